This is an optimization exercise on Yosys and OpenROAD, whose aim is small area, a short achievable clock period and few clock cycles per item, not a production implementation.
The RTL was checked by simulation tests, not by an equivalence proof against the original design.
Runs are listed by start time; runs that overlapped did not see each other's results, and the first one shown may already differ from the original design.
Some runs may be left out. An edit can pass the tests and still lose a function that they never use.
Power figures rest on the tool's default switching activity, not on a simulated workload.

==> flow/design.v <==
module padder1(in, byte_num, out);
    input      [63:0] in;
    input      [2:0]  byte_num;
    output reg [63:0] out;
    always @ (*)
      case (byte_num)
        0: out =             64'h0100000000000000;
        1: out = {in[63:56], 56'h01000000000000};
        2: out = {in[63:48], 48'h010000000000};
        3: out = {in[63:40], 40'h0100000000};
        4: out = {in[63:32], 32'h01000000};
        5: out = {in[63:24], 24'h010000};
        6: out = {in[63:16], 16'h0100};
        7: out = {in[63:8],   8'h01};
      endcase
endmodule
module padder(clk, reset, in, in_ready, is_last, byte_num, buffer_full, out, out_ready, f_ack);
    input              clk, reset;
    input      [63:0]  in;
    input              in_ready, is_last;
    input      [2:0]   byte_num;
    output             buffer_full;  
    output reg [575:0] out;          
    output             out_ready;    
    input              f_ack;        
    reg                state;       
    reg                done;         
    reg        [8:0]   i;            
    wire       [63:0]  v0;           
    reg        [63:0]  v1;           
    wire               accept,       
                       update;
    assign buffer_full = i[8];
    assign out_ready = buffer_full;
    assign accept = (~ state) & in_ready & (~ buffer_full);  
    assign update = (accept | (state & (~ buffer_full))) & (~ done);  
    always @ (posedge clk)
      if (reset)
        out <= 0;
      else if (update)
        out <= {out[575-64:0], v1};
    always @ (posedge clk)
      if (reset)
        i <= 0;
      else if (f_ack | update)
        i <= {i[7:0], 1'b1} & {9{~ f_ack}};
    always @ (posedge clk)
      if (reset)
        state <= 0;
      else if (is_last)
        state <= 1;
    always @ (posedge clk)
      if (reset)
        done <= 0;
      else if (state & out_ready)
        done <= 1;
    padder1 p0 (in, byte_num, v0);
    always @ (*)
      begin
        if (state)
          begin
            v1 = 0;
            v1[7] = v1[7] | i[7];  
          end
        else if (is_last == 0)
          v1 = in;
        else
          begin
            v1 = v0;
            v1[7] = v1[7] | i[7];
          end
      end
endmodule
module rconst2in1(i, rc1, rc2);
    input  [11:0] i;
    output [63:0] rc1, rc2;
    reg    [63:0] rc1, rc2;
    always @ (i)
      begin
        rc1 = 0;
        rc1[0] = i[0] | i[2] | i[3] | i[5] | i[6] | i[7] | i[10] | i[11];
        rc1[1] = i[1] | i[2] | i[4] | i[6] | i[8] | i[9];
        rc1[3] = i[1] | i[2] | i[4] | i[5] | i[6] | i[7] | i[9];
        rc1[7] = i[1] | i[2] | i[3] | i[4] | i[6] | i[7] | i[10];
        rc1[15] = i[1] | i[2] | i[3] | i[5] | i[6] | i[7] | i[8] | i[9] | i[10];
        rc1[31] = i[3] | i[5] | i[6] | i[10] | i[11];
        rc1[63] = i[1] | i[3] | i[7] | i[8] | i[10];
      end
    always @ (i)
      begin
        rc2 = 0;
        rc2[0] = i[2] | i[3] | i[6] | i[7];
        rc2[1] = i[0] | i[5] | i[6] | i[7] | i[9];
        rc2[3] = i[3] | i[4] | i[5] | i[6] | i[9] | i[11];
        rc2[7] = i[0] | i[4] | i[6] | i[8] | i[10];
        rc2[15] = i[0] | i[1] | i[3] | i[7] | i[10] | i[11];
        rc2[31] = i[1] | i[2] | i[5] | i[9] | i[11];
        rc2[63] = i[1] | i[3] | i[6] | i[7] | i[8] | i[9] | i[10] | i[11];
      end
endmodule
module round2in1(in, round_const_1, round_const_2, out);
    input  [1599:0] in;
    input  [63:0]   round_const_1, round_const_2;
    output [1599:0] out;
    wire   [63:0]   a[4:0][4:0];
    wire   [63:0]   b[4:0];
    wire   [63:0]   c[4:0][4:0], d[4:0][4:0], e[4:0][4:0], f[4:0][4:0], g[4:0][4:0];
    wire   [63:0]   bb[4:0];
    wire   [63:0]   cc[4:0][4:0], dd[4:0][4:0], ee[4:0][4:0], ff[4:0][4:0], gg[4:0][4:0];
    genvar x, y;
    generate
      for(y=0; y<5; y=y+1)
        begin : L0
          for(x=0; x<5; x=x+1)
            begin : L1
              assign a[x][y] = in[1599 - 64*(5*y+x) : 1599 - 64*(5*y+x) - 63];
            end
        end
    endgenerate
    generate
      for(x=0; x<5; x=x+1)
        begin : L2
          assign b[x] = a[x][0] ^ a[x][1] ^ a[x][2] ^ a[x][3] ^ a[x][4];
        end
    endgenerate
    generate
      for(y=0; y<5; y=y+1)
        begin : L3
          for(x=0; x<5; x=x+1)
            begin : L4
              assign c[x][y] = a[x][y] ^ b[(x == 0 ? 4 : x - 1)] ^ {b[(x == 4 ? 0 : x + 1)][62:0], b[(x == 4 ? 0 : x + 1)][63]};
            end
        end
    endgenerate
    assign d[0][0] = c[0][0];
    assign d[1][0] = {c[1][0][62:0], c[1][0][63]};
    assign d[2][0] = {c[2][0][63-62:0], c[2][0][63:63-62+1]};
    assign d[3][0] = {c[3][0][63-28:0], c[3][0][63:63-28+1]};
    assign d[4][0] = {c[4][0][63-27:0], c[4][0][63:63-27+1]};
    assign d[0][1] = {c[0][1][63-36:0], c[0][1][63:63-36+1]};
    assign d[1][1] = {c[1][1][63-44:0], c[1][1][63:63-44+1]};
    assign d[2][1] = {c[2][1][63-6:0], c[2][1][63:63-6+1]};
    assign d[3][1] = {c[3][1][63-55:0], c[3][1][63:63-55+1]};
    assign d[4][1] = {c[4][1][63-20:0], c[4][1][63:63-20+1]};
    assign d[0][2] = {c[0][2][63-3:0], c[0][2][63:63-3+1]};
    assign d[1][2] = {c[1][2][63-10:0], c[1][2][63:63-10+1]};
    assign d[2][2] = {c[2][2][63-43:0], c[2][2][63:63-43+1]};
    assign d[3][2] = {c[3][2][63-25:0], c[3][2][63:63-25+1]};
    assign d[4][2] = {c[4][2][63-39:0], c[4][2][63:63-39+1]};
    assign d[0][3] = {c[0][3][63-41:0], c[0][3][63:63-41+1]};
    assign d[1][3] = {c[1][3][63-45:0], c[1][3][63:63-45+1]};
    assign d[2][3] = {c[2][3][63-15:0], c[2][3][63:63-15+1]};
    assign d[3][3] = {c[3][3][63-21:0], c[3][3][63:63-21+1]};
    assign d[4][3] = {c[4][3][63-8:0], c[4][3][63:63-8+1]};
    assign d[0][4] = {c[0][4][63-18:0], c[0][4][63:63-18+1]};
    assign d[1][4] = {c[1][4][63-2:0], c[1][4][63:63-2+1]};
    assign d[2][4] = {c[2][4][63-61:0], c[2][4][63:63-61+1]};
    assign d[3][4] = {c[3][4][63-56:0], c[3][4][63:63-56+1]};
    assign d[4][4] = {c[4][4][63-14:0], c[4][4][63:63-14+1]};
    assign e[0][0] = d[0][0];
    assign e[0][2] = d[1][0];
    assign e[0][4] = d[2][0];
    assign e[0][1] = d[3][0];
    assign e[0][3] = d[4][0];
    assign e[1][3] = d[0][1];
    assign e[1][0] = d[1][1];
    assign e[1][2] = d[2][1];
    assign e[1][4] = d[3][1];
    assign e[1][1] = d[4][1];
    assign e[2][1] = d[0][2];
    assign e[2][3] = d[1][2];
    assign e[2][0] = d[2][2];
    assign e[2][2] = d[3][2];
    assign e[2][4] = d[4][2];
    assign e[3][4] = d[0][3];
    assign e[3][1] = d[1][3];
    assign e[3][3] = d[2][3];
    assign e[3][0] = d[3][3];
    assign e[3][2] = d[4][3];
    assign e[4][2] = d[0][4];
    assign e[4][4] = d[1][4];
    assign e[4][1] = d[2][4];
    assign e[4][3] = d[3][4];
    assign e[4][0] = d[4][4];
    generate
      for(y=0; y<5; y=y+1)
        begin : L5
          for(x=0; x<5; x=x+1)
            begin : L6
              assign f[x][y] = e[x][y] ^ ((~ e[(x == 4 ? 0 : x + 1)][y]) & e[(x == 3 ? 0 : x == 4 ? 1 : x + 2)][y]);
            end
        end
    endgenerate
    generate
      for(x=0; x<64; x=x+1)
        begin : L60
          if(x==0 || x==1 || x==3 || x==7 || x==15 || x==31 || x==63)
            assign g[0][0][x] = f[0][0][x] ^ round_const_1[x];
          else
            assign g[0][0][x] = f[0][0][x];
        end
    endgenerate
    generate
      for(y=0; y<5; y=y+1)
        begin : L7
          for(x=0; x<5; x=x+1)
            begin : L8
              if(x!=0 || y!=0)
                assign g[x][y] = f[x][y];
            end
        end
    endgenerate
    generate
      for(x=0; x<5; x=x+1)
        begin : L12
          assign bb[x] = g[x][0] ^ g[x][1] ^ g[x][2] ^ g[x][3] ^ g[x][4];
        end
    endgenerate
    generate
      for(y=0; y<5; y=y+1)
        begin : L13
          for(x=0; x<5; x=x+1)
            begin : L14
              assign cc[x][y] = g[x][y] ^ bb[(x == 0 ? 4 : x - 1)] ^ {bb[(x == 4 ? 0 : x + 1)][62:0], bb[(x == 4 ? 0 : x + 1)][63]};
            end
        end
    endgenerate
    assign dd[0][0] = cc[0][0];
    assign dd[1][0] = {cc[1][0][62:0], cc[1][0][63]};
    assign dd[2][0] = {cc[2][0][63-62:0], cc[2][0][63:63-62+1]};
    assign dd[3][0] = {cc[3][0][63-28:0], cc[3][0][63:63-28+1]};
    assign dd[4][0] = {cc[4][0][63-27:0], cc[4][0][63:63-27+1]};
    assign dd[0][1] = {cc[0][1][63-36:0], cc[0][1][63:63-36+1]};
    assign dd[1][1] = {cc[1][1][63-44:0], cc[1][1][63:63-44+1]};
    assign dd[2][1] = {cc[2][1][63-6:0], cc[2][1][63:63-6+1]};
    assign dd[3][1] = {cc[3][1][63-55:0], cc[3][1][63:63-55+1]};
    assign dd[4][1] = {cc[4][1][63-20:0], cc[4][1][63:63-20+1]};
    assign dd[0][2] = {cc[0][2][63-3:0], cc[0][2][63:63-3+1]};
    assign dd[1][2] = {cc[1][2][63-10:0], cc[1][2][63:63-10+1]};
    assign dd[2][2] = {cc[2][2][63-43:0], cc[2][2][63:63-43+1]};
    assign dd[3][2] = {cc[3][2][63-25:0], cc[3][2][63:63-25+1]};
    assign dd[4][2] = {cc[4][2][63-39:0], cc[4][2][63:63-39+1]};
    assign dd[0][3] = {cc[0][3][63-41:0], cc[0][3][63:63-41+1]};
    assign dd[1][3] = {cc[1][3][63-45:0], cc[1][3][63:63-45+1]};
    assign dd[2][3] = {cc[2][3][63-15:0], cc[2][3][63:63-15+1]};
    assign dd[3][3] = {cc[3][3][63-21:0], cc[3][3][63:63-21+1]};
    assign dd[4][3] = {cc[4][3][63-8:0], cc[4][3][63:63-8+1]};
    assign dd[0][4] = {cc[0][4][63-18:0], cc[0][4][63:63-18+1]};
    assign dd[1][4] = {cc[1][4][63-2:0], cc[1][4][63:63-2+1]};
    assign dd[2][4] = {cc[2][4][63-61:0], cc[2][4][63:63-61+1]};
    assign dd[3][4] = {cc[3][4][63-56:0], cc[3][4][63:63-56+1]};
    assign dd[4][4] = {cc[4][4][63-14:0], cc[4][4][63:63-14+1]};
    assign ee[0][0] = dd[0][0];
    assign ee[0][2] = dd[1][0];
    assign ee[0][4] = dd[2][0];
    assign ee[0][1] = dd[3][0];
    assign ee[0][3] = dd[4][0];
    assign ee[1][3] = dd[0][1];
    assign ee[1][0] = dd[1][1];
    assign ee[1][2] = dd[2][1];
    assign ee[1][4] = dd[3][1];
    assign ee[1][1] = dd[4][1];
    assign ee[2][1] = dd[0][2];
    assign ee[2][3] = dd[1][2];
    assign ee[2][0] = dd[2][2];
    assign ee[2][2] = dd[3][2];
    assign ee[2][4] = dd[4][2];
    assign ee[3][4] = dd[0][3];
    assign ee[3][1] = dd[1][3];
    assign ee[3][3] = dd[2][3];
    assign ee[3][0] = dd[3][3];
    assign ee[3][2] = dd[4][3];
    assign ee[4][2] = dd[0][4];
    assign ee[4][4] = dd[1][4];
    assign ee[4][1] = dd[2][4];
    assign ee[4][3] = dd[3][4];
    assign ee[4][0] = dd[4][4];
    generate
      for(y=0; y<5; y=y+1)
        begin : L15
          for(x=0; x<5; x=x+1)
            begin : L16
              assign ff[x][y] = ee[x][y] ^ ((~ ee[(x == 4 ? 0 : x + 1)][y]) & ee[(x == 3 ? 0 : x == 4 ? 1 : x + 2)][y]);
            end
        end
    endgenerate
    generate
      for(x=0; x<64; x=x+1)
        begin : L160
          if(x==0 || x==1 || x==3 || x==7 || x==15 || x==31 || x==63)
            assign gg[0][0][x] = ff[0][0][x] ^ round_const_2[x];
          else
            assign gg[0][0][x] = ff[0][0][x];
        end
    endgenerate
    generate
      for(y=0; y<5; y=y+1)
        begin : L17
          for(x=0; x<5; x=x+1)
            begin : L18
              if(x!=0 || y!=0)
                assign gg[x][y] = ff[x][y];
            end
        end
    endgenerate
    generate
      for(y=0; y<5; y=y+1)
        begin : L99
          for(x=0; x<5; x=x+1)
            begin : L100
              assign out[1599 - 64*(5*y+x) : 1599 - 64*(5*y+x) - 63] = gg[x][y];
            end
        end
    endgenerate
endmodule
module f_permutation(clk, reset, in, in_ready, ack, out, out_ready);
    input               clk, reset;
    input      [575:0]  in;
    input               in_ready;
    output              ack;
    output reg [1599:0] out;
    output reg          out_ready;
    reg        [10:0]   i;  
    wire       [1599:0] round_in, round_out;
    wire       [63:0]   rc1, rc2;
    wire                update;
    wire                accept;
    reg                 calc;  
    assign accept = in_ready & (~ calc);  
    always @ (posedge clk)
      if (reset) i <= 0;
      else       i <= {i[9:0], accept};
    always @ (posedge clk)
      if (reset) calc <= 0;
      else       calc <= (calc & (~ i[10])) | accept;
    assign update = calc | accept;
    assign ack = accept;
    always @ (posedge clk)
      if (reset)
        out_ready <= 0;
      else if (accept)
        out_ready <= 0;
      else if (i[10])  
        out_ready <= 1;
    assign round_in = accept ? {in ^ out[1599:1599-575], out[1599-576:0]} : out;
    rconst2in1
      rconst_ ({i, accept}, rc1, rc2);
    round2in1
      round_ (round_in, rc1, rc2, round_out);
    always @ (posedge clk)
      if (reset)
        out <= 0;
      else if (update)
        out <= round_out;
endmodule
module keccak(clk, reset, in, in_ready, is_last, byte_num, buffer_full, out, out_ready);
    input              clk, reset;
    input      [63:0]  in;
    input              in_ready, is_last;
    input      [2:0]   byte_num;
    output             buffer_full;  
    output     [511:0] out;
    output reg         out_ready;
    reg                state;     
    wire       [575:0] padder_out,
                       padder_out_1;  
    wire               padder_out_ready;
    wire               f_ack;
    wire      [1599:0] f_out;
    wire               f_out_ready;
    wire       [511:0] out1;       
    reg        [10:0]  i;          
    genvar w, b;
    assign out1 = f_out[1599:1599-511];
    always @ (posedge clk)
      if (reset)
        i <= 0;
      else
        i <= {i[9:0], state & f_ack};
    always @ (posedge clk)
      if (reset)
        state <= 0;
      else if (is_last)
        state <= 1;
    generate
      for(w=0; w<8; w=w+1)
        begin : L0
          for(b=0; b<8; b=b+1)
            begin : L1
              assign out[(((w)*64 + (b)*8) + 7):((w)*64 + (b)*8)] = out1[(((w)*64 + (7-b)*8) + 7):((w)*64 + (7-b)*8)];
            end
        end
    endgenerate
    generate
      for(w=0; w<9; w=w+1)
        begin : L2
          for(b=0; b<8; b=b+1)
            begin : L3
              assign padder_out[(((w)*64 + (b)*8) + 7):((w)*64 + (b)*8)] = padder_out_1[(((w)*64 + (7-b)*8) + 7):((w)*64 + (7-b)*8)];
            end
        end
    endgenerate
    always @ (posedge clk)
      if (reset)
        out_ready <= 0;
      else if (i[10])
        out_ready <= 1;
    padder
      padder_ (clk, reset, in, in_ready, is_last, byte_num, buffer_full, padder_out_1, padder_out_ready, f_ack);
    f_permutation
      f_permutation_ (clk, reset, padder_out, padder_out_ready, f_ack, f_out, f_out_ready);
endmodule
==> flow/run.sh <==
#!/bin/bash
# synth_recipe.tcl (not shown) runs the flow's synth.tcl, then flattens the netlist and writes it again
# the make line also repeats each setting of config.mk as NAME=value (left out here)
make -C /OpenROAD-flow-scripts/flow DESIGN_CONFIG=/design/flow/config.mk WORK_HOME=/design/flow/orfs CLKGATE_MAP_FILE= SYNTH_SCRIPT=/design/flow/synth_recipe.tcl finish
==> flow/config.mk <==
export PLATFORM = sky130hd
export DESIGN_NAME = keccak
export DESIGN_NICKNAME = keccak
export VERILOG_FILES = /design/flow/design.v
export SDC_FILE = /design/flow/constraint.sdc
export NUM_CORES = 4
export LEC_CHECK = 0
export CAP_MARGIN = 30
export CORE_MARGIN = 2
export CORE_UTILIZATION = 25
export GPL_ROUTABILITY_DRIVEN = 1
export PLACE_DENSITY = 0.35
export SLEW_MARGIN = 40
==> flow/constraint.sdc <==
create_clock -name core_clock -period 9.0 [get_ports {clk}]
set_input_delay 1.8000 -clock core_clock [delete_from_list [all_inputs] [get_ports {clk}]]
set_output_delay 1.8000 -clock core_clock [all_outputs]
set_load 0.01 [all_outputs]
==> out/results.tsv, run 1 <==
stage	metric	value	unit
timing	hold_viol_final	0	
setup_path	worst_ep_required_time	9960	ps
placed_design	place_hpwl	2470000	um
synthesis	yosysWarnings	6	
global_routing	grt_use_total	55.0	%
power_and_ir_drop	p_int	21700	uW
timing	min_period_over_period	90.5	%
timing	fin_skew	145	ps
floorplanning	io_pins	585	
clocking	cts_buffers	353	
timing	clock.fmax	0.123	GHz
setup_path	cp-start-kind	flip-flop	
synthesis	async_flop_share	0	%
clocking	clk_path_buf_depth	5	
power_and_ir_drop	powerDensity	125	nW/um2
drt	top_layer_used	met5	
timing	grt_setup_unrepaired	no	
drt	wl_met1	997000	um
drt	vias	216000	
timing	setup_viol	0	
floorplanning	fp.coreArea	955000	um2
setup_path	r2r-start	f_permutation_.calc	
cells_and_area	regArea	44300	um2
cells_and_area	final_common_cell	nand2_1	
cells_and_area	layout_common_cells	nand2_1 (3,600), xnor2_1 (3,219), xnor3_1 (2,614)	
drt	drt_first_pass_iters	9	
floorplanning	die_w	983	um
global_routing	grt_pass1_vias	179000	
run	cap_violations	0	
setup_path	critPathKind	reg2reg	
drt	wl_met2	1040000	um
global_routing	grt_first_pass_wirelength	3140000	um
synthesis	synth_area	240000	um2
floorplanning	die_area	966000	um2
worst_hold_path	worstHoldStart	padder_.out[274]	
setup_path	critPathArrivalTime	9100	ps
cells_and_area	multi_input_area	191000	um2
clocking	cts_tree	done	
synthesis	synthTopCellsByArea	xnor3_1 (32%), dfxtp_1 (18%), xnor2_1 (13%), xor2_1 (7.7%), nand2_1 (5.6%)	
power_and_ir_drop	swShare	40.0	%
global_routing	grt_max_degree	145	
clocking	clk_pin_slew_worst_paths	60	ps
power_and_ir_drop	power_leakage	0.133	uW
drt	viasPerCell	5.72	
synthesis	synth_seq_area_share	18.5	%
drt	ant_nets	0	
synthesis	ys.flop_type	dfxtp_1	
synthesis	syn_inst	22800	
timing	tightest_slew	1230	ps
power_and_ir_drop	seq_power_share	27.4	%
clocking	clock_latency	1170	ps
global_routing	antenna_found_initial	478	
clocking	cts_hold_buf	0	
power_and_ir_drop	p_clk_share	43.5	%
timing	min_period	8140	ps
cells_and_area	syn_to_final_growth	20.8	%
worst_hold_path	hold_class	reg2reg	
run_status	status	no timing/DRC/antenna violations	
drt	routed_wl	2750000	um
setup_path	critPathLaunch	f_permutation_.calc	
drt	wl_met3	371000	um
floorplanning	initial_core_util	25.1	%
synthesis	synth-edff-count	0	
global_routing	overflow	0	
drt	wl_per_cell	72.8	um
cells_and_area	design_area	290000	um2
setup_path	worstPathMaxFanout	45	
synthesis	yosysTopAreaCell	xnor3_1	
synthesis	synth_top_area_share	31.8	%
floorplanning	rows	359	
clocking	post-cts-setup-buffers	0	
synthesis	ys_seq_elements	2211	
timing	holdWs	394	ps
cells_and_area	fillCellCount	98400	
synthesis	post_synth_num_cell_types	72	
placed_design	placed_area	276000	um2
setup_path	cp-end-kind	flip-flop	
power_and_ir_drop	power_frac_comb	29.2	%
placed_design	place.gp.congestion	1.19	
clocking	cts.sinks	2211	
clocking	cts_resized	0	
floorplanning	die_h	983	um
clocking	clockRootBuffer	clkbuf_16	
power_and_ir_drop	ir_worst_vdd	0.153	mV
timing	relSlewSlack	17.8	%
drt	drt_iter0_drc	37400	
clocking	cts_max_level	5	
synthesis	synth_area_per_cell	10.5	um2
cells_and_area	nets	24400	
cells_and_area	drive_above_1_share	17.5	%
synthesis	synth_fp_nets	22900	
drt	route.detailed.drc	0	
placed_design	io_buffers	584	
power_and_ir_drop	p_sw	14500	uW
timing	slew_violations	0	
==> per-layer routing <==
| layer | vias up | global-route usage [%] |
|---|---|---|
| met5 | - | 1.11 |
| met4 | 112 | 56.9 |
| met3 | 4565 | 30.0 |
| met2 | 18200 | 71.6 |
| met1 | 114000 | 60.9 |
| li1 | 78900 | - |
==> worst max-delay path, cell delays in order (launching register included) <==
cell and delay [ps]:
dfxtp_4 360, buf_12 160, buf_12 330, nand3b_1 350, xor2_1 660, xnor3_1 890, buf_4 280, xnor3_1 670
xnor2_1 770, xnor3_1 360, xnor2_2 670, xnor3_1 910, xnor2_1 820, o21ai_0 180
==> per-stage QoR <==
stage	setup TNS, ps	setup slack, ps	util, %	power [uW]	cells
after floorplan	0	4590	-	13400	22800
after global routing	0	1300	30.2	35700	37300
after global placement	-33140	-1520	28.5	19800	36600
after detailed placement	0	1510	28.8	19800	36600
final	0	858	30.3	36200	37800
after CTS	0	1410	30.1	35400	37200
==> layout make-up <==
cell class | count | share of cell area (%)
Antenna cell | 576 | 0.498
Clock buffer | 483 | 3.50
Clock inverter | 135 | 0.701
Inverter | 15 | 0.0220
Multi-Input combinational cell | 19000 | 66.0
Sequential cell | 2211 | 15.3
Tap cell | 12600 | 5.46
Timing Repair Buffer | 2784 | 8.48
==> power groups by stage <==
stage	Clock [uW]	Combinational (uW)	Sequential (uW)
global placement	0	9700	10100
CTS	15700	9740	9900
global route	15900	9850	9900
detailed placement	0	9690	10100
floorplan	0	3380	10100
finish	15700	10500	9900
==> path summary, 6_finish.rpt <==
check / endpoint / slack [ps] / cells past startpoint
max reg2reg: f_permutation_.out[701] / 860 / 13
max: f_permutation_.out[701] / 860 / 13
min: padder_.out[338] / 390 / 2
min reg2reg: padder_.out[338] / 390 / 2
==> sequential cells by signal (all words and copies together), names as in the netlist <==
name	cells
i	11
padder_.out	576
padder_.state	1
f_permutation_.calc	1
padder_.done	1
out_ready	1
padder_.i	9
f_permutation_.i	11
f_permutation_.out	1600
==> cell usage after synthesis, types with 59 or more instances <==
library cell and n:
a211oi_1 371, a21oi_1 630, buf_2 307, buf_4 581, clkbuf_1 631, dfxtp_1 2211
nand2_1 3601, nand2b_1 433, nand3b_1 170, nor2_1 1776, nor2b_1 528, o21ai_0 1097
o22ai_1 59, xnor2_1 3468, xnor2_2 97, xnor2_4 90, xnor3_1 3386, xor2_1 2104
xor3_1 517
==> logic make-up after synthesis <==
kind of cell,after synthesis,share of synthesized area [%]
xor+xnor,9760,59.8
simple gates,6823,12.3
compound gates,2403,5.70
flops,2211,18.5
buf+inv,1593,3.70
mux,4,0.0167
Testbench counts, summed over its fixed seeds: cycles 13,196, messages 320.
==> run 2: changes to the inputs <==
==> flow/design.v (replaced) <==
module padder1(in, is_last, byte_num, out);
    input  [63:0] in;
    input         is_last;
    input  [2:0]  byte_num;
    output [63:0] out;
    genvar k;
    generate
      for (k = 0; k < 8; k = k + 1) begin : B
        wire keep = ~is_last | (byte_num > k);
        wire pad  = is_last & (byte_num == k);
        assign out[8*k +: 8] = (in[63-8*k -: 8] & {8{keep}}) | {7'b0, pad};
      end
    endgenerate
endmodule
module padder(clk, reset, in, in_ready, is_last, byte_num, buffer_full,
              out, lane_valid, ready, fin, f_busy, f_ack);
    input              clk, reset;
    input      [63:0]  in;
    input              in_ready, is_last;
    input      [2:0]   byte_num;
    output             buffer_full;
    output     [575:0] out;          
    output     [8:0]   lane_valid;   
    output reg         ready;        
    output reg         fin;        
    input              f_busy;       
    input              f_ack;        
    reg        [575:0] buf_q;
    reg        [3:0]   wc;           
    wire       [3:0]   slot;
    wire       [63:0]  lane;
    wire               accept;
    assign buffer_full = fin | (ready & f_busy);
    assign accept      = in_ready & ~buffer_full;
    assign slot        = f_ack ? 4'd0 : wc;
    assign out         = buf_q;
    genvar j;
    generate
      for (j = 0; j < 9; j = j + 1) begin : L
        assign lane_valid[j] = (wc > j);
        always @ (posedge clk)
          if (accept && slot == j)
            buf_q[64*j +: 64] <= lane;
      end
    endgenerate
    padder1 p0 (in, is_last, byte_num, lane);
    always @ (posedge clk)
      if (reset)
        wc <= 0;
      else if (accept)
        wc <= slot + 1;
      else if (f_ack)
        wc <= 0;
    always @ (posedge clk)
      if (reset)
        ready <= 0;
      else if (accept && (is_last || slot == 8))
        ready <= 1;
      else if (f_ack)
        ready <= 0;
    always @ (posedge clk)
      if (reset)
        fin <= 0;
      else if (accept && is_last)
        fin <= 1;
endmodule
module rconst2in1(i, rc);
    input      [4:0]  i;
    output     [63:0] rc;
    reg        [6:0]  r;    
    always @ (*)
      case (i)
        5'd0:  r = 7'b0000001;   
        5'd1:  r = 7'b0011010;   
        5'd2:  r = 7'b1011110;   
        5'd3:  r = 7'b1110000;   
        5'd4:  r = 7'b0011111;   
        5'd5:  r = 7'b0100001;   
        5'd6:  r = 7'b1111001;   
        5'd7:  r = 7'b1010101;   
        5'd8:  r = 7'b0001110;   
        5'd9:  r = 7'b0001100;   
        5'd10: r = 7'b0110101;   
        5'd11: r = 7'b0100110;   
        5'd12: r = 7'b0111111;   
        5'd13: r = 7'b1001111;   
        5'd14: r = 7'b1011101;   
        5'd15: r = 7'b1010011;   
        5'd16: r = 7'b1010010;   
        5'd17: r = 7'b1001000;   
        5'd18: r = 7'b0010110;   
        5'd19: r = 7'b1100110;   
        5'd20: r = 7'b1111001;   
        5'd21: r = 7'b1011000;   
        5'd22: r = 7'b0100001;   
        5'd23: r = 7'b1110100;   
        default: r = 7'b0000000;
      endcase
    assign rc = {r[6], 31'b0, r[5], 15'b0, r[4], 7'b0, r[3], 3'b0, r[2], 1'b0, r[1], r[0]};
endmodule
module round2in1(in, rc, out);
    input  [1599:0] in;
    input  [63:0]   rc;
    output [1599:0] out;
    wire   [63:0]   c[0:4];
    wire   [63:0]   d[0:4];
    wire   [63:0]   b[0:24];
    function integer rotc(input integer l);
        case (l)
           0: rotc =  0;  1: rotc =  1;  2: rotc = 62;  3: rotc = 28;  4: rotc = 27;
           5: rotc = 36;  6: rotc = 44;  7: rotc =  6;  8: rotc = 55;  9: rotc = 20;
          10: rotc =  3; 11: rotc = 10; 12: rotc = 43; 13: rotc = 25; 14: rotc = 39;
          15: rotc = 41; 16: rotc = 45; 17: rotc = 15; 18: rotc = 21; 19: rotc =  8;
          20: rotc = 18; 21: rotc =  2; 22: rotc = 61; 23: rotc = 56; 24: rotc = 14;
          default: rotc = 0;
        endcase
    endfunction
    genvar x, y;
    generate
      for (x = 0; x < 5; x = x + 1) begin : TC
        assign c[x] = in[64*x +: 64] ^ in[64*(x+5) +: 64] ^ in[64*(x+10) +: 64]
                    ^ in[64*(x+15) +: 64] ^ in[64*(x+20) +: 64];
      end
      for (x = 0; x < 5; x = x + 1) begin : TD
        assign d[x] = c[(x+4)%5] ^ {c[(x+1)%5][62:0], c[(x+1)%5][63]};
      end
      for (y = 0; y < 5; y = y + 1) begin : TY
        for (x = 0; x < 5; x = x + 1) begin : TX
          wire [63:0] t = in[64*(5*y+x) +: 64] ^ d[x];
          if (rotc(5*y+x) == 0) begin : R0
            assign b[y + 5*((2*x+3*y)%5)] = t;
          end else begin : RN
            assign b[y + 5*((2*x+3*y)%5)] = {t[63-rotc(5*y+x):0], t[63:64-rotc(5*y+x)]};
          end
        end
      end
      for (y = 0; y < 5; y = y + 1) begin : CY
        for (x = 0; x < 5; x = x + 1) begin : CX
          if (x == 0 && y == 0) begin : IO
            assign out[0 +: 64] = b[0] ^ (~b[1] & b[2]) ^ rc;
          end else begin : CH
            assign out[64*(5*y+x) +: 64] = b[5*y+x] ^ (~b[5*y+(x+1)%5] & b[5*y+(x+2)%5]);
          end
        end
      end
    endgenerate
endmodule
module f_permutation(clk, reset, in, lane_valid, in_ready, in_final, ack, busy, out, out_ready);
    input               clk, reset;
    input      [575:0]  in;
    input      [8:0]    lane_valid;
    input               in_ready;    
    input               in_final;    
    output              ack;         
    output reg          busy;        
    output reg [1599:0] out;
    output reg          out_ready;
    reg        [4:0]    i;           
    reg                 last;        
    wire       [1599:0] round_in, round_out;
    wire       [575:0]  blk;
    wire       [63:0]   rc;
    wire                run, hold;
    assign ack  = in_ready & ~busy;
    assign run  = (ack | busy) & ~reset;
    assign hold = ~(ack | busy) & ~reset;
    genvar j;
    generate
      for (j = 0; j < 9; j = j + 1) begin : M
        if (j == 8) begin : P
          assign blk[64*j +: 64] = (in[64*j +: 64] & {64{ack & lane_valid[j]}})
                                 ^ {ack & in_final, 63'b0};
        end else begin : D
          assign blk[64*j +: 64] = in[64*j +: 64] & {64{ack & lane_valid[j]}};
        end
      end
    endgenerate
    assign round_in = {out[1599:576], out[575:0] ^ blk};
    rconst2in1 rconst_ (i, rc);
    round2in1 round_ (round_in, rc, round_out);
    always @ (posedge clk)
      out <= (round_out & {1600{run}}) | (out & {1600{hold}});
    always @ (posedge clk)
      if (reset)
        i <= 0;
      else if (ack)
        i <= 1;
      else if (busy)
        i <= (i == 23) ? 5'd0 : i + 1;
    always @ (posedge clk)
      if (reset)
        busy <= 0;
      else if (ack)
        busy <= 1;
      else if (i == 23)
        busy <= 0;
    always @ (posedge clk)
      if (reset)
        last <= 0;
      else if (ack)
        last <= in_final;
    always @ (posedge clk)
      if (reset)
        out_ready <= 0;
      else if (busy && i == 23 && last)
        out_ready <= 1;
endmodule
module keccak(clk, reset, in, in_ready, is_last, byte_num, buffer_full, out, out_ready);
    input              clk, reset;
    input      [63:0]  in;
    input              in_ready, is_last;
    input      [2:0]   byte_num;
    output             buffer_full;
    output     [511:0] out;
    output             out_ready;
    wire       [575:0] blk;
    wire       [8:0]   lane_valid;
    wire               blk_ready, blk_final, f_ack, f_busy;
    wire      [1599:0] state;
    padder
      padder_ (clk, reset, in, in_ready, is_last, byte_num, buffer_full,
               blk, lane_valid, blk_ready, blk_final, f_busy, f_ack);
    f_permutation
      f_permutation_ (clk, reset, blk, lane_valid, blk_ready, blk_final, f_ack, f_busy,
                      state, out_ready);
    genvar w, b;
    generate
      for (w = 0; w < 8; w = w + 1) begin : L0
        for (b = 0; b < 8; b = b + 1) begin : L1
          assign out[511 - 64*w - 8*b -: 8] = state[64*w + 8*b +: 8];
        end
      end
    endgenerate
endmodule
==> out/results.tsv, run 2 <==
stage	metric	value	unit	change
run_status	status	no timing/DRC/antenna violations		
synthesis	ys.flop_type	dfxtp_1		
worst_hold_path	hold_class	reg2reg		
floorplanning	initial_core_util	25.1	%	about the same
drt	top_layer_used	met5		
clocking	cts_hold_buf	0		unchanged
cells_and_area	design_area	184000	um2	-36%
global_routing	grt_use_total	38.5	%	-17 points
synthesis	yosysWarnings	4		-2
synthesis	post_synth_num_cell_types	59		-18%
clocking	cts_max_level	5		unchanged
setup_path	cp_cell_sequence	and2b_4, buf_4, buf_12, nand3_1, xor2_2, xnor3_1, xnor2_1, nand2_1, xnor2_1, o21ai_0		
timing	setup_viol	0		unchanged
synthesis	yosysTopAreaCell	dfxtp_1		
cells_and_area	fillCellCount	61700		-37%
drt	route.detailed.drc	0		unchanged
clocking	post-cts-setup-buffers	0		unchanged
cells_and_area	syn_to_final_growth	22.7	%	
cells_and_area	nets	15000		-39%
setup_path	critPathKind	reg2reg		
clocking	clk_path_buf_depth	4		-1
global_routing	overflow	0		unchanged
timing	relSlewSlack	24.5	%	+6.6 points
synthesis	synth_compound_area_share	5.83	%	+0.13 points
timing	clock.fmax	0.179	GHz	+45%
setup_path	cp-start-kind	flip-flop		
placed_design	io_buffers	584		unchanged
drt	wl_met2	499000	um	-52%
drt	viasPerCell	5.04		-12%
placed_design	placed_area	174000	um2	-37%
synthesis	synth_fp_nets	14400		-37%
clocking	clock_latency	1060	ps	-110 ps
synthesis	synthMuxAreaShare	0.0483	%	+0.032 points
setup_path	worst_ep_required_time	9910	ps	-50 ps
synthesis	synth_seq_area_share	33.0	%	+15 points
floorplanning	io_pins	585		unchanged
placed_design	place.gp.congestion	1.11		-7.0%
timing	slew_violations	0		unchanged
drt	vias	117000		-46%
drt	drt_first_pass_iters	5		-4
clocking	cts.sinks	2190		-0.95%
synthesis	yosys.area_share.simple	11.8	%	-0.47 points
setup_path	crit_path_frequent_cell	xnor2_1		
cells_and_area	reg.largest.list	f_permutation_.out: 1600 flops, padder_.buf_q: 576 flops, f_permutation_.i: 5 flops		
clocking	clk_pin_slew_worst_paths	60	ps	about the same
drt	drt_iter0_drc	16100		-57%
synthesis	synth_top_family_by_area	XOR/XNOR gates		
clocking	cts_buffers	314		-11%
floorplanning	rows	284		-21%
floorplanning	die_area	607000	um2	-37%
synthesis	yosys.cell_count.top_type	xnor2_1		
timing	min_period_over_period	62.2	%	-28 points
clocking	cts_resized	0		unchanged
drt	wl_met1	484000	um	-51%
timing	tns	0	ps	unchanged
floorplanning	die_w	779	um	-21%
timing	fin_skew	86.0	ps	-58.7 ps
synthesis	ys_seq_elements	2190		-0.95%
drt	routed_wl	1200000	um	-56%
synthesis	synthXorXnorAreaFrac	45.1	%	-15 points
synthesis	synthTopCellsByArea	dfxtp_1 (21%), xnor2_1 (16%), xnor3_1 (12%), edfxtp_1 (12%), xor2_1 (7.7%)		
drt	ant_nets	0		unchanged
timing	hold_viol_final	0		unchanged
setup_path	critPathSlowestCell	xnor2_1		
setup_path	cp_slowest_stage_delay	850	ps	-60 ps
timing	grt_setup_unrepaired	no		
floorplanning	fp.coreArea	599000	um2	-37%
synthesis	synthTopCellsByCount	xnor2_1 (2,675), nand2_1 (2,084), dfxtp_1 (1,614)		
synthesis	synth_area_per_cell	10.5	um2	about the same
cells_and_area	largest-register	f_permutation_.out		
global_routing	antenna_found_initial	199		-58%
cells_and_area	drive_above_1_share	17.4	%	-0.031 points
floorplanning	die_h	779	um	-21%
timing	tightest_slew	1130	ps	-99.6 ps
cells_and_area	layout_common_cells	xnor2_1 (2,366), nand2_1 (2,083), dfxtp_1 (1,607)		
cells_and_area	final_common_cell	xnor2_1		
setup_path	worstPathMaxFanout	75		+67%
synthesis	synth-edff-count	576		+576
clocking	cts_tree	done		
drt	wl_met3	114000	um	-69%
placed_design	place_hpwl	1030000	um	-58%
timing	min_period	5600	ps	-2550 ps
global_routing	grt_max_degree	157		+8.3%
drt	wl_per_cell	51.7	um	-29%
synthesis	synth_fa_ha_area_share	0.0832	%	+0.083 points
cells_and_area	largest_reg_flops	1600		unchanged
run	cap_violations	0		unchanged
setup_path	cp-end-kind	flip-flop		
clocking	clockRootBuffer	clkbuf_16		
global_routing	grt_pass1_vias	106000		-41%
synthesis	async_flop_share	0	%	unchanged
synthesis	syn_inst	14300		-37%
synthesis	synth_area	150000	um2	-37%
synthesis	synth_top_area_share	21.5	%	-10 points
setup_path	critPathArrivalTime	6510	ps	-2590 ps
cells_and_area	final_util	30.8	%	+0.49 points
global_routing	grt_first_pass_wirelength	1440000	um	-54%
run 2: cell families after synthesis:
| group | after synthesis |
|---|---|
| mux | 6 |
| compound gates | 1707 |
| simple gates | 3844 |
| fa+ha+maj | 10 |
| flops | 2190 |
| xor+xnor | 5504 |
| buf+inv | 1030 |
run 2: path summary, 6_finish.rpt:
kind	from	to	slack [ps]	cells after the start
setup reg to reg	f_permutation_.busy	f_permutation_.out[407]	3400	10
setup / recovery	f_permutation_.busy	f_permutation_.out[407]	3400	10
hold reg to reg	f_permutation_.last	f_permutation_.last	470	2
hold / removal	f_permutation_.last	f_permutation_.last	470	2
run 2: worst max-delay path: cells and delay by family, from the launching register on:
| family | cells | cell delay [ps] |
|---|---|---|
| xor gates and xnor gates | 4 | 2720 |
| DFF | 1 | 440 |
| buffers and inverters | 2 | 890 |
| and+or+nand+nor | 3 | 1130 |
| AOI/OAI and AO/OA | 1 | 150 |
run 2: layout make-up:
class	count	area, um2	area share, %
multi-input combinational	11100	102000	55.1
tap	8008	10000	5.43
timing repair buffer	1311	12400	6.70
clock inverter	99	1270	0.689
clock buffer	476	9180	4.98
inverter	10	37.5	0.0204
sequential	2190	49600	26.9
antenna	109	273	0.148
run 2: metrics by stage:
stage / std cells / hold slack, ps / setup WS, ps
final: 23300 / 467 / 3400
after detailed placement: 22600 / 462 / 3410
after global routing: 23200 / 491 / 3560
after floorplan: 14300 / 437 / 3870
after CTS: 23200 / 471 / 3460
after global placement: 22500 / 456 / 2380
run 2: per-layer routing:
metal	global-route usage, %	up-vias
li1	-	47500
met3	12.1	1573
met1	48.2	61800
met4	27.2	90
met2	56.0	6345
met5	0	-
Testbench counts for the RTL of run 2, summed over its fixed seeds: cycles 22,651, messages 320.
Power of run 2 is not shown: default switching activity piles up to over one toggle a cycle in this logic, so the estimate is an artifact.
==> run 3: changes to the inputs <==
--- a/flow/design.v
+++ b/flow/design.v
@@ -13,7 +13,7 @@
     endgenerate
 endmodule
 module padder(clk, reset, in, in_ready, is_last, byte_num, buffer_full,
-              out, lane_valid, ready, fin, f_busy, f_ack);
+              out, lane_valid, ready_n, fin, f_busy, f_ack);
     input              clk, reset;
     input      [63:0]  in;
     input              in_ready, is_last;
@@ -21,10 +21,11 @@
     output             buffer_full;
     output     [575:0] out;          
     output     [8:0]   lane_valid;   
-    output reg         ready;        
+    output             ready_n;      
     output reg         fin;        
     input              f_busy;       
     input              f_ack;        
+    reg                ready;        
     reg        [575:0] buf_q;
     reg        [3:0]   wc;           
     wire       [3:0]   slot;
@@ -51,13 +52,9 @@
         wc <= slot + 1;
       else if (f_ack)
         wc <= 0;
-    always @ (posedge clk)
-      if (reset)
-        ready <= 0;
-      else if (accept && (is_last || slot == 8))
-        ready <= 1;
-      else if (f_ack)
-        ready <= 0;
+    assign ready_n = ~reset & ((accept & (is_last | (slot == 8))) | (ready & ~f_ack));
+    always @ (posedge clk)
+      ready <= ready_n;
     always @ (posedge clk)
       if (reset)
         fin <= 0;
@@ -98,10 +95,12 @@
       endcase
     assign rc = {r[6], 31'b0, r[5], 15'b0, r[4], 7'b0, r[3], 3'b0, r[2], 1'b0, r[1], r[0]};
 endmodule
-module round2in1(in, rc, out);
+module round2in1(in, m, rc, out);
     input  [1599:0] in;
+    input  [575:0]  m;
     input  [63:0]   rc;
     output [1599:0] out;
+    wire   [63:0]   pm[0:4];    
     wire   [63:0]   c[0:4];
     wire   [63:0]   d[0:4];
     wire   [63:0]   b[0:24];
@@ -118,15 +117,26 @@
     genvar x, y;
     generate
       for (x = 0; x < 5; x = x + 1) begin : TC
-        assign c[x] = in[64*x +: 64] ^ in[64*(x+5) +: 64] ^ in[64*(x+10) +: 64]
-                    ^ in[64*(x+15) +: 64] ^ in[64*(x+20) +: 64];
+        if (x < 4) begin : M2
+          assign pm[x] = m[64*x +: 64] ^ m[64*(x+5) +: 64];
+        end else begin : M1
+          assign pm[x] = m[64*x +: 64];
+        end
+        assign c[x] = ((in[64*x +: 64] ^ in[64*(x+5) +: 64]) ^ (in[64*(x+10) +: 64]
+                    ^ in[64*(x+15) +: 64])) ^ (in[64*(x+20) +: 64] ^ pm[x]);
       end
       for (x = 0; x < 5; x = x + 1) begin : TD
         assign d[x] = c[(x+4)%5] ^ {c[(x+1)%5][62:0], c[(x+1)%5][63]};
       end
       for (y = 0; y < 5; y = y + 1) begin : TY
         for (x = 0; x < 5; x = x + 1) begin : TX
-          wire [63:0] t = in[64*(5*y+x) +: 64] ^ d[x];
+          wire [63:0] a;
+          if (5*y+x < 9) begin : AM
+            assign a = in[64*(5*y+x) +: 64] ^ m[64*(5*y+x) +: 64];
+          end else begin : AN
+            assign a = in[64*(5*y+x) +: 64];
+          end
+          wire [63:0] t = a ^ d[x];
           if (rotc(5*y+x) == 0) begin : R0
             assign b[y + 5*((2*x+3*y)%5)] = t;
           end else begin : RN
@@ -151,19 +161,19 @@
     input      [8:0]    lane_valid;
     input               in_ready;    
     input               in_final;    
-    output              ack;         
+    output reg          ack;         
     output reg          busy;        
     output reg [1599:0] out;
     output reg          out_ready;
     reg        [4:0]    i;           
     reg                 last;        
-    wire       [1599:0] round_in, round_out;
+    reg                 run, hold;   
+    wire       [1599:0] round_out;
     wire       [575:0]  blk;
     wire       [63:0]   rc;
-    wire                run, hold;
-    assign ack  = in_ready & ~busy;
-    assign run  = (ack | busy) & ~reset;
-    assign hold = ~(ack | busy) & ~reset;
+    wire                busy_n, ack_n;
+    assign busy_n = ack | (busy & (i != 23));
+    assign ack_n  = in_ready & ~busy_n;
     genvar j;
     generate
       for (j = 0; j < 9; j = j + 1) begin : M
@@ -175,11 +185,20 @@
         end
       end
     endgenerate
-    assign round_in = {out[1599:576], out[575:0] ^ blk};
     rconst2in1 rconst_ (i, rc);
-    round2in1 round_ (round_in, rc, round_out);
+    round2in1 round_ (out, blk, rc, round_out);
     always @ (posedge clk)
       out <= (round_out & {1600{run}}) | (out & {1600{hold}});
+    always @ (posedge clk)
+      begin
+        run  <= ~reset & (ack_n | busy_n);
+        hold <= ~reset & ~(ack_n | busy_n);
+      end
+    always @ (posedge clk)
+      if (reset)
+        ack <= 0;
+      else
+        ack <= ack_n;
     always @ (posedge clk)
       if (reset)
         i <= 0;
@@ -190,10 +209,8 @@
     always @ (posedge clk)
       if (reset)
         busy <= 0;
-      else if (ack)
-        busy <= 1;
-      else if (i == 23)
-        busy <= 0;
+      else
+        busy <= busy_n;
     always @ (posedge clk)
       if (reset)
         last <= 0;
--- a/flow/config.mk
+++ b/flow/config.mk
@@ -5,9 +5,12 @@
 export SDC_FILE = /design/flow/constraint.sdc
 export NUM_CORES = 4
 export LEC_CHECK = 0
+export ABC_CLOCK_PERIOD_IN_PS = 4000
 export CAP_MARGIN = 30
 export CORE_MARGIN = 2
-export CORE_UTILIZATION = 25
+export CORE_UTILIZATION = 30
 export GPL_ROUTABILITY_DRIVEN = 1
-export PLACE_DENSITY = 0.35
+export GPL_TIMING_DRIVEN = 1
+export PLACE_DENSITY = 0.45
+export SETUP_SLACK_MARGIN = 5
 export SLEW_MARGIN = 40
==> out/results.tsv, run 3 <==
stage	metric	value	unit	change
setup_path	critPathSlowestCell	xnor2_4		
global_routing	grt_use_total	54.6	%	+16 points
run_status	status	no timing/DRC/antenna violations		
clocking	clk_pin_slew_worst_paths	60	ps	about the same
placed_design	place_hpwl	1200000	um	+16%
floorplanning	initial_core_util	30.1	%	+5.0 points
global_routing	grt_pass1_vias	125000		+18%
timing	fin_skew	67.5	ps	-18.5 ps
floorplanning	die_area	511000	um2	-16%
drt	drt_first_pass_iters	7		+2
clocking	cts_hold_buf	0		unchanged
setup_path	critPathArrivalTime	5170	ps	-1340 ps
synthesis	async_flop_share	0	%	unchanged
synthesis	syn_inst	14300		+0.098%
cells_and_area	largest_reg_flops	1600		unchanged
synthesis	synth_fp_nets	14400		+0.097%
setup_path	r2r_cells	11		+1
timing	hold_viol_final	0		unchanged
clocking	cts_max_level	5		unchanged
cells_and_area	fillCellCount	48900		-21%
placed_design	place.gp.congestion	1.15		+4.2%
run	cap_violations	0		unchanged
cells_and_area	largest-register	f_permutation_.out		
cells_and_area	drive_above_1_share	25.6	%	+8.2 points
cells_and_area	syn_to_final_growth	32.3	%	
timing	grt_setup_unrepaired	yes		
cells_and_area	reg.largest.list	f_permutation_.out: 1600 flops, padder_.buf_q: 576 flops, f_permutation_.i: 5 flops		
setup_path	worst_ep_required_time	9910	ps	about the same
global_routing	overflow	0		unchanged
global_routing	grt_max_degree	149		-5.1%
synthesis	synth_seq_area_share	32.8	%	-0.25 points
clocking	cts_buffers	311		-0.96%
synthesis	yosysWarnings	4		unchanged
global_routing	antenna_found_initial	185		-7.0%
drt	wl_met3	215000	um	+89%
floorplanning	fp.coreArea	504000	um2	-16%
synthesis	post_synth_num_cell_types	70		+19%
floorplanning	rows	261		-8.1%
clocking	clockRootBuffer	clkbuf_16		
timing	min_period	4260	ps	-1340 ps
drt	wl_met1	515000	um	+6.4%
worst_hold_path	holdPathStages	2		unchanged
timing	relSlewSlack	28.3	%	+3.9 points
timing	tns	0	ps	unchanged
setup_path	worstPathMaxFanout	29		-61%
timing	slew_violations	0		unchanged
timing	clock.fmax	0.235	GHz	+31%
drt	top_layer_used	met5		
drt	wl_per_cell	63.5	um	+23%
timing	setup_viol	0		unchanged
clocking	clk_path_buf_depth	4		unchanged
cells_and_area	final_common_cell	nand2_1		
drt	ant_nets	0		unchanged
placed_design	io_buffers	584		unchanged
drt	viasPerCell	6.52		+29%
timing	tightest_slew	1080	ps	-57.9 ps
worst_hold_path	hold_class	reg2reg		
floorplanning	die_h	715	um	-8.3%
synthesis	yosys.cell_count.top_type	xnor2_1		
synthesis	ys.flop_type	dfxtp_1		
setup_path	cp-start-kind	flip-flop		
setup_path	cp-end-kind	flip-flop		
global_routing	grt_first_pass_wirelength	1720000	um	+19%
floorplanning	io_pins	585		unchanged
synthesis	synthTopCellsByCount	xnor2_1 (2,248), nand2_1 (1,640), dfxtp_1 (1,617)		
floorplanning	die_w	715	um	-8.3%
synthesis	synthTopCellsByArea	dfxtp_1 (21%), xnor2_1 (13%), edfxtp_1 (11%), xnor3_1 (9.0%), xor2_1 (5.6%)		
synthesis	yosysTopAreaCell	dfxtp_1		
synthesis	synth-edff-count	576		unchanged
drt	route.detailed.drc	0		unchanged
cells_and_area	layout_common_cells	nand2_1 (1,626), xnor2_1 (1,321), dfxtp_1 (1,312)		
drt	vias	148000		+26%
clocking	clock_latency	1070	ps	about the same
setup_path	critPathKind	reg2reg		
clocking	cts_tree	done		
drt	drt_iter0_drc	27900		+73%
synthesis	synth_area_per_cell	10.6	um2	+0.78%
clocking	cts.sinks	2193		+0.14%
drt	routed_wl	1440000	um	+20%
setup_path	cp_cell_sequence	buf_4, o21a_4, buf_12, buf_12, o211ai_1, xnor2_2, xnor2_2, buf_4, xnor2_4, o21ai_0, a32o_1		
drt	wl_met2	526000	um	+5.4%
synthesis	ys_seq_elements	2193		+0.14%
synthesis	synth_top_area_share	21.3	%	-0.15 points
timing	min_period_over_period	47.3	%	-15 points
setup_path	cp_slowest_stage_delay	710	ps	-140 ps
synthesis	synth_area	152000	um2	+0.88%
cells_and_area	nets	15700		+4.6%
[run 3: metal layers]
| metal | vias to the layer above | track usage [%] |
|---|---|---|
| met1 | 76900 | 64.0 |
| li1 | 55100 | - |
| met3 | 3085 | 27.0 |
| met2 | 12900 | 69.4 |
| met5 | - | 0.358 |
| met4 | 58 | 55.6 |
[run 3: timing repair]
item | CTS | global route
resized for setup | 868 | 252
pin swaps | 174 | 81
setup buffers | 308 | 97
gates cloned | 15 | 1
setup endpoints to repair | 1893 | 471
[run 3: final cells by class]
type / count / area [um2] / area share [%]
diodes: 164 / 410 / 0.205
flip-flops and latches: 2193 / 50100 / 25.0
clock inverters: 103 / 1000 / 0.500
repair buffers: 2086 / 21700 / 10.8
well taps: 6706 / 8390 / 4.18
inverters: 16 / 67.6 / 0.0337
clock buffers: 464 / 9130 / 4.55
multi-input cells: 11000 / 110000 / 54.7
[run 3: path summary, 6_finish.rpt]
| kind | start | to | slack (ps) |
|---|---|---|---|
| setup / recovery | padder_.wc[1] | f_permutation_.out[975] | 4740 |
| hold / removal | f_permutation_.last | f_permutation_.last | 460 |
| hold reg to reg | f_permutation_.last | f_permutation_.last | 460 |
| setup reg to reg | padder_.wc[1] | f_permutation_.out[975] | 4740 |
[run 3: logic make-up (layout without fill, tap and decap cells)]
logic type / Yosys count / in the layout / share of synthesized area (%)
fa+ha+maj: 10 / 10 / 0.0825
buf+inv: 1134 / 2669 / 4.28
other cells: 0 / 164 / 0
mux: 5 / 5 / 0.0413
simple gates: 3641 / 3641 / 12.0
compound gates: 2928 / 2928 / 15.0
flops: 2193 / 2193 / 32.8
xor+xnor: 4394 / 4394 / 35.8
[run 3: worst max-delay path: cells and delay by family, from the launching register on]
kind	cells	cell delay (ps)
buffers and inverters	4	740
AO/OA/AOI/OAI	4	1410
flip-flops	1	430
XOR/XNOR	3	1240
[run 3: metrics by stage]
stage	utilization [%]	cell area, um2	worst slack (ps)	instances	hold WS (ps)
6_report	39.8	201000	4740	22700	463
5_1_grt	39.7	200000	4930	22500	505
4_1_cts	39.1	197000	4930	22400	463
3_5_place_dp	35.4	178000	3400	21600	455
3_3_place_gp	34.1	172000	2550	21500	449
2_1_floorplan	-	152000	4120	14300	436
Testbench counts for the RTL of run 3, summed over its fixed seeds: cycles 22,651, messages 320.
Power of run 3 is left out for the same reason.
==> run 4: changes to the inputs <==
--- a/flow/config.mk
+++ b/flow/config.mk
@@ -8,9 +8,9 @@
 export ABC_CLOCK_PERIOD_IN_PS = 4000
 export CAP_MARGIN = 30
 export CORE_MARGIN = 2
-export CORE_UTILIZATION = 30
+export CORE_UTILIZATION = 25
 export GPL_ROUTABILITY_DRIVEN = 1
 export GPL_TIMING_DRIVEN = 1
-export PLACE_DENSITY = 0.45
+export PLACE_DENSITY = 0.35
 export SETUP_SLACK_MARGIN = 5
 export SLEW_MARGIN = 40
==> out/results.tsv, run 4 <==
stage	metric	value	unit	change
clocking	cts_max_level	5		unchanged
synthesis	yosys.cell_count.top_type	xnor2_1		
synthesis	synth_area	152000	um2	unchanged
synthesis	synthTopCellsByCount	xnor2_1 (2,248), nand2_1 (1,640), dfxtp_1 (1,617)		
clocking	cts_hold_buf	0		unchanged
drt	drt_iter0_drc	25700		-7.7%
global_routing	grt_max_degree	148		-0.67%
timing	min_period	4210	ps	-49.6 ps
cells_and_area	regArea	50200	um2	+0.20%
global_routing	grt_first_pass_wirelength	1750000	um	+1.7%
synthesis	async_flop_share	0	%	unchanged
timing	min_period_over_period	46.8	%	-0.55 points
clocking	cts.sinks	2193		unchanged
floorplanning	io_pins	585		unchanged
drt	route.detailed.drc	0		unchanged
clocking	clock_latency	1080	ps	about the same
cells_and_area	multi_input_area	109000	um2	-0.62%
timing	relSlewSlack	26.8	%	-1.5 points
clocking	cts_tree	done		
cells_and_area	reg.largest.list	f_permutation_.out: 1600 flops, padder_.buf_q: 576 flops, f_permutation_.i: 5 flops		
timing	setup_viol	0		unchanged
synthesis	ys.flop_type	dfxtp_1		
run	cap_violations	0		unchanged
clocking	clockRootBuffer	clkbuf_16		
global_routing	overflow	0		unchanged
drt	drt_first_pass_iters	7		unchanged
setup_path	worstPathMaxFanout	34		+17%
run_status	status	no timing/DRC/antenna violations		
synthesis	synth_area_per_cell	10.6	um2	unchanged
cells_and_area	largest_reg_flops	1600		unchanged
synthesis	synthTopCellsByArea	dfxtp_1 (21%), xnor2_1 (13%), edfxtp_1 (11%), xnor3_1 (9.0%), xor2_1 (5.6%)		
synthesis	post_synth_num_cell_types	70		unchanged
synthesis	synth_top_area_share	21.3	%	unchanged
placed_design	io_buffers	584		unchanged
drt	wl_per_cell	61.2	um	-3.7%
placed_design	place.gp.congestion	1.11		-3.8%
synthesis	synth-edff-count	576		unchanged
setup_path	cp_cell_sequence	buf_4, o311a_4, buf_16, nand2_1, xor3_1, xnor3_4, xnor2_4, buf_4, and3_1, o31ai_1		
clocking	clk_pin_slew_worst_paths	60	ps	about the same
timing	clock.fmax	0.237	GHz	+1.2%
placed_design	place_hpwl	1230000	um	+2.8%
drt	routed_wl	1470000	um	+2.1%
cells_and_area	syn_to_final_growth	33.1	%	
synthesis	yosysWarnings	4		unchanged
setup_path	critPathKind	reg2reg		
clocking	clk_path_buf_depth	4		unchanged
timing	tightest_slew	1100	ps	+20.7 ps
floorplanning	die_h	783	um	+9.5%
floorplanning	die_area	613000	um2	+20%
setup_path	critPathArrivalTime	5130	ps	-40 ps
timing	slew_violations	0		unchanged
timing	grt_setup_unrepaired	yes		
floorplanning	die_w	783	um	+9.5%
cells_and_area	final_common_cell	nand2_1		
synthesis	syn_inst	14300		unchanged
drt	vias	145000		-2.0%
synthesis	synth_seq_area_share	32.8	%	unchanged
global_routing	grt_use_total	46.3	%	-8.3 points
setup_path	critPathSlowestCell	xnor3_4		
timing	hold_viol_final	0		unchanged
timing	tns	0	ps	unchanged
floorplanning	rows	286		+9.6%
floorplanning	initial_core_util	25.0	%	-5.0 points
cells_and_area	nets	15700		+0.16%
drt	viasPerCell	6.02		-7.5%
synthesis	yosysTopAreaCell	dfxtp_1		
setup_path	crit_path_frequent_cell	buf_4		
setup_path	cp-end-kind	flip-flop		
worst_hold_path	hold_class	reg2reg		
cells_and_area	largest-register	f_permutation_.out		
global_routing	grt_pass1_vias	123000		-1.7%
drt	ant_nets	0		unchanged
setup_path	cp_slowest_stage_delay	670	ps	-40 ps
global_routing	antenna_found_initial	172		-7.0%
setup_path	cp-start-kind	flip-flop		
cells_and_area	layout_common_cells	nand2_1 (1,630), xnor2_1 (1,366), dfxtp_1 (1,256)		
cells_and_area	fillCellCount	61100		+25%
setup_path	worst_ep_required_time	9920	ps	about the same
clocking	cts_buffers	321		+3.2%
synthesis	ys_seq_elements	2193		unchanged
cells_and_area	drive_above_1_share	25.5	%	-0.15 points
floorplanning	fp.coreArea	605000	um2	+20%
timing	fin_skew	79.3	ps	+11.8 ps
synthesis	synth_fp_nets	14400		unchanged
run 4: cell type report:
class	count	area share, %
Timing Repair Buffer	2100	10.7
Sequential cell	2193	24.9
Clock buffer	469	4.57
Multi-Input combinational cell	11000	54.1
Clock inverter	112	0.556
Antenna cell	144	0.179
Inverter	16	0.0335
Tap cell	8064	5.00
run 4: worst max-delay path, delay by kind of cell (launching register included):
kind | cells | cell delay, ps
buf+inv | 3 | 620
compound gates | 2 | 450
xor+xnor | 3 | 1780
simple gates | 2 | 490
flops | 1 | 410
run 4: cells by family (layout without fill, tap and decap cells):
family                   count (synthesis)  count (layout)  synth area share (%)
XOR/XNOR                              4394            4394                  35.8
AND/OR/NAND/NOR                       3641            3641                  12.0
AO/OA/AOI/OAI                         2928            2929                  15.0
flip-flops                            2193            2193                  32.8
buffers and inverters                 1134            2697                  4.28
adder cells (fa/ha/maj)                 10              10                0.0825
multiplexers                             5               5                0.0413
other                                    0             144                     0
run 4: per-layer routing:
layer  share of wire (%)  up-vias  GRT usage (%)  routed length [um]
li1                    -    55100              -                   -
met1                  39    76300           58.8              574000
met2                  38    11200           60.9              555000
met3                  12     2315           16.1              178000
met4                  11       54           41.6              166000
met5               0.027        -              0                 396
run 4: what timing repair did:
action	4_1_cts	5_1_grt
cloned	23	1
endpoints found under the setup margin	1863	410
setup buffers	309	117
gates resized for setup	927	251
pin swaps	148	67
run 4: metrics by stage:
stage	std cells	area [um2]	hold WS, ps	util [%]	setup WS [ps]
after floorplan	14300	152000	436	-	4120
after global placement	22800	173000	449	28.6	2940
after detailed placement	22900	179000	457	29.6	3840
after CTS	23800	199000	467	32.8	4870
after global routing	23900	201000	493	33.3	4950
final	24100	202000	464	33.3	4790
run 4: path summary, 6_finish.rpt:
| check | startpoint | endpoint | slack (ps) | cells after the start |
|---|---|---|---|---|
| max | padder_.wc[1] | f_permutation_.out[248] | 4790 | 10 |
| min | f_permutation_.last | f_permutation_.last | 460 | 2 |
| max reg2reg | padder_.wc[1] | f_permutation_.out[248] | 4790 | 10 |
| min reg2reg | f_permutation_.last | f_permutation_.last | 460 | 2 |
Power of run 4 is left out for the same reason.
==> run 5: changes to the inputs <==
--- a/flow/design.v
+++ b/flow/design.v
@@ -13,19 +13,21 @@
     endgenerate
 endmodule
 module padder(clk, reset, in, in_ready, is_last, byte_num, buffer_full,
-              out, lane_valid, ready_n, fin, f_busy, f_ack);
+              out, lane_valid_n, ready_n, fin_n, f_busy, f_ack);
     input              clk, reset;
     input      [63:0]  in;
     input              in_ready, is_last;
     input      [2:0]   byte_num;
     output             buffer_full;
     output     [575:0] out;          
-    output     [8:0]   lane_valid;   
+    output     [8:0]   lane_valid_n;  
     output             ready_n;      
-    output reg         fin;        
+    output             fin_n;        
     input              f_busy;       
     input              f_ack;        
     reg                ready;        
+    reg                fin;          
+    wire       [3:0]   wc_n;
     reg        [575:0] buf_q;
     reg        [3:0]   wc;           
     wire       [3:0]   slot;
@@ -38,28 +40,22 @@
     genvar j;
     generate
       for (j = 0; j < 9; j = j + 1) begin : L
-        assign lane_valid[j] = (wc > j);
+        assign lane_valid_n[j] = (wc_n > j);
         always @ (posedge clk)
           if (accept && slot == j)
             buf_q[64*j +: 64] <= lane;
       end
     endgenerate
     padder1 p0 (in, is_last, byte_num, lane);
-    always @ (posedge clk)
-      if (reset)
-        wc <= 0;
-      else if (accept)
-        wc <= slot + 1;
-      else if (f_ack)
-        wc <= 0;
+    assign wc_n = reset ? 4'd0 : accept ? slot + 4'd1 : f_ack ? 4'd0 : wc;
+    always @ (posedge clk)
+      wc <= wc_n;
     assign ready_n = ~reset & ((accept & (is_last | (slot == 8))) | (ready & ~f_ack));
     always @ (posedge clk)
       ready <= ready_n;
-    always @ (posedge clk)
-      if (reset)
-        fin <= 0;
-      else if (accept && is_last)
-        fin <= 1;
+    assign fin_n = ~reset & (fin | (accept & is_last));
+    always @ (posedge clk)
+      fin <= fin_n;
 endmodule
 module rconst2in1(i, rc);
     input      [4:0]  i;
@@ -155,12 +151,12 @@
       end
     endgenerate
 endmodule
-module f_permutation(clk, reset, in, lane_valid, in_ready, in_final, ack, busy, out, out_ready);
+module f_permutation(clk, reset, in, lane_valid_n, in_ready, in_final_n, ack, busy, out, out_ready);
     input               clk, reset;
     input      [575:0]  in;
-    input      [8:0]    lane_valid;
+    input      [8:0]    lane_valid_n;  
     input               in_ready;    
-    input               in_final;    
+    input               in_final_n;  
     output reg          ack;         
     output reg          busy;        
     output reg [1599:0] out;
@@ -168,6 +164,9 @@
     reg        [4:0]    i;           
     reg                 last;        
     reg                 run, hold;   
+    reg        [8:0]    am;          
+    reg                 pad;         
+    reg                 fin;         
     wire       [1599:0] round_out;
     wire       [575:0]  blk;
     wire       [63:0]   rc;
@@ -178,10 +177,9 @@
     generate
       for (j = 0; j < 9; j = j + 1) begin : M
         if (j == 8) begin : P
-          assign blk[64*j +: 64] = (in[64*j +: 64] & {64{ack & lane_valid[j]}})
-                                 ^ {ack & in_final, 63'b0};
+          assign blk[64*j +: 64] = (in[64*j +: 64] & {64{am[j]}}) ^ {pad, 63'b0};
         end else begin : D
-          assign blk[64*j +: 64] = in[64*j +: 64] & {64{ack & lane_valid[j]}};
+          assign blk[64*j +: 64] = in[64*j +: 64] & {64{am[j]}};
         end
       end
     endgenerate
@@ -193,6 +191,12 @@
       begin
         run  <= ~reset & (ack_n | busy_n);
         hold <= ~reset & ~(ack_n | busy_n);
+      end
+    always @ (posedge clk)
+      begin
+        am  <= lane_valid_n & {9{~reset & ack_n}};
+        pad <= ~reset & ack_n & in_final_n;
+        fin <= in_final_n;
       end
     always @ (posedge clk)
       if (reset)
@@ -215,7 +219,7 @@
       if (reset)
         last <= 0;
       else if (ack)
-        last <= in_final;
+        last <= fin;
     always @ (posedge clk)
       if (reset)
         out_ready <= 0;
@@ -231,14 +235,14 @@
     output     [511:0] out;
     output             out_ready;
     wire       [575:0] blk;
-    wire       [8:0]   lane_valid;
+    wire       [8:0]   lane_valid_n;
     wire               blk_ready, blk_final, f_ack, f_busy;
     wire      [1599:0] state;
     padder
       padder_ (clk, reset, in, in_ready, is_last, byte_num, buffer_full,
-               blk, lane_valid, blk_ready, blk_final, f_busy, f_ack);
+               blk, lane_valid_n, blk_ready, blk_final, f_busy, f_ack);
     f_permutation
-      f_permutation_ (clk, reset, blk, lane_valid, blk_ready, blk_final, f_ack, f_busy,
+      f_permutation_ (clk, reset, blk, lane_valid_n, blk_ready, blk_final, f_ack, f_busy,
                       state, out_ready);
     genvar w, b;
     generate
==> flow/flow/run.sh (new file) <==
#!/bin/bash
# The standard layout, with two changes: the port buffers are buf_4 cells
# rather than the default pick, and timing repair may change a cell's
# footprint (so it can resize the port buffers too).
set -euo pipefail
bash standard.sh synth > synth.log 2>&1
sed -e 's#"\${@:-finish}"#MATCH_CELL_FOOTPRINT=0 "BUFFER_PORTS_ARGS=-buffer_cell sky130_fd_sc_hd__buf_4" "${@:-finish}"#' \
    standard.sh > layout.sh
grep -q 'MATCH_CELL_FOOTPRINT=0' layout.sh
bash layout.sh finish > layout.log 2>&1
test -s out/final.def
==> flow/standard.sh (new file) <==
#!/bin/bash
# synth_recipe.tcl (not shown) runs the flow's synth.tcl, then flattens the netlist and writes it again
# the make line also repeats each setting of config.mk as NAME=value (left out here)
make -C /OpenROAD-flow-scripts/flow DESIGN_CONFIG=/design/flow/config.mk WORK_HOME=/design/flow/orfs CLKGATE_MAP_FILE= SYNTH_SCRIPT=/design/flow/synth_recipe.tcl "${@:-finish}"
removed: flow/run.sh
==> out/results.tsv, run 5 <==
stage	metric	value	unit	change
timing	hold_viol_final	0		unchanged
floorplanning	die_h	791	um	+1.0%
clocking	cts.sinks	2203		+0.46%
setup_path	r2r_setup_slack	4860	ps	+70 ps
drt	drt_first_pass_iters	6		-1
drt	vias	112000		-23%
drt	wl_per_cell	51.5	um	-16%
cells_and_area	reg.largest.list	f_permutation_.out: 1600 flops, padder_.buf_q: 576 flops, f_permutation_.am: 9 flops		
global_routing	met3_usage	9.24	%	-6.9 points
global_routing	grt_first_pass_wirelength	1400000	um	-20%
drt	ant_nets	0		unchanged
timing	fin_skew	76.5	ps	-2.79 ps
cells_and_area	largest_reg_flops	1600		unchanged
timing	setup_viol	0		unchanged
synthesis	synthTopCellsByCount	nand2_1 (2,740), xnor3_1 (1,807), dfxtp_1 (1,627)		
setup_path	cp-end-kind	flip-flop		
floorplanning	fp.coreArea	618000	um2	+2.1%
setup_path	r2r-start	f_permutation_.am[7]		
timing	relSlewSlack	23.5	%	-3.3 points
cells_and_area	final_common_cell	nand2_1		
floorplanning	initial_core_util	25.0	%	about the same
drt	drt_iter0_drc	16000		-38%
cells_and_area	regArea	49900	um2	-0.55%
timing	clock.fmax	0.241	GHz	+1.6%
synthesis	synth_fp_nets	14100		-2.1%
floorplanning	io_pins	585		unchanged
run_status	status	no timing/DRC/antenna violations		
drt	routed_wl	1170000	um	-21%
synthesis	synthTopCellsByArea	xnor3_1 (26%), dfxtp_1 (21%), edfxtp_1 (11%), xnor2_1 (8.1%), xor2_1 (7.6%)		
global_routing	overflow	0		unchanged
placed_design	io_buffers	584		unchanged
drt	route.detailed.drc	0		unchanged
setup_path	worst_ep_required_time	9870	ps	-50 ps
clocking	cts_hold_buf	0		unchanged
worst_hold_path	holdPathStages	2		unchanged
floorplanning	die_w	791	um	+1.0%
cells_and_area	drive_above_1_share	17.6	%	-7.9 points
clocking	clock_latency	1060	ps	-20 ps
cells_and_area	nets	14200		-9.3%
clocking	clk_pin_slew_worst_paths	60	ps	about the same
timing	grt_setup_unrepaired	yes		
synthesis	synth_top_area_share	26.3	%	+4.9 points
cells_and_area	multi_input_area	99100	um2	-9.2%
setup_path	cp-start-kind	flip-flop		
clocking	clockRootBuffer	clkbuf_16		
synthesis	syn_inst	14000		-2.1%
cells_and_area	syn_to_final_growth	15.3	%	
drt	viasPerCell	4.94		-18%
timing	finalWorstSetupSlack	4860	ps	+67.9 ps
cells_and_area	largest-register	f_permutation_.out		
global_routing	grt_pass1_vias	102000		-17%
synthesis	ys.flop_type	dfxtp_1		
cells_and_area	layout_common_cells	nand2_1 (2,740), dfxtp_1 (1,615), xnor2_1 (1,374)		
synthesis	yosysWarnings	4		unchanged
placed_design	place_hpwl	998000	um	-19%
synthesis	ys_seq_elements	2203		+0.46%
clocking	clk_path_buf_depth	4		unchanged
global_routing	grt-busiest-layer	met2		
global_routing	grtUsageMet2	53.6	%	-7.4 points
synthesis	post_synth_num_cell_types	56		-20%
floorplanning	rows	289		+1.0%
timing	min_period	4140	ps	-67.9 ps
timing	min_period_over_period	46.0	%	-0.75 points
worst_hold_path	min_to	f_permutation_.out[517]		
synthesis	async_flop_share	0	%	unchanged
setup_path	critPathArrivalTime	5010	ps	-120 ps
clocking	cts_buffers	316		-1.6%
timing	tightest_slew	1150	ps	+51.1 ps
setup_path	critPathLaunch	f_permutation_.am[7]		
clocking	cts_max_level	5		unchanged
setup_path	worstPathMaxFanout	18		-47%
synthesis	synth-edff-count	576		unchanged
placed_design	placed_area	167000	um2	-6.9%
worst_hold_path	worstHoldStart	f_permutation_.out[517]		
timing	slew_violations	0		unchanged
global_routing	grt_max_degree	171		+16%
synthesis	synth_area	155000	um2	+2.1%
cells_and_area	design_area	179000	um2	-12%
synthesis	yosysTopAreaCell	xnor3_1		
setup_path	r2r_cells	9		-1
synthesis	synth_area_per_cell	11.1	um2	+4.3%
timing	tns	0	ps	unchanged
placed_design	place.gp.congestion	1.07		-3.4%
global_routing	grt_use_total	36.1	%	-10 points
synthesis	yosys.cell_count.top_type	nand2_1		
run	cap_violations	0		unchanged
global_routing	use_met1	46.7	%	-12 points
setup_path	critPathKind	reg2reg		
cells_and_area	fillCellCount	64100		+4.9%
clocking	cts_tree	done		
worst_hold_path	hold_class	reg2reg		
floorplanning	die_area	626000	um2	+2.1%
synthesis	synth_seq_area_share	32.2	%	-0.55 points
placed_design	post-place-ws	4360	ps	+517 ps
global_routing	antenna_found_initial	174		+1.2%
setup_path	timing.rr.end	f_permutation_.out[640]		
==> run 5: timing repair <==
action	4_1_cts	5_1_grt
setup endpoints to repair	738	58
gates cloned	0	0
pin swaps	1	0
resized for setup	205	31
setup buffers	8	0
==> run 5: worst max path at each step <==
stage	slack, ps	cells after the start	endpoint
floorplan	4510	5	padder_.buf_q[448]
global placement	4100	8	f_permutation_.out[523]
detailed placement	4360	9	f_permutation_.out[471]
CTS	4860	10	f_permutation_.out[1281]
global route	4950	9	f_permutation_.out[1213]
finish	4860	9	f_permutation_.out[640]
==> run 5: layer usage <==
metal,part of all wire [%],up-vias
li1,-,45800
met2,42,5607
met3,8.8,1284
met1,41,58900
met5,0.046,-
met4,8.0,72
==> run 5: metrics by stage <==
stage               instances  util (%)  hold slack [ps]
floorplan               14000         -              445
global placement        22000      26.8              456
detailed placement      22000      27.0              458
CTS                     22500      28.8              467
global route            22600      28.9              503
finish                  22600      28.9              465
==> run 5: final cells by class <==
cell class | instances | area share (%)
inverter | 14 | 0.0336
antenna | 58 | 0.0813
tap | 8148 | 5.71
timing repair buffer | 1074 | 4.89
clock buffer | 439 | 4.94
multi-input combinational | 10500 | 55.5
sequential | 2203 | 28.0
clock inverter | 125 | 0.898
==> run 5: logic make-up (layout without fill, tap and decap cells) <==
logic type | count (synthesis) | after routing | synth area share [%]
compound gates | 1661 | 1661 | 5.44
mux | 5 | 5 | 0.0331
simple gates | 3919 | 3919 | 10.4
fa+ha+maj | 6 | 6 | 0.0485
other cells | 0 | 58 | 0
buf+inv | 1249 | 1652 | 5.16
xor+xnor | 4957 | 4957 | 46.8
flops | 2203 | 2203 | 32.2
==> run 5: critical path: stages, from the launching register on <==
cell and delay [ps]:
dfxtp_4 510, buf_4 380, buf_12 230, nand2_1 140, xor2_2 330, xor3_1 740
xnor3_2 790, nand2_1 170, xnor2_1 370, o21ai_1 100
Testbench counts for the RTL of run 5, summed over its fixed seeds: cycles 22,651, messages 320.
Power of run 5 is left out for the same reason.
==> run 6: changes to the inputs <==
==> flow/design.v (replaced) <==
module padder1(in, is_last, byte_num, out);
    input  [63:0] in;
    input         is_last;
    input  [2:0]  byte_num;
    output [63:0] out;
    genvar k;
    generate
      for (k = 0; k < 8; k = k + 1) begin : B
        wire keep = ~is_last | (byte_num > k);
        wire pad  = is_last & (byte_num == k);
        assign out[8*k +: 8] = (in[63-8*k -: 8] & {8{keep}}) | {7'b0, pad};
      end
    endgenerate
endmodule
module padder(clk, reset, in, in_ready, is_last, byte_num, buffer_full,
              lane, sel, pad_now, buf_q, gv, gp, rnd, run, hold, out_ready);
    input              clk, reset;
    input      [63:0]  in;
    input              in_ready, is_last;
    input      [2:0]   byte_num;
    output reg         buffer_full;
    output     [63:0]  lane;         
    output     [8:0]   sel;          
    output             pad_now;      
    output reg [575:0] buf_q;        
    output reg [8:0]   gv;           
    output reg         gp;           
    output reg [4:0]   rnd;          
    output reg         run;          
    output reg         hold;         
    output reg         out_ready;
    reg                busy;         
    reg        [3:0]   wc;           
    reg                ready;        
    reg                fin;          
    reg                lastperm;     
    reg        [8:0]   v;            
    reg                p;            
    wire               r23, accept, direct, buffered, complete, start;
    wire               busy_n, ready_n, fin_n, p_n, r23_n;
    wire       [4:0]   rnd_n;
    wire       [3:0]   wc_n;
    wire       [8:0]   v_n;
    padder1 p0 (in, is_last, byte_num, lane);
    assign r23      = busy & (rnd == 5'd23);
    assign accept   = in_ready & ~buffer_full;
    assign direct   = accept & ~busy;
    assign buffered = accept & busy;
    assign complete = accept & (is_last | (wc == 4'd8));
    assign start    = (~busy & complete) | (r23 & ready);
    assign pad_now  = direct & is_last;
    assign busy_n   = ~reset & (start | (busy & ~r23));
    assign rnd_n    = (~reset & busy & ~r23) ? rnd + 5'd1 : 5'd0;
    assign r23_n    = busy_n & (rnd_n == 5'd23);
    assign wc_n     = (reset | start) ? 4'd0 : accept ? wc + 4'd1 : wc;
    assign ready_n  = ~reset & ~start & (ready | (buffered & complete));
    assign fin_n    = ~reset & (fin | (accept & is_last));
    assign p_n      = ~reset & ~r23 & (p | (buffered & is_last));
    genvar j;
    generate
      for (j = 0; j < 9; j = j + 1) begin : L
        assign sel[j] = direct & (wc == j);
        assign v_n[j] = ~reset & ~r23 & (v[j] | (buffered & (wc == j)));
        always @ (posedge clk)
          if (buffered && wc == j)
            buf_q[64*j +: 64] <= lane;
      end
    endgenerate
    always @ (posedge clk)
      begin
        busy        <= busy_n;
        rnd         <= rnd_n;
        wc          <= wc_n;
        ready       <= ready_n;
        fin         <= fin_n;
        v           <= v_n;
        p           <= p_n;
        gv          <= v_n & {9{r23_n}};
        gp          <= p_n & r23_n;
        run         <= busy_n;
        hold        <= ~reset & ~busy_n;
        buffer_full <= fin_n | ready_n | r23_n;
      end
    always @ (posedge clk)
      if (reset)
        lastperm <= 0;
      else if (start)
        lastperm <= fin_n;
    always @ (posedge clk)
      if (reset)
        out_ready <= 0;
      else if (r23 && lastperm)
        out_ready <= 1;
endmodule
module rconst2in1(i, rc);
    input      [4:0]  i;
    output     [63:0] rc;
    reg        [6:0]  r;    
    always @ (*)
      case (i)
        5'd0:  r = 7'b0000001;   
        5'd1:  r = 7'b0011010;   
        5'd2:  r = 7'b1011110;   
        5'd3:  r = 7'b1110000;   
        5'd4:  r = 7'b0011111;   
        5'd5:  r = 7'b0100001;   
        5'd6:  r = 7'b1111001;   
        5'd7:  r = 7'b1010101;   
        5'd8:  r = 7'b0001110;   
        5'd9:  r = 7'b0001100;   
        5'd10: r = 7'b0110101;   
        5'd11: r = 7'b0100110;   
        5'd12: r = 7'b0111111;   
        5'd13: r = 7'b1001111;   
        5'd14: r = 7'b1011101;   
        5'd15: r = 7'b1010011;   
        5'd16: r = 7'b1010010;   
        5'd17: r = 7'b1001000;   
        5'd18: r = 7'b0010110;   
        5'd19: r = 7'b1100110;   
        5'd20: r = 7'b1111001;   
        5'd21: r = 7'b1011000;   
        5'd22: r = 7'b0100001;   
        5'd23: r = 7'b1110100;   
        default: r = 7'b0000000;
      endcase
    assign rc = {r[6], 31'b0, r[5], 15'b0, r[4], 7'b0, r[3], 3'b0, r[2], 1'b0, r[1], r[0]};
endmodule
module round2in1(in, rc, out);
    input  [1599:0] in;
    input  [63:0]   rc;
    output [1599:0] out;
    wire   [63:0]   c[0:4];
    wire   [63:0]   d[0:4];
    wire   [63:0]   b[0:24];
    function integer rotc(input integer l);
        case (l)
           0: rotc =  0;  1: rotc =  1;  2: rotc = 62;  3: rotc = 28;  4: rotc = 27;
           5: rotc = 36;  6: rotc = 44;  7: rotc =  6;  8: rotc = 55;  9: rotc = 20;
          10: rotc =  3; 11: rotc = 10; 12: rotc = 43; 13: rotc = 25; 14: rotc = 39;
          15: rotc = 41; 16: rotc = 45; 17: rotc = 15; 18: rotc = 21; 19: rotc =  8;
          20: rotc = 18; 21: rotc =  2; 22: rotc = 61; 23: rotc = 56; 24: rotc = 14;
          default: rotc = 0;
        endcase
    endfunction
    genvar x, y;
    generate
      for (x = 0; x < 5; x = x + 1) begin : TC
        assign c[x] = in[64*x +: 64] ^ in[64*(x+5) +: 64] ^ in[64*(x+10) +: 64]
                    ^ in[64*(x+15) +: 64] ^ in[64*(x+20) +: 64];
      end
      for (x = 0; x < 5; x = x + 1) begin : TD
        assign d[x] = c[(x+4)%5] ^ {c[(x+1)%5][62:0], c[(x+1)%5][63]};
      end
      for (y = 0; y < 5; y = y + 1) begin : TY
        for (x = 0; x < 5; x = x + 1) begin : TX
          wire [63:0] t = in[64*(5*y+x) +: 64] ^ d[x];
          if (rotc(5*y+x) == 0) begin : R0
            assign b[y + 5*((2*x+3*y)%5)] = t;
          end else begin : RN
            assign b[y + 5*((2*x+3*y)%5)] = {t[63-rotc(5*y+x):0], t[63:64-rotc(5*y+x)]};
          end
        end
      end
      for (y = 0; y < 5; y = y + 1) begin : CY
        for (x = 0; x < 5; x = x + 1) begin : CX
          if (x == 0 && y == 0) begin : IO
            assign out[0 +: 64] = b[0] ^ (~b[1] & b[2]) ^ rc;
          end else begin : CH
            assign out[64*(5*y+x) +: 64] = b[5*y+x] ^ (~b[5*y+(x+1)%5] & b[5*y+(x+2)%5]);
          end
        end
      end
    endgenerate
endmodule
module f_permutation(clk, lane, sel, pad_now, buf_q, gv, gp, rnd, run, hold, out);
    input               clk;
    input      [63:0]   lane;
    input      [8:0]    sel;
    input               pad_now;
    input      [575:0]  buf_q;
    input      [8:0]    gv;
    input               gp;
    input      [4:0]    rnd;
    input               run, hold;
    output reg [1599:0] out;
    wire       [1599:0] round_out;
    wire       [63:0]   rc;
    wire       [575:0]  mb, md;      
    genvar j;
    generate
      for (j = 0; j < 9; j = j + 1) begin : M
        if (j == 8) begin : P
          assign mb[64*j +: 64] = (buf_q[64*j +: 64] & {64{gv[j]}}) ^ {gp, 63'b0};
          assign md[64*j +: 64] = (lane & {64{sel[j]}}) ^ {pad_now, 63'b0};
        end else begin : D
          assign mb[64*j +: 64] = buf_q[64*j +: 64] & {64{gv[j]}};
          assign md[64*j +: 64] = lane & {64{sel[j]}};
        end
      end
    endgenerate
    rconst2in1 rconst_ (rnd, rc);
    round2in1 round_ (out, rc, round_out);
    always @ (posedge clk)
      out <= run ? (round_out ^ {1024'b0, mb})
                 : ((out & {1600{hold}}) ^ {1024'b0, md});
endmodule
module keccak(clk, reset, in, in_ready, is_last, byte_num, buffer_full, out, out_ready);
    input              clk, reset;
    input      [63:0]  in;
    input              in_ready, is_last;
    input      [2:0]   byte_num;
    output             buffer_full;
    output     [511:0] out;
    output             out_ready;
    wire       [63:0]  lane;
    wire       [8:0]   sel, gv;
    wire               pad_now, gp, run, hold;
    wire       [575:0] buf_q;
    wire       [4:0]   rnd;
    wire      [1599:0] state;
    padder
      padder_ (clk, reset, in, in_ready, is_last, byte_num, buffer_full,
               lane, sel, pad_now, buf_q, gv, gp, rnd, run, hold, out_ready);
    f_permutation
      f_permutation_ (clk, lane, sel, pad_now, buf_q, gv, gp, rnd, run, hold, state);
    genvar w, b;
    generate
      for (w = 0; w < 8; w = w + 1) begin : L0
        for (b = 0; b < 8; b = b + 1) begin : L1
          assign out[511 - 64*w - 8*b -: 8] = state[64*w + 8*b +: 8];
        end
      end
    endgenerate
endmodule
--- a/flow/config.mk
+++ b/flow/config.mk
@@ -9,6 +9,8 @@
 export CAP_MARGIN = 30
 export CORE_MARGIN = 2
 export CORE_UTILIZATION = 25
+export CTS_CLUSTER_DIAMETER = 100
+export CTS_CLUSTER_SIZE = 30
 export GPL_ROUTABILITY_DRIVEN = 1
 export GPL_TIMING_DRIVEN = 1
 export PLACE_DENSITY = 0.35
==> out/results.tsv, run 6 <==
stage	metric	value	unit	change
clocking	clockRootBuffer	clkbuf_16		
cells_and_area	syn_to_final_growth	13.6	%	
clocking	clock_latency	1050	ps	about the same
cells_and_area	largest-register	f_permutation_.out		
setup_path	cp_slowest_stage_delay	900	ps	+110 ps
clocking	cts.sinks	2219		+0.73%
cells_and_area	largest_reg_flops	1600		unchanged
global_routing	grt_first_pass_wirelength	1450000	um	+4.1%
synthesis	syn_inst	14800		+5.9%
floorplanning	die_h	820	um	+3.7%
global_routing	grt_max_degree	148		-13%
timing	tightest_slew	1090	ps	-56.2 ps
global_routing	grt_pass1_vias	105000		+2.7%
floorplanning	io_pins	585		unchanged
clocking	cts_hold_buf	0		unchanged
timing	grt_setup_unrepaired	no		
setup_path	cp_num_buf_inv	1		-1
drt	wl_per_cell	49.8	um	-3.3%
floorplanning	fp.coreArea	663000	um2	+7.2%
timing	min_period	3990	ps	-156 ps
timing	relSlewSlack	27.3	%	+3.7 points
cells_and_area	final_util	28.5	%	-0.37 points
cells_and_area	regArea	50200	um2	+0.63%
synthesis	ys.flop_type	dfxtp_1		
synthesis	yosys.cell_count.top_type	nand2_1		
clocking	cts_buffers	172		-46%
timing	clock.fmax	0.251	GHz	+3.9%
synthesis	synth_top_area_share	25.6	%	-0.72 points
worst_hold_path	hold_class	reg2reg		
drt	routed_wl	1210000	um	+3.6%
cells_and_area	fillCellCount	68800		+7.4%
timing	hold_viol_final	0		unchanged
setup_path	worstPathMaxFanout	4		-14
setup_path	critPathSlowestCell	dfxtp_1		
synthesis	yosysTopAreaCell	xnor3_1		
drt	drt_iter0_drc	15800		-1.5%
setup_path	cp-end-kind	output port		
synthesis	synth-edff-count	576		unchanged
floorplanning	die_w	820	um	+3.7%
setup_path	cp_cell_sequence	buf_4		
floorplanning	die_area	672000	um2	+7.4%
drt	route.detailed.drc	0		unchanged
cells_and_area	layout_common_cells	nand2_1 (2,633), xnor2_1 (2,321), dfxtp_1 (1,632)		
cells_and_area	nets	15200		+6.7%
floorplanning	rows	299		+3.5%
timing	slew_violations	0		unchanged
setup_path	critical-path-top-delay-family	flip-flops		
synthesis	synth_seq_area_share	30.2	%	-2.1 points
setup_path	critPathArrivalTime	2190	ps	-2820 ps
clocking	cts_tree	done		
synthesis	synth_area	166000	um2	+7.5%
setup_path	cp-start-kind	flip-flop		
placed_design	place_hpwl	1030000	um	+3.0%
setup_path	critPathKind	reg2out		
clocking	clk_pin_slew_worst_paths	120	ps	+60 ps
cells_and_area	final_common_cell	nand2_1		
synthesis	synthTopCellsByCount	nand2_1 (2,641), xnor2_1 (2,340), xnor3_1 (1,889)		
drt	viasPerCell	4.83		-2.2%
drt	ant_nets	0		unchanged
synthesis	async_flop_share	0	%	unchanged
cells_and_area	reg.largest.list	f_permutation_.out: 1600 flops, padder_.buf_q: 576 flops		
synthesis	synthTopCellsByArea	xnor3_1 (26%), dfxtp_1 (20%), xnor2_1 (12%), edfxtp_1 (10%), nand2_1 (6.0%)		
setup_path	worst_ep_required_time	7200	ps	-2670 ps
global_routing	grt_use_total	34.9	%	-1.3 points
synthesis	ys_seq_elements	2219		+0.73%
timing	fin_skew	78.8	ps	+2.23 ps
placed_design	place.gp.congestion	1.05		-2.2%
timing	min_period_over_period	44.3	%	-1.7 points
global_routing	overflow	0		unchanged
global_routing	antenna_found_initial	182		+4.6%
floorplanning	initial_core_util	25.1	%	+0.064 points
placed_design	post-place-ws	3570	ps	-790 ps
synthesis	yosysWarnings	4		unchanged
placed_design	io_buffers	584		unchanged
timing	setup_viol	0		unchanged
clocking	cts_max_level	4		-1
synthesis	synth_fp_nets	14900		+5.9%
synthesis	post_synth_num_cell_types	52		-7.1%
clocking	clk_path_buf_depth	4		unchanged
cells_and_area	multi_input_area	112000	um2	+13%
drt	vias	117000		+4.8%
timing	tns	0	ps	unchanged
cells_and_area	drive_above_1_share	14.8	%	-2.8 points
synthesis	synth_area_per_cell	11.2	um2	+1.5%
drt	drt_first_pass_iters	5		-1
run_status	status	no timing/DRC/antenna violations		
run	cap_violations	0		unchanged
timing	finalWorstSetupSlack	5010	ps	+156 ps
## run 6: changes by cell type in the layout (fill, tap and decap cells not counted), sizes merged, moves of 78 or more
| cell | before | now |
|---|---|---|
| nor2b | 289 | 586 |
| xnor3 | 1811 | 1889 |
| xor3 | 162 | 31 |
| nand2b | 122 | 989 |
| nor2 | 673 | 243 |
| clkbuf | 439 | 185 |
| nand2 | 2770 | 2641 |
| o21ai | 1608 | 1041 |
| mux2i | 4 | 567 |
| xnor2 | 1458 | 2668 |
| xor2 | 1526 | 734 |
## run 6: final timing paths
check	depth (start not counted)	end	slack (ps)	from
max reg2reg	6	f_permutation_.out[628]	5230	f_permutation_.out[152]
min reg2reg	2	padder_.v[6]	470	padder_.v[6]
max	1	out[311]	5010	f_permutation_.out[207]
min	2	padder_.v[6]	470	padder_.v[6]
## run 6: logic make-up after synthesis
logic type,share of synthesized area (%)
buffers and inverters,3.59
adder cells (fa/ha/maj),0.0902
flip-flops,30.2
AO/OA/AOI/OAI,3.30
XOR/XNOR,46.7
AND/OR/NAND/NOR,12.7
multiplexers,3.42
## run 6: what timing repair did
action	CTS	global route
gates resized for setup	5	1
pin swaps	0	1
setup endpoints to repair	79	12
cloned	2	0
buffers inserted	2	4
hold endpoints to repair	0	0
## run 6: area by class of cell
class / count / area share (%)
Clock buffer: 185 / 2.35
Sequential cell: 2219 / 26.6
Timing Repair Buffer: 1150 / 4.84
Clock inverter: 134 / 1.04
Inverter: 29 / 0.0616
Antenna cell: 94 / 0.124
Multi-Input combinational cell: 11500 / 59.1
Tap cell: 8879 / 5.88
## run 6: layer usage
layer / GRT usage [%] / routed length, um / vias up
li1: - / - / 48900
met1: 47.7 / 531000 / 61700
met2: 49.3 / 491000 / 5546
met3: 9.80 / 106000 / 853
met4: 19.4 / 79200 / 60
met5: 0 / 413 / -
## run 6: metrics by stage
step	cell area (um2)	hold slack, ps	std cells
final	189000	467	24200
after global routing	189000	489	24100
after CTS	188000	472	24100
after detailed placement	182000	444	23800
after global placement	181000	434	23800
after floorplan	166000	427	14800
Testbench counts for the RTL of run 6, summed over its fixed seeds: cycles 22,651, messages 320.
Power of run 6 is left out for the same reason.
==> run 7: changes to the inputs <==
==> flow/flow/run.sh (replaced) <==
#!/bin/bash
# The standard flow (standard.sh make command and settings) with
# three changes: the 3-input XOR/XNOR cells are not used (two 2-input ones
# are smaller and as fast), the port buffers are buf_4 cells rather than the
# default pick, and timing repair may change a cell's footprint.
set -euo pipefail
PDU=$(sed -n '/export DONT_USE_CELLS += /,/^#/p' "$FLOW_HOME/platforms/sky130hd/config.mk" | grep -o 'sky130_fd_sc_hd__[A-Za-z0-9_]*' | tr '\n' ' ')
X3="sky130_fd_sc_hd__xnor3_1 sky130_fd_sc_hd__xnor3_2 sky130_fd_sc_hd__xnor3_4 sky130_fd_sc_hd__xor3_1 sky130_fd_sc_hd__xor3_2 sky130_fd_sc_hd__xor3_4"
sed -e "s#\"\\\${@:-finish}\"#'DONT_USE_CELLS=$PDU $X3' MATCH_CELL_FOOTPRINT=0 'BUFFER_PORTS_ARGS=-buffer_cell sky130_fd_sc_hd__buf_4' \"\${@:-finish}\"#" \
    standard.sh > layout.sh
grep -q 'MATCH_CELL_FOOTPRINT=0' layout.sh
bash layout.sh finish > layout.log 2>&1
test -s out/final.def
==> out/results.tsv, run 7 <==
stage	metric	value	unit	change
floorplanning	io_pins	585		unchanged
drt	viasPerCell	4.89		+1.2%
clocking	clockRootBuffer	clkbuf_16		
timing	relSlewSlack	26.7	%	-0.59 points
clocking	clk_pin_slew_worst_paths	100	ps	-20 ps
floorplanning	die_w	763	um	-7.0%
global_routing	antenna_found_initial	190		+4.4%
drt	ant_nets	0		unchanged
synthesis	ys_seq_elements	2219		unchanged
synthesis	synth_top_area_share	22.9	%	-2.7 points
synthesis	yosysWarnings	4		unchanged
setup_path	critical-path-top-delay-family	XOR/XNOR gates		
setup_path	critPathKind	reg2reg		
synthesis	post_synth_num_cell_types	41		-21%
clocking	cts_max_level	4		unchanged
setup_path	worstPathMaxFanout	5		+1
cells_and_area	nets	15000		-1.2%
drt	drt_first_pass_iters	5		unchanged
clocking	cts_hold_buf	0		unchanged
timing	tightest_slew	1100	ps	+7.97 ps
placed_design	place_hpwl	932000	um	-9.3%
setup_path	cp-end-kind	flip-flop		
synthesis	synth_area_per_cell	9.96	um2	-11%
setup_path	cp_cell_sequence	xnor2_1, xnor2_1, xnor2_2, xor2_4, xor2_1, nand2b_1, xnor2_1, a22o_1		
timing	slew_violations	0		unchanged
floorplanning	rows	278		-7.0%
synthesis	synthTopCellsByCount	xnor2_1 (3,684), nand2_1 (1,827), xor2_1 (1,772)		
timing	hold_viol_final	0		unchanged
placed_design	place.gp.congestion	1.13		+7.5%
drt	wl_per_cell	47.8	um	-4.2%
floorplanning	die_area	582000	um2	-13%
floorplanning	fp.coreArea	573000	um2	-14%
setup_path	worst_ep_required_time	9990	ps	+2790 ps
clocking	clk_path_buf_depth	4		unchanged
timing	clock.fmax	0.243	GHz	-3.0%
drt	route.detailed.drc	0		unchanged
clocking	cts_tree	done		
clocking	cts_buffers	163		-5.2%
timing	min_period	4110	ps	+122 ps
global_routing	grt_pass1_vias	102000		-2.9%
setup_path	critPathSlowestCell	xnor2_1		
setup_path	cp-start-kind	flip-flop		
global_routing	overflow	0		unchanged
timing	setup_viol	0		unchanged
synthesis	synth_area	144000	um2	-14%
worst_hold_path	hold_class	reg2reg		
cells_and_area	largest_reg_flops	1600		unchanged
global_routing	grt_first_pass_wirelength	1320000	um	-9.0%
setup_path	cp_slowest_stage_delay	760	ps	-140 ps
cells_and_area	fillCellCount	59100		-14%
timing	tns	0	ps	unchanged
global_routing	grt_max_degree	140		-5.4%
placed_design	io_buffers	584		unchanged
setup_path	cp_num_buf_inv	0		-1
synthesis	synth_fp_nets	14500		-2.5%
clocking	clock_latency	1070	ps	+20 ps
timing	fin_skew	77.9	ps	-0.838 ps
cells_and_area	final_common_cell	xnor2_1		
cells_and_area	layout_common_cells	xnor2_1 (3,529), nand2_1 (1,819), dfxtp_1 (1,629)		
synthesis	synth_seq_area_share	34.9	%	+4.7 points
cells_and_area	drive_above_1_share	20.5	%	+5.6 points
synthesis	synth-edff-count	576		unchanged
floorplanning	initial_core_util	25.1	%	about the same
setup_path	critPathArrivalTime	5090	ps	+2900 ps
synthesis	syn_inst	14500		-2.5%
timing	min_period_over_period	45.7	%	+1.4 points
drt	vias	111000		-5.1%
cells_and_area	largest-register	f_permutation_.out		
drt	drt_iter0_drc	14000		-11%
clocking	cts.sinks	2219		unchanged
cells_and_area	syn_to_final_growth	22.7	%	
synthesis	async_flop_share	0	%	unchanged
synthesis	synthTopCellsByArea	dfxtp_1 (23%), xnor2_1 (22%), edfxtp_1 (12%), xor2_1 (11%), a22o_1 (6.1%)		
run	cap_violations	0		unchanged
drt	routed_wl	1080000	um	-10%
run_status	status	no timing/DRC/antenna violations		
floorplanning	die_h	763	um	-7.0%
timing	grt_setup_unrepaired	no		
setup_path	crit_path_frequent_cell	xnor2_1		
global_routing	grt_use_total	36.2	%	+1.3 points
synthesis	yosysTopAreaCell	dfxtp_1		
synthesis	yosys.cell_count.top_type	xnor2_1		
synthesis	ys.flop_type	dfxtp_1		
cells_and_area	reg.largest.list	f_permutation_.out: 1600 flops, padder_.buf_q: 576 flops		
[run 7: cell types whose count changed after synthesis, sizes merged, moves of 31 or more]
cell    delta
a22o    +1008
nand2    -814
nand2b   -299
nor2     +182
nor2b     -82
o21ai   -1029
xnor2   +1196
xnor3   -1889
xor2    +1368
xor3      -31
[run 7: logic make-up after synthesis]
kind of cell               Yosys count  share of synthesized area, %
AOI/OAI and AO/OA                 1061                          6.36
DFF                               2219                          34.9
muxes                              584                          4.06
xor gates and xnor gates          5966                          39.0
and+or+nand+nor                   3540                          11.5
buffers and inverters             1068                          4.12
adders and majority gates           12                         0.104
[run 7: worst paths after layout]
check,start,endpoint,slack [ps],depth (start not counted)
max,f_permutation_.out[803],f_permutation_.out[1115],4890,8
min,padder_.v[4],padder_.v[4],460,2
max reg2reg,f_permutation_.out[803],f_permutation_.out[1115],4890,8
min reg2reg,padder_.v[4],padder_.v[4],460,2
[run 7: timing repair]
| action | in CTS | in global routing |
|---|---|---|
| buffers inserted | 3 | 0 |
| gates cloned | 4 | 0 |
| setup endpoints to repair | 97 | 2 |
| pin swaps | 3 | 0 |
| gates resized for setup | 2 | 2 |
[run 7: tightest hold or removal path, cell delays in order (launching register included)]
cell,delay (ps)
dfxtp_1,310
nor2_1,50
nor2_1,70
[run 7: routing by layer]
layer | GRT usage (%) | vias to the layer above | routed length, um
li1 | - | 46400 | -
met1 | 46.9 | 58100 | 456000
met2 | 52.1 | 5189 | 446000
met3 | 10.3 | 1269 | 94300
met4 | 23.8 | 74 | 87800
met5 | 0 | - | 570
[run 7: layout make-up]
class,count,area [um2],area share [%]
Sequential cell,2219,50200,28.5
Clock buffer,183,4290,2.43
Clock inverter,117,1610,0.913
Timing Repair Buffer,1336,11000,6.23
Inverter,27,101,0.0574
Tap cell,7560,9460,5.36
Multi-Input combinational cell,11200,99600,56.4
Antenna cell,90,225,0.128
[run 7: per-stage QoR]
step           hold WS [ps]  setup slack (ps)  util (%)  std cells  cell area (um2)
5_1_grt                 500              5040      30.8      22600           176000
3_5_place_dp            443              3640      29.6      22300           170000
4_1_cts                 469              5020      30.7      22600           176000
3_3_place_gp            437              3070      28.5      22300           163000
2_1_floorplan           427              4520         -      14500           144000
6_report                462              4890      30.8      22700           177000
Power of run 7 is left out for the same reason.
==> run 8: changes to the inputs <==
--- a/flow/config.mk
+++ b/flow/config.mk
@@ -9,8 +9,8 @@
 export CAP_MARGIN = 30
 export CORE_MARGIN = 2
 export CORE_UTILIZATION = 25
-export CTS_CLUSTER_DIAMETER = 100
-export CTS_CLUSTER_SIZE = 30
+export CTS_CLUSTER_DIAMETER = 80
+export CTS_CLUSTER_SIZE = 20
 export GPL_ROUTABILITY_DRIVEN = 1
 export GPL_TIMING_DRIVEN = 1
 export PLACE_DENSITY = 0.35
==> out/results.tsv, run 8 <==
stage	metric	value	unit	change
worst_hold_path	holdPathStages	2		unchanged
floorplanning	die_h	763	um	unchanged
timing	tns	0	ps	unchanged
setup_path	r2r_cells	8		unchanged
synthesis	synthTopCellsByCount	xnor2_1 (3,684), nand2_1 (1,827), xor2_1 (1,772)		
timing	slew_violations	9		+9
drt	wl_per_cell	47.5	um	-0.55%
drt	ant_nets	0		unchanged
clocking	cts_hold_buf	0		unchanged
cells_and_area	multi_input_area	99600	um2	about the same
timing	relSlewSlack	-9.97	%	-37 points
floorplanning	die_w	763	um	unchanged
global_routing	grt_use_total	36.0	%	-0.10 points
setup_path	r2r_setup_slack	4850	ps	-40 ps
cells_and_area	drive_above_1_share	21.1	%	+0.68 points
drt	drt_first_pass_iters	6		+1
cells_and_area	fillCellCount	58900		-0.30%
floorplanning	initial_core_util	25.1	%	unchanged
run_status	failed_checks	capacitance limit, slew limit		
timing	fin_skew	63.3	ps	-14.7 ps
synthesis	ys_seq_elements	2219		unchanged
timing	min_period_over_period	46.1	%	+0.46 points
synthesis	synth_area	144000	um2	unchanged
clocking	cts_tree	done		
setup_path	worst_ep_required_time	9930	ps	-60 ps
clocking	cts_buffers	231		+42%
synthesis	post_synth_num_cell_types	41		unchanged
setup_path	critPathArrivalTime	5080	ps	about the same
cells_and_area	largest_reg_flops	1600		unchanged
cells_and_area	final_common_cell	xnor2_1		
clocking	cts_max_level	4		unchanged
synthesis	yosysTopAreaCell	dfxtp_1		
synthesis	yosys.cell_count.top_type	xnor2_1		
global_routing	antenna_found_initial	165		-13%
setup_path	critPathKind	reg2reg		
timing	clock.fmax	0.241	GHz	-1.0%
drt	viasPerCell	4.89		about the same
synthesis	synth_top_area_share	22.9	%	unchanged
timing	setup_viol	0		unchanged
placed_design	io_buffers	584		unchanged
setup_path	critPathSlowestCell	xnor2_1		
cells_and_area	syn_to_final_growth	24.3	%	
worst_hold_path	worstHoldStart	padder_.v[1]		
setup_path	critical-path-top-delay-family	XOR/XNOR gates		
setup_path	crit_path_frequent_cell	xnor2_1		
drt	routed_wl	1080000	um	about the same
worst_hold_path	min_to	padder_.v[1]		
synthesis	yosysWarnings	4		unchanged
setup_path	timing.rr.end	f_permutation_.out[667]		
global_routing	grt_max_degree	140		unchanged
setup_path	cp-start-kind	flip-flop		
cells_and_area	layout_common_cells	xnor2_1 (3,531), nand2_1 (1,819), dfxtp_1 (1,629)		
drt	vias	112000		+0.58%
synthesis	syn_inst	14500		unchanged
clocking	clk_pin_slew_worst_paths	80	ps	-20 ps
drt	drt_iter0_drc	13800		-0.91%
cells_and_area	reg.largest.list	f_permutation_.out: 1600 flops, padder_.buf_q: 576 flops		
worst_hold_path	hold_class	reg2reg		
cells_and_area	largest-register	f_permutation_.out		
synthesis	synth_seq_area_share	34.9	%	unchanged
clocking	clockRootBuffer	clkbuf_16		
synthesis	async_flop_share	0	%	unchanged
drt	route.detailed.drc	0		unchanged
placed_design	place.gp.congestion	1.13		unchanged
timing	min_period	4150	ps	+41.8 ps
timing	grt_setup_unrepaired	no		
setup_path	worstPathMaxFanout	5		unchanged
clocking	clock_latency	1030	ps	-40 ps
synthesis	synth_fp_nets	14500		unchanged
synthesis	ys.flop_type	dfxtp_1		
floorplanning	io_pins	585		unchanged
setup_path	cp_cell_sequence	xnor2_1, xnor2_1, xnor2_2, xor2_2, xor2_4, nand2b_1, xnor2_1, a22o_1		
setup_path	cp_slowest_stage_delay	770	ps	about the same
global_routing	grt_pass1_vias	102000		+0.61%
setup_path	r2r-start	f_permutation_.out[770]		
timing	tightest_slew	1650	ps	+551 ps
run_status	status	failed layout checks		
clocking	clk_path_buf_depth	4		unchanged
setup_path	cp_num_buf_inv	0		unchanged
synthesis	synth-edff-count	576		unchanged
global_routing	grt_first_pass_wirelength	1320000	um	-0.17%
cells_and_area	nets	15100		+0.46%
cells_and_area	regArea	50200	um2	unchanged
run	cap_violations	1		+1
setup_path	cp-end-kind	flip-flop		
floorplanning	fp.coreArea	573000	um2	unchanged
clocking	cts.sinks	2219		unchanged
floorplanning	rows	278		unchanged
synthesis	synthTopCellsByArea	dfxtp_1 (23%), xnor2_1 (22%), edfxtp_1 (12%), xor2_1 (11%), a22o_1 (6.1%)		
placed_design	place_hpwl	932000	um	unchanged
synthesis	synth_area_per_cell	9.96	um2	unchanged
floorplanning	die_area	582000	um2	unchanged
global_routing	overflow	0		unchanged
timing	hold_viol_final	0		unchanged
[run 8: changes by cell type in the layout (fill, tap and decap cells not counted), moves of 3 or more]
cell | before | now
inv_12 | 10 | 2
clkbuf_16 | 166 | 234
inv_6 | 22 | 34
inv_8 | 15 | 27
clkinv_4 | 9 | 19
ha_1 | 9 | 12
clkinv_2 | 7 | 23
bufinv_16 | 12 | 15
clkinvlp_4 | 9 | 25
clkinv_8 | 22 | 29
ha_2 | 3 | 0
diode_2 | 90 | 93
[run 8: cell type report]
type	count	share of cell area [%]
clock inverters	180	1.19
multi-input cells	11200	55.7
diodes	93	0.130
well taps	7560	5.29
clock buffers	253	3.36
flip-flops and latches	2219	28.1
inverters	27	0.0567
repair buffers	1338	6.17
[run 8: metal layers]
metal / global-route usage (%) / vias up / share of wire, %
li1: - / 46700 / -
met5: 0 / - / 0.033
met1: 46.8 / 58400 / 42
met4: 23.9 / 50 / 8.1
met2: 51.9 / 5178 / 41
met3: 10.2 / 1332 / 8.7
[run 8: cells by family (layout without fill, tap and decap cells)]
group | after synthesis | after routing | synth area share, %
DFF | 2219 | 2219 | 34.9
xor gates and xnor gates | 5966 | 5966 | 39.0
muxes | 584 | 584 | 4.06
AOI/OAI and AO/OA | 1061 | 1061 | 6.36
and+or+nand+nor | 3540 | 3543 | 11.5
other | 0 | 93 | 0
adders and majority gates | 12 | 12 | 0.104
buffers and inverters | 1068 | 1798 | 4.12
[run 8: worst register-to-register path, stage by stage, from the launching register on]
cell,delay (ps)
dfxtp_1,360
xnor2_1,770
xnor2_1,240
xnor2_2,420
xor2_2,640
xor2_4,560
nand2b_1,170
xnor2_1,660
a22o_1,230
[run 8: timing repair]
| action | 4_1_cts | 5_1_grt |
|---|---|---|
| gates cloned | 0 | 3 |
| endpoints found under the setup margin | 94 | 104 |
| buffers inserted | 0 | 5 |
| pin swaps | 1 | 2 |
| gates resized for setup | 0 | 5 |
[run 8: worst max path at each step]
stage	startpoint	to	slack, ps	cells after the start
detailed placement	in_ready	f_permutation_.out[323]	3640	10
global placement	in_ready	f_permutation_.out[317]	3070	10
finish	f_permutation_.out[770]	f_permutation_.out[667]	4850	8
CTS	in_ready	f_permutation_.out[331]	4730	10
global route	padder_.run	f_permutation_.out[287]	5010	5
floorplan	in_ready	padder_.buffer_full	4520	6
[run 8: metrics by stage]
stage	instances	hold WS (ps)	setup WS (ps)	util, %	area (um2)
detailed placement	22300	443	3640	29.6	170000
CTS	22700	464	4730	31.1	178000
global placement	22300	437	3070	28.5	163000
floorplan	14500	427	4520	-	144000
finish	22800	461	4850	31.2	179000
global route	22700	498	5010	31.1	179000
Power of run 8 is left out for the same reason.
==> run 9: changes to the inputs <==
--- a/flow/config.mk
+++ b/flow/config.mk
@@ -9,8 +9,6 @@
 export CAP_MARGIN = 30
 export CORE_MARGIN = 2
 export CORE_UTILIZATION = 25
-export CTS_CLUSTER_DIAMETER = 80
-export CTS_CLUSTER_SIZE = 20
 export GPL_ROUTABILITY_DRIVEN = 1
 export GPL_TIMING_DRIVEN = 1
 export PLACE_DENSITY = 0.35
==> out/results.tsv, run 9 <==
stage	metric	value	unit	change
synthesis	syn_inst	14500		unchanged
floorplanning	rows	278		unchanged
cells_and_area	fillCellCount	58900		-0.015%
setup_path	crit_path_end	f_permutation_.out[982]		
cells_and_area	multi_input_area	99600	um2	about the same
cells_and_area	layout_common_cells	xnor2_1 (3,529), nand2_1 (1,819), dfxtp_1 (1,628)		
global_routing	grt_use_total	36.3	%	+0.22 points
synthesis	ys.flop_type	dfxtp_1		
floorplanning	io_pins	585		unchanged
worst_hold_path	hold_class	reg2reg		
clocking	cts_tree	done		
floorplanning	die_h	763	um	unchanged
cells_and_area	syn_to_final_growth	25.7	%	
floorplanning	initial_core_util	25.1	%	unchanged
global_routing	grt_first_pass_wirelength	1330000	um	+0.60%
run	cap_violations	0		-1
global_routing	overflow	0		unchanged
cells_and_area	final_common_cell	xnor2_1		
timing	min_period_over_period	45.3	%	-0.86 points
timing	fin_skew	63.4	ps	+0.102 ps
synthesis	synth_area_per_cell	9.96	um2	unchanged
synthesis	synth_top_area_share	22.9	%	unchanged
setup_path	timing.rr.end	f_permutation_.out[982]		
drt	wl_per_cell	47.4	um	-0.31%
synthesis	synthTopCellsByArea	dfxtp_1 (23%), xnor2_1 (22%), edfxtp_1 (12%), xor2_1 (11%), a22o_1 (6.1%)		
synthesis	async_flop_share	0	%	unchanged
drt	vias	112000		+0.16%
drt	route.detailed.drc	0		unchanged
synthesis	synth-edff-count	576		unchanged
cells_and_area	drive_above_1_share	21.3	%	+0.11 points
timing	tns	0	ps	unchanged
cells_and_area	instances_no_fill	23000		+0.63%
synthesis	yosysWarnings	4		unchanged
clocking	clk_pin_slew_worst_paths	60	ps	-20 ps
setup_path	critPathKind	reg2reg		
synthesis	synth_seq_area_share	34.9	%	unchanged
timing	relSlewSlack	29.6	%	+40 points
cells_and_area	reg.largest.list	f_permutation_.out: 1600 flops, padder_.buf_q: 576 flops		
drt	drt_iter0_drc	13800		+0.072%
synthesis	synth_fp_nets	14500		unchanged
drt	routed_wl	1090000	um	+0.32%
placed_design	placed_area	170000	um2	unchanged
cells_and_area	largest_reg_flops	1600		unchanged
global_routing	grt_max_degree	140		unchanged
cells_and_area	design_area	181000	um2	+1.2%
timing	setup_viol	0		unchanged
setup_path	worst_ep_required_time	10020	ps	+90 ps
synthesis	yosysTopAreaCell	dfxtp_1		
setup_path	cp-start-kind	flip-flop		
timing	finalWorstSetupSlack	4930	ps	+77.4 ps
global_routing	antenna_found_initial	170		+3.0%
setup_path	r2r_cells	9		+1
synthesis	synth_area	144000	um2	unchanged
timing	slew_violations	0		-9
synthesis	post_synth_num_cell_types	41		unchanged
floorplanning	die_w	763	um	unchanged
clocking	clockRootBuffer	clkbuf_16		
timing	tightest_slew	1050	ps	-597 ps
drt	ant_nets	0		unchanged
drt	viasPerCell	4.87		-0.47%
clocking	clk_path_buf_depth	4		unchanged
setup_path	r2r_setup_slack	4930	ps	+80 ps
placed_design	io_buffers	584		unchanged
placed_design	place.gp.congestion	1.13		unchanged
setup_path	worstPathMaxFanout	5		unchanged
floorplanning	die_area	582000	um2	unchanged
setup_path	r2r-start	f_permutation_.out[332]		
placed_design	place_hpwl	932000	um	unchanged
setup_path	critPathArrivalTime	5090	ps	about the same
run_status	status	no timing/DRC/antenna violations		
timing	grt_setup_unrepaired	no		
placed_design	dp_cells	22300		unchanged
clocking	cts_max_level	5		+1
clocking	cts.sinks	2219		unchanged
placed_design	post-place-ws	3640	ps	unchanged
cells_and_area	largest-register	f_permutation_.out		
clocking	clock_latency	1090	ps	+60 ps
global_routing	grt_pass1_vias	103000		+1.0%
synthesis	yosys.cell_count.top_type	xnor2_1		
floorplanning	fp.coreArea	573000	um2	unchanged
synthesis	ys_seq_elements	2219		unchanged
setup_path	critPathLaunch	f_permutation_.out[332]		
clocking	cts_hold_buf	0		unchanged
cells_and_area	regArea	50200	um2	about the same
clocking	cts_buffers	319		+38%
cells_and_area	nets	15200		+0.58%
timing	hold_viol_final	0		unchanged
drt	drt_first_pass_iters	5		-1
synthesis	synthTopCellsByCount	xnor2_1 (3,684), nand2_1 (1,827), xor2_1 (1,772)		
setup_path	cp-end-kind	flip-flop		
timing	min_period	4070	ps	-77.4 ps
timing	clock.fmax	0.246	GHz	+1.9%
-- run 9: cell counts after synthesis --
No cell type changed its count.
-- run 9: cell type report --
class                      instances  area share, %
antenna                           90          0.125
clock buffer                     466           5.06
clock inverter                   115          0.611
inverter                          27         0.0560
multi-input combinational      11200           55.1
sequential                      2219           27.8
tap                             7560           5.23
timing repair buffer            1336           6.08
-- run 9: how the worst min path moves through the flow --
stage	depth (start not counted)	from	endpoint
finish	2	padder_.v[4]	padder_.v[4]
global route	2	padder_.v[8]	padder_.v[8]
CTS	2	padder_.v[1]	padder_.v[1]
detailed placement	2	padder_.v[1]	padder_.v[1]
global placement	2	padder_.v[6]	padder_.v[6]
floorplan	2	padder_.p	padder_.p
-- run 9: cells by family after synthesis --
kind of cell / count (synthesis) / share of synthesized area, %
adders and majority gates: 12 / 0.104
xor gates and xnor gates: 5966 / 39.0
and+or+nand+nor: 3540 / 11.5
muxes: 584 / 4.06
DFF: 2219 / 34.9
AOI/OAI and AO/OA: 1061 / 6.36
buffers and inverters: 1068 / 4.12
-- run 9: repair_timing --
item                                    CTS  global route
buffers inserted                          3             0
gates resized for setup                   4             0
endpoints found under the setup margin   98             0
endpoints found under the hold margin     0             0
-- run 9: critical path, stage by stage, from the launching register on --
cell and delay, ps:
dfxtp_1 420, xnor2_1 760, xnor2_1 210, xnor2_2 420, xor2_2 150, buf_4 240
xor2_1 770, nand2b_1 150, xnor2_1 680, a22o_1 220
-- run 9: layer usage --
metal | share of wire, % | vias up | GRT usage [%]
met2 | 41 | 5305 | 52.2
met4 | 8.1 | 78 | 24.2
met5 | 0.11 | - | 0
met3 | 9.1 | 1412 | 10.5
li1 | - | 46800 | -
met1 | 42 | 58200 | 46.9
-- run 9: per-stage QoR --
stage	hold WS (ps)	utilization, %
floorplan	427	-
global placement	437	28.5
detailed placement	443	29.6
CTS	458	31.4
global route	489	31.5
finish	455	31.6
Power of run 9 is left out for the same reason.
==> run 10: changes to the inputs <==
--- a/flow/config.mk
+++ b/flow/config.mk
@@ -9,6 +9,8 @@
 export CAP_MARGIN = 30
 export CORE_MARGIN = 2
 export CORE_UTILIZATION = 25
+export CTS_CLUSTER_DIAMETER = 100
+export CTS_CLUSTER_SIZE = 24
 export GPL_ROUTABILITY_DRIVEN = 1
 export GPL_TIMING_DRIVEN = 1
 export PLACE_DENSITY = 0.35
==> out/results.tsv, run 10 <==
stage	metric	value	unit	change
clocking	cts.sinks	2219		unchanged
drt	vias	111000		-1.1%
synthesis	synth_area	144000	um2	unchanged
synthesis	synthTopCellsByArea	dfxtp_1 (23%), xnor2_1 (22%), edfxtp_1 (12%), xor2_1 (11%), a22o_1 (6.1%)		
worst_hold_path	hold_class	reg2reg		
timing	clock.fmax	0.247	GHz	+0.62%
drt	viasPerCell	4.87		+0.17%
clocking	clockRootBuffer	clkbuf_16		
global_routing	grt_use_total	36.2	%	-0.12 points
timing	relSlewSlack	28.6	%	-1.0 points
setup_path	crit_path_frequent_cell	xnor2_1		
clocking	clk_path_buf_depth	4		unchanged
cells_and_area	reg.largest.list	f_permutation_.out: 1600 flops, padder_.buf_q: 576 flops		
cells_and_area	layout_common_cells	xnor2_1 (3,528), nand2_1 (1,819), dfxtp_1 (1,629)		
timing	min_period_over_period	45.0	%	-0.28 points
synthesis	syn_inst	14500		unchanged
setup_path	critPathArrivalTime	5050	ps	-40 ps
clocking	clk_pin_slew_worst_paths	110	ps	+50 ps
synthesis	synth-edff-count	576		unchanged
drt	wl_per_cell	47.8	um	+0.87%
global_routing	antenna_found_initial	174		+2.4%
synthesis	yosysWarnings	4		unchanged
drt	route.detailed.drc	0		unchanged
floorplanning	die_area	582000	um2	unchanged
clocking	cts_buffers	164		-49%
drt	drt_iter0_drc	14100		+1.5%
synthesis	synth_top_area_share	22.9	%	unchanged
synthesis	async_flop_share	0	%	unchanged
synthesis	ys.flop_type	dfxtp_1		
setup_path	critPathSlowestCell	xor2_2		
timing	fin_skew	85.8	ps	+22.4 ps
timing	grt_setup_unrepaired	no		
floorplanning	initial_core_util	25.1	%	unchanged
floorplanning	rows	278		unchanged
placed_design	place.gp.congestion	1.13		unchanged
cells_and_area	nets	15000		-1.0%
timing	setup_viol	0		unchanged
run	cap_violations	0		unchanged
synthesis	synth_top_family_by_area	XOR/XNOR gates		
cells_and_area	largest-register	f_permutation_.out		
setup_path	worstPathMaxFanout	5		unchanged
setup_path	critPathKind	reg2reg		
setup_path	cp-start-kind	flip-flop		
synthesis	yosys.area_share.simple	11.5	%	unchanged
cells_and_area	final_common_cell	xnor2_1		
global_routing	grt_max_degree	140		unchanged
setup_path	cp_num_buf_inv	0		-1
synthesis	yosysTopAreaCell	dfxtp_1		
timing	min_period	4050	ps	-24.9 ps
floorplanning	io_pins	585		unchanged
synthesis	synthMuxAreaShare	4.06	%	unchanged
cells_and_area	drive_above_1_share	20.5	%	-0.79 points
drt	routed_wl	1080000	um	-0.41%
synthesis	synth_fa_ha_area_share	0.104	%	unchanged
global_routing	grt_pass1_vias	102000		-1.5%
setup_path	cp_slowest_stage_delay	740	ps	-30 ps
drt	drt_first_pass_iters	6		+1
setup_path	worst_ep_required_time	10000	ps	-20 ps
setup_path	r2r_setup_slack	4950	ps	+20 ps
clocking	clock_latency	1080	ps	about the same
synthesis	ys_seq_elements	2219		unchanged
floorplanning	die_w	763	um	unchanged
floorplanning	die_h	763	um	unchanged
global_routing	grt_first_pass_wirelength	1320000	um	-0.42%
timing	tns	0	ps	unchanged
synthesis	synth_compound_area_share	6.36	%	unchanged
setup_path	cp-end-kind	flip-flop		
timing	hold_viol_final	0		unchanged
placed_design	io_buffers	584		unchanged
synthesis	yosys.cell_count.top_type	xnor2_1		
global_routing	overflow	0		unchanged
cells_and_area	syn_to_final_growth	22.7	%	
timing	slew_violations	0		unchanged
placed_design	place_hpwl	932000	um	unchanged
synthesis	synth_fp_nets	14500		unchanged
synthesis	synthTopCellsByCount	xnor2_1 (3,684), nand2_1 (1,827), xor2_1 (1,772)		
clocking	cts_max_level	4		-1
floorplanning	fp.coreArea	573000	um2	unchanged
synthesis	synthXorXnorAreaFrac	39.0	%	unchanged
setup_path	critical-path-top-delay-family	XOR/XNOR gates		
synthesis	post_synth_num_cell_types	41		unchanged
cells_and_area	largest_reg_flops	1600		unchanged
setup_path	cp_cell_sequence	xnor2_1, xnor2_1, xnor2_2, xor2_2, xor2_1, nand2b_1, xnor2_1, a22o_1		
clocking	cts_tree	done		
synthesis	synth_area_per_cell	9.96	um2	unchanged
run_status	status	no timing/DRC/antenna violations		
timing	tightest_slew	1070	ps	+15.6 ps
drt	ant_nets	0		unchanged
clocking	cts_hold_buf	0		unchanged
synthesis	synth_seq_area_share	34.9	%	unchanged
-- run 10: cell count changes in the layout (fill, tap and decap cells not counted), moves of 9 or more --
cell	change
clkbuf_16	-160
clkbuf_1	-80
clkbuf_8	-41
clkinv_2	-41
clkinv_1	-21
inv_6	+17
clkinv_8	+16
diode_2	-14
inv_8	+14
clkinv_4	+9
-- run 10: worst register-to-register path: stages, from the launching register on --
cell      delay (ps)
dfxtp_1          410
xnor2_1          660
xnor2_1          230
xnor2_2          480
xor2_2           740
xor2_1           490
nand2b_1         140
xnor2_1          600
a22o_1           230
-- run 10: through the flow --
| step | utilization [%] | setup slack, ps | instance area (um2) | std cells | hold slack [ps] |
|---|---|---|---|---|---|
| final | 30.8 | 4950 | 176000 | 22700 | 462 |
| after detailed placement | 29.6 | 3640 | 170000 | 22300 | 443 |
| after global routing | 30.8 | 5020 | 176000 | 22600 | 500 |
| after global placement | 28.5 | 3070 | 163000 | 22300 | 437 |
| after CTS | 30.7 | 5020 | 176000 | 22600 | 469 |
| after floorplan | - | 4520 | 144000 | 14500 | 427 |
-- run 10: area by class of cell --
class / count / area, um2
fill: 59100 / 397000
multi-input combinational: 11200 / 99600
sequential: 2219 / 50200
timing repair buffer: 1336 / 11000
tap: 7560 / 9460
clock buffer: 185 / 4290
clock inverter: 117 / 1550
antenna: 76 / 190
inverter: 27 / 101
-- run 10: final timing paths --
kind	startpoint	end	cells past startpoint
worst max-delay path	f_permutation_.out[805]	f_permutation_.out[1008]	8
worst min-delay path	padder_.v[4]	padder_.v[4]	2
worst max register to register	f_permutation_.out[805]	f_permutation_.out[1008]	8
worst min register to register	padder_.v[4]	padder_.v[4]	2
-- run 10: per-layer routing --
layer / up-vias / wire length, um / global-route usage, % / share of wire, %
met5: - / 687 / 0 / 0.063
met2: 5121 / 445000 / 52.0 / 41
li1: 46400 / - / - / -
met4: 48 / 88000 / 23.9 / 8.1
met1: 57800 / 457000 / 47.3 / 42
met3: 1178 / 93100 / 9.75 / 8.6
-- run 10: repair_timing --
item                       4_1_cts  5_1_grt
setup endpoints to repair       97        3
pin swaps                        3        0
buffers inserted                 2        0
cloned                           4        0
gates resized for setup          2        2
-- run 10: kinds of logic after synthesis --
logic type,Yosys count
compound gates,1061
simple gates,3540
flops,2219
fa+ha+maj,12
mux,584
buf+inv,1068
xor+xnor,5966
Power of run 10 is left out for the same reason.
==> run 11: changes to the inputs <==
--- a/flow/config.mk
+++ b/flow/config.mk
@@ -8,11 +8,11 @@
 export ABC_CLOCK_PERIOD_IN_PS = 4000
 export CAP_MARGIN = 30
 export CORE_MARGIN = 2
-export CORE_UTILIZATION = 25
+export CORE_UTILIZATION = 30
 export CTS_CLUSTER_DIAMETER = 100
 export CTS_CLUSTER_SIZE = 24
 export GPL_ROUTABILITY_DRIVEN = 1
 export GPL_TIMING_DRIVEN = 1
-export PLACE_DENSITY = 0.35
+export PLACE_DENSITY = 0.45
 export SETUP_SLACK_MARGIN = 5
 export SLEW_MARGIN = 40
==> out/results.tsv, run 11 <==
stage	metric	value	unit	change
timing	fin_skew	58.5	ps	-27.3 ps
worst_hold_path	worstHoldStart	padder_.v[1]		
global_routing	overflow	0		unchanged
setup_path	worstPathMaxFanout	5		unchanged
clocking	clk_path_buf_depth	4		unchanged
placed_design	post-place-ws	3590	ps	-53.0 ps
drt	viasPerCell	5.23		+7.4%
worst_hold_path	holdPathStages	2		unchanged
clocking	clockRootBuffer	clkbuf_16		
synthesis	synth-edff-count	576		unchanged
global_routing	grt_use_total	44.4	%	+8.3 points
clocking	clock_latency	990	ps	-90 ps
clocking	cts_buffers	164		unchanged
timing	setup_viol	0		unchanged
synthesis	syn_inst	14500		unchanged
placed_design	place_hpwl	952000	um	+2.1%
drt	ant_nets	0		unchanged
clocking	clk_pin_slew_worst_paths	100	ps	about the same
worst_hold_path	min_to	padder_.v[1]		
synthesis	yosysTopAreaCell	dfxtp_1		
floorplanning	die_area	485000	um2	-17%
setup_path	cp-end-kind	flip-flop		
synthesis	yosysWarnings	4		unchanged
placed_design	placed_area	169000	um2	-0.45%
global_routing	grt_first_pass_wirelength	1340000	um	+1.5%
setup_path	timing.rr.end	f_permutation_.out[699]		
synthesis	synth_seq_area_share	34.9	%	unchanged
floorplanning	die_w	697	um	-8.7%
global_routing	grt_max_degree	148		+5.7%
timing	min_period_over_period	46.1	%	+1.1 points
synthesis	async_flop_share	0	%	unchanged
setup_path	r2r-start	f_permutation_.out[437]		
timing	tightest_slew	1080	ps	+10.2 ps
setup_path	r2r_setup_slack	4850	ps	-100 ps
drt	drt_iter0_drc	15500		+10%
timing	grt_setup_unrepaired	no		
setup_path	critPathArrivalTime	5060	ps	about the same
synthesis	synth_area	144000	um2	unchanged
drt	routed_wl	1110000	um	+2.0%
cells_and_area	drive_above_1_share	20.7	%	+0.28 points
drt	route.detailed.drc	0		unchanged
clocking	cts.sinks	2219		unchanged
floorplanning	fp.coreArea	478000	um2	-17%
setup_path	critPathKind	reg2reg		
floorplanning	rows	254		-8.6%
floorplanning	initial_core_util	30.1	%	+5.0 points
timing	min_period	4150	ps	+97.2 ps
cells_and_area	layout_common_cells	xnor2_1 (3,531), nand2_1 (1,820), dfxtp_1 (1,631)		
setup_path	cp-start-kind	flip-flop		
cells_and_area	design_area	176000	um2	-0.53%
floorplanning	die_h	697	um	-8.7%
run	cap_violations	0		unchanged
clocking	cts_max_level	4		unchanged
timing	slew_violations	0		unchanged
run_status	status	no timing/DRC/antenna violations		
drt	vias	113000		+2.3%
cells_and_area	reg.largest.list	f_permutation_.out: 1600 flops, padder_.buf_q: 576 flops		
synthesis	synthTopCellsByArea	dfxtp_1 (23%), xnor2_1 (22%), edfxtp_1 (12%), xor2_1 (11%), a22o_1 (6.1%)		
synthesis	ys_seq_elements	2219		unchanged
timing	relSlewSlack	27.9	%	-0.68 points
cells_and_area	final_common_cell	xnor2_1		
setup_path	r2r_cells	8		unchanged
clocking	cts_tree	done		
clocking	cts_hold_buf	0		unchanged
cells_and_area	nets	15000		+0.29%
cells_and_area	syn_to_final_growth	22.0	%	
timing	hold_viol_final	0		unchanged
synthesis	ys.flop_type	dfxtp_1		
drt	wl_per_cell	51.2	um	+7.1%
setup_path	worst_ep_required_time	9920	ps	-80 ps
timing	tns	0	ps	unchanged
cells_and_area	largest_reg_flops	1600		unchanged
timing	finalWorstSetupSlack	4850	ps	-97.2 ps
synthesis	synth_area_per_cell	9.96	um2	unchanged
drt	drt_first_pass_iters	5		-1
timing	holdWs	461	ps	-0.438 ps
global_routing	grt_pass1_vias	102000		+0.53%
synthesis	yosys.cell_count.top_type	xnor2_1		
floorplanning	io_pins	585		unchanged
cells_and_area	largest-register	f_permutation_.out		
synthesis	synth_top_area_share	22.9	%	unchanged
global_routing	antenna_found_initial	165		-5.2%
synthesis	synth_fp_nets	14500		unchanged
synthesis	post_synth_num_cell_types	41		unchanged
timing	clock.fmax	0.241	GHz	-2.3%
worst_hold_path	hold_class	reg2reg		
placed_design	io_buffers	584		unchanged
placed_design	place.gp.congestion	1.09		-3.4%
synthesis	synthTopCellsByCount	xnor2_1 (3,684), nand2_1 (1,827), xor2_1 (1,772)		
## run 11: layout make-up
cell class              count  area [um2]
diodes                    111         278
clock buffers             188        4320
clock inverters           111        1440
fillers                 48000      302000
inverters                  27         101
multi-input cells       11200       99900
flip-flops and latches   2219       50200
well taps                6400        8010
repair buffers           1383       11300
## run 11: timing repair
item / 4_1_cts / 5_1_grt
buffers inserted: 5 / 0
hold endpoints to repair: 0 / 0
endpoints found under the setup margin: 225 / 27
gates resized for setup: 5 / 2
pin swaps: 1 / 0
## run 11: worst max-delay path by stage
stage | endpoint | slack [ps] | depth (start not counted) | from
global placement | f_permutation_.out[277] | 3050 | 9 | in_ready
CTS | out[112] | 5050 | 1 | f_permutation_.out[392]
floorplan | padder_.buffer_full | 4520 | 6 | in_ready
detailed placement | f_permutation_.out[282] | 3590 | 9 | in_ready
finish | f_permutation_.out[699] | 4850 | 8 | f_permutation_.out[437]
global route | f_permutation_.out[699] | 5010 | 8 | f_permutation_.out[437]
## run 11: stage by stage
| stage | utilization [%] | cells |
|---|---|---|
| after floorplan | - | 14500 |
| final | 36.7 | 21600 |
| after detailed placement | 35.4 | 21200 |
| after global routing | 36.7 | 21500 |
| after global placement | 34.0 | 21200 |
| after CTS | 36.6 | 21500 |
## run 11: cell families (layout without fill, tap and decap cells)
family                     after synthesis  in the layout  share of synthesized area (%)
muxes                                  584            584                           4.06
xor gates and xnor gates              5966           5966                           39.0
adders and majority gates               12             12                          0.104
buffers and inverters                 1068           1709                           4.12
and+or+nand+nor                       3540           3540                           11.5
AOI/OAI and AO/OA                     1061           1061                           6.36
other                                    0            111                              0
DFF                                   2219           2219                           34.9
## run 11: routing by layer
metal,global-route usage [%],vias to the layer above,part of all wire [%]
met3,12.0,1276,8.9
met5,0.337,-,0.053
met4,30.6,52,8.3
met2,63.8,5948,41
li1,-,46500,-
met1,57.8,59300,41
## run 11: critical path, stage by stage (launching register included)
cell      delay [ps]
dfxtp_1          900
xnor2_1          170
xnor2_1          470
xnor2_2          270
xor2_2           760
xor2_1           370
nand2b_1         270
xnor2_1          620
a22o_1           230
Power of run 11 is left out for the same reason.
==> run 12: changes to the inputs <==
==> flow/config.mk (replaced) <==
export PLATFORM = sky130hd
export DESIGN_NAME = keccak
export DESIGN_NICKNAME = keccak
export VERILOG_FILES = /design/flow/design.v
export SDC_FILE = /design/flow/constraint.sdc
export NUM_CORES = 4
export LEC_CHECK = 0
export ABC_CLOCK_PERIOD_IN_PS = 4000
export CAP_MARGIN = 20
export CORE_MARGIN = 2
export CORE_UTILIZATION = 25
export CTS_CLUSTER_DIAMETER = 100
export CTS_CLUSTER_SIZE = 24
export GPL_ROUTABILITY_DRIVEN = 1
export GPL_TIMING_DRIVEN = 1
export PLACE_DENSITY = 0.35
export SETUP_SLACK_MARGIN = 5
export SLEW_MARGIN = 25
==> out/results.tsv, run 12 <==
stage	metric	value	unit	change
setup_path	timing.rr.end	f_permutation_.out[1272]		
synthesis	synth_area_per_cell	9.96	um2	unchanged
global_routing	grtUsageMet2	52.7	%	-11 points
timing	tns	0	ps	unchanged
synthesis	async_flop_share	0	%	unchanged
setup_path	worstPathMaxFanout	5		unchanged
drt	viasPerCell	4.88		-6.9%
timing	grt_setup_unrepaired	yes		
floorplanning	die_w	763	um	+9.5%
global_routing	met3_usage	8.87	%	-3.1 points
synthesis	yosys.cell_count.top_type	xnor2_1		
worst_hold_path	min_to	padder_.v[4]		
floorplanning	fp.coreArea	573000	um2	+20%
setup_path	cp_cell_sequence	xnor2_1, xnor2_1, xnor2_1, xor2_2, xor2_2, nand2b_1, xnor2_1, a22o_1		
global_routing	grt_first_pass_wirelength	1320000	um	-1.5%
worst_hold_path	holdPathStages	2		unchanged
global_routing	antenna_found_initial	152		-7.9%
run	cap_violations	0		unchanged
setup_path	critPathKind	reg2reg		
timing	min_period	4200	ps	+56.2 ps
synthesis	post_synth_num_cell_types	41		unchanged
synthesis	ys_seq_elements	2219		unchanged
global_routing	grt_use_total	36.2	%	-8.2 points
global_routing	grt-busiest-layer	met2		
cells_and_area	reg.largest.list	f_permutation_.out: 1600 flops, padder_.buf_q: 576 flops		
floorplanning	rows	278		+9.4%
timing	fin_skew	86.9	ps	+28.4 ps
placed_design	io_buffers	584		unchanged
clocking	cts_buffers	164		unchanged
setup_path	crit_path_frequent_cell	xnor2_1		
run_status	status	no timing/DRC/antenna violations		
clocking	cts_hold_buf	0		unchanged
cells_and_area	multi_input_area	95000	um2	-4.9%
floorplanning	die_area	582000	um2	+20%
placed_design	place.gp.congestion	1.13		+3.6%
cells_and_area	syn_to_final_growth	18.8	%	
setup_path	cp-start-kind	flip-flop		
floorplanning	initial_core_util	25.1	%	-5.0 points
synthesis	synth-edff-count	576		unchanged
setup_path	r2r_cells	8		unchanged
worst_hold_path	hold_class	reg2reg		
cells_and_area	largest_reg_flops	1600		unchanged
drt	drt_iter0_drc	14600		-5.7%
setup_path	r2r_setup_slack	4800	ps	-60 ps
clocking	cts.sinks	2219		unchanged
global_routing	use_met1	47.8	%	-10 points
synthesis	yosysWarnings	4		unchanged
cells_and_area	nets	15000		-0.52%
synthesis	synth_seq_area_share	34.9	%	unchanged
timing	hold_viol_final	0		unchanged
global_routing	grt_pass1_vias	102000		-0.50%
clocking	clk_pin_slew_worst_paths	100	ps	about the same
synthesis	yosysTopAreaCell	dfxtp_1		
setup_path	cp_slowest_stage_delay	930	ps	+30 ps
cells_and_area	fillCellCount	59700		+24%
timing	clock.fmax	0.238	GHz	-1.3%
timing	setup_viol	0		unchanged
synthesis	ys.flop_type	dfxtp_1		
synthesis	syn_inst	14500		unchanged
timing	relSlewSlack	3.61	%	-24 points
worst_hold_path	worstHoldStart	padder_.v[4]		
setup_path	critPathSlowestCell	xor2_2		
clocking	clock_latency	1070	ps	+80 ps
cells_and_area	drive_above_1_share	19.4	%	-1.3 points
timing	min_period_over_period	46.7	%	+0.62 points
cells_and_area	layout_common_cells	xnor2_1 (3,554), nand2_1 (1,820), dfxtp_1 (1,630)		
drt	wl_per_cell	48.0	um	-6.1%
cells_and_area	largest-register	f_permutation_.out		
setup_path	cp-end-kind	flip-flop		
global_routing	grt_max_degree	140		-5.4%
timing	slew_violations	0		unchanged
setup_path	r2r-start	f_permutation_.out[348]		
synthesis	synth_area	144000	um2	unchanged
drt	routed_wl	1090000	um	-1.6%
global_routing	overflow	0		unchanged
placed_design	place_hpwl	928000	um	-2.5%
setup_path	critPathArrivalTime	5130	ps	+70 ps
clocking	cts_max_level	4		unchanged
synthesis	synth_fp_nets	14500		unchanged
timing	tightest_slew	1450	ps	+368 ps
synthesis	synth_top_area_share	22.9	%	unchanged
synthesis	synthTopCellsByCount	xnor2_1 (3,684), nand2_1 (1,827), xor2_1 (1,772)		
setup_path	worst_ep_required_time	9930	ps	about the same
drt	route.detailed.drc	0		unchanged
clocking	clk_path_buf_depth	4		unchanged
drt	drt_first_pass_iters	6		+1
floorplanning	io_pins	585		unchanged
drt	ant_nets	0		unchanged
cells_and_area	regArea	50200	um2	about the same
drt	vias	110000		-2.3%
clocking	clockRootBuffer	clkbuf_16		
cells_and_area	final_common_cell	xnor2_1		
floorplanning	die_h	763	um	+9.5%
synthesis	synthTopCellsByArea	dfxtp_1 (23%), xnor2_1 (22%), edfxtp_1 (12%), xor2_1 (11%), a22o_1 (6.1%)		
clocking	cts_tree	done		
run 12: logic make-up (layout without fill, tap and decap cells):
family | count (synthesis) | count (layout) | share of synthesized area (%)
XOR/XNOR | 5966 | 5966 | 39.0
multiplexers | 584 | 584 | 4.06
buffers and inverters | 1068 | 1625 | 4.12
other | 0 | 82 | 0
AO/OA/AOI/OAI | 1061 | 1061 | 6.36
flip-flops | 2219 | 2219 | 34.9
AND/OR/NAND/NOR | 3540 | 3548 | 11.5
adder cells (fa/ha/maj) | 12 | 12 | 0.104
run 12: worst max-delay path, delay by kind of cell (launching register included):
| family | cells | cell delay, ps |
|---|---|---|
| DFF | 1 | 470 |
| and+or+nand+nor | 1 | 260 |
| AOI/OAI and AO/OA | 1 | 210 |
| xor gates and xnor gates | 6 | 3120 |
run 12: per-stage QoR:
stage	cells	utilization, %	worst slack, ps	instance area (um2)	hold WS (ps)
5_1_grt	22600	29.8	4920	171000	497
3_5_place_dp	22300	28.7	3410	164000	445
3_3_place_gp	22300	28.5	3070	163000	437
2_1_floorplan	14500	-	4520	144000	427
6_report	22700	29.8	4800	171000	464
4_1_cts	22600	29.7	4890	170000	471
run 12: area by class of cell:
cell class / instances / area share (%)
diodes: 82 / 0.120
clock buffers: 186 / 2.59
clock inverters: 115 / 0.816
inverters: 27 / 0.0593
multi-input cells: 11200 / 55.6
flip-flops and latches: 2219 / 29.4
well taps: 7560 / 5.53
repair buffers: 1297 / 5.88
run 12: worst max-delay path by stage:
stage                            startpoint                     endpoint  slack [ps]  cells after the start
floorplan                          in_ready          padder_.buffer_full        4520                      6
global placement                   in_ready      f_permutation_.out[317]        3070                     10
detailed placement                 in_ready      f_permutation_.out[317]        3410                     10
CTS                 f_permutation_.out[805]       f_permutation_.out[82]        4890                      8
global route                    padder_.run  f_permutation_.rconst_.r[4]        4920                     10
finish              f_permutation_.out[348]     f_permutation_.out[1272]        4800                      8
run 12: timing repair:
action                     4_1_cts  5_1_grt
hold endpoints to repair         0        0
setup endpoints to repair      207       31
setup buffers                    2        1
gates cloned                     7        1
pin swaps                        3        0
resized for setup               22        8
run 12: routing by layer:
metal	share of wire, %	routed length [um]	up-vias
met5	0.14	1560	-
met1	42	459000	57900
met3	8.5	92500	1158
li1	-	-	46200
met4	7.8	85100	54
met2	41	450000	5128
Power of run 12 is left out for the same reason.

## re-timing with driven ports
Ports are ideal in the flow. The routed layouts listed here were re-timed in OpenROAD.
Step 1 assumes that a clkbuf_16 drives the clock port and a buf_2 every other input.
Step 2 adds t to the input delays and takes it off the output delays; t is the mean of the earliest and latest rising clock arrival at the registers after step 1. Input paths then give back, and output paths get back, about the clock's delay inside the block.
Slacks: ideal ports / drivers / drivers and shift; pairs: ideal ports / drivers.
run | shift t [ns] | slack for setup (ns) | worst register clock-pin slew, ns | worst data-port slew with drivers (ns)
run 1 | 1.298 | 0.858 / 0.858 / 0.858 | 0.08 / 0.08 | 0.30
run 2 | 1.155 | 3.403 / 3.403 / 3.403 | 0.07 / 0.07 | 0.07
run 3 | 1.165 | 4.740 / 4.740 / 4.079 | 0.07 / 0.07 | 0.05
run 4 | 1.176 | 4.789 / 4.789 / 4.018 | 0.07 / 0.07 | 0.05
run 5 | 1.155 | 4.857 / 4.857 / 4.634 | 0.07 / 0.07 | 0.07
run 6 | 1.159 | 5.013 / 4.863 / 4.095 | 0.12 / 0.12 | 0.11
run 7 | 1.138 | 4.891 / 4.891 / 4.011 | 0.12 / 0.12 | 0.09
run 8 | 1.145 | 4.850 / 4.850 / 4.001 | 0.10 / 0.10 | 0.09
run 9 | 1.168 | 4.927 / 4.927 / 3.998 | 0.07 / 0.07 | 0.09
run 10 | 1.139 | 4.952 / 4.924 / 4.005 | 0.12 / 0.12 | 0.09
run 11 | 1.112 | 4.855 / 4.855 / 4.099 | 0.12 / 0.12 | 0.15
run 12 | 1.135 | 4.799 / 4.799 / 4.049 | 0.12 / 0.12 | 0.09
For run 10, which loses most, drivers alone change the setup slack by -0.028 ns; drivers and shift together by -0.947 ns.
